This design comes from an exercise in tuning for a short achievable clock period and few clock cycles on the open sky130 flow, not from production work.
Only simulation tests tie the RTL to the original design; equivalence was not proved.
Runs are listed by start time; runs that overlapped did not see each other's results, and the first one shown may already differ from the original design.
Some runs may be left out. An edit can pass the tests and still lose a function that they never use.
Power is estimated from default activity; no workload was simulated.

==> design/flow/design.v <==
module cpu (
    input clk,               
    input reset,             
    output reg [31:0] iaddr,     
    input [31:0] idata,      
    output reg [31:0] daddr,     
    input [31:0] drdata,     
    output reg [31:0] dwdata,    
    output reg [3:0] dwe         
);
    reg [31:0] drdata_f;         
    wire [4:0] rs1, rs2, rd;     
    wire [31:0] rv1, rv2, r_rv2, rv2_imm, rvout, rwdata, PCplus4, Br_Adder;  
    wire [5:0] ALUop;                
    reg Br_Ok;                       
    wire RegWrite, ALUSrc;           
    wire [1:0] PCSrc, ToReg;         
    parameter [6:0] LUI = 7'b0110111,
                    AUIPC = 7'b0010111,
                    JAL = 7'b1101111,
                    JALR = 7'b1100111,
                    BRANCH = 7'b1100011,
                    LOAD = 7'b0000011,
                    STORE = 7'b0100011,
                    OPIMM = 7'b0010011,
                    OP = 7'b0110011;
    alu32 u4(
        .op(ALUop),
        .rv1(rv1),
        .rv2(rv2),
        .rvout(rvout)
    );
    regfile u5(
        .reset(reset),
        .clk(clk),
        .rs1(rs1),
        .rs2(rs2),
        .rd(rd),
        .we(RegWrite),
        .wdata(rwdata),
        .rv1(rv1),
        .rv2(r_rv2)
    );
    decoder u6(
        .instr(idata),
        .Br_Ok(Br_Ok),
        .RegWrite(RegWrite),
        .ALUSrc(ALUSrc),
        .PCSrc(PCSrc),
        .ToReg(ToReg),
        .rv2_imm(rv2_imm),
        .ALUop(ALUop),
        .rs1(rs1),
        .rs2(rs2),
        .rd(rd)
    );
    always @(posedge clk) begin
        if (reset) begin
            iaddr <= 0;
        end else begin 
            case (PCSrc)                                        
                2'b10 : iaddr <= rvout;                          
                2'b01 : iaddr <= Br_Adder;                       
                default : iaddr <= PCplus4;                      
            endcase
        end
    end
    assign PCplus4 = iaddr + 4;                                  
    assign Br_Adder = iaddr + rv2_imm;                           
    assign rv2 = (ALUSrc) ? rv2_imm : r_rv2;                     
    assign rwdata = (ToReg == 2'b01) ? drdata_f :                
                    (ToReg == 2'b10) ? PCplus4 :                 
                    (ToReg == 2'b11) ? Br_Adder : rvout;         
    always @(*) begin                                
        case (idata[6:0])
            STORE : begin                                                           
                daddr = rvout;                                                      
                drdata_f = drdata;                                                  
                Br_Ok = 0;                                                          
                if(idata[14:12] == 3'b010 && rvout[1:0] == 2'b00) begin              
                    dwe = 4'b1111;
                    dwdata = r_rv2;
                end
                else if(idata[14:12] == 3'b001 && rvout[1:0] == 2'b00) begin         
                    dwe = 4'b0011;
                    dwdata = r_rv2;
                end
                else if(idata[14:12] == 3'b001 && rvout[1:0] == 2'b10) begin         
                    dwe = 4'b1100;
                    dwdata = { r_rv2[15:0],{16{1'b0}} };
                end
                else if(idata[14:12] == 3'b000 && rvout[1:0] == 2'b00) begin         
                    dwe = 4'b0001;
                    dwdata = r_rv2;
                end
                else if(idata[14:12] == 3'b000 && rvout[1:0] == 2'b01) begin         
                    dwe = 4'b0010;
                    dwdata = { {16{1'b0}}, r_rv2[7:0], {8{1'b0}} };
                end
                else if(idata[14:12] == 3'b000 && rvout[1:0] == 2'b10) begin         
                    dwe = 4'b0100;
                    dwdata = { {8{1'b0}}, r_rv2[7:0], {16{1'b0}} };
                end
                else if(idata[14:12] == 3'b000 && rvout[1:0] == 2'b11) begin         
                    dwe = 4'b1000;
                    dwdata = { r_rv2[7:0], {24{1'b0}} };
                end
                else begin
                    dwe = 4'b0000;
                    dwdata = r_rv2;
                end
            end
            LOAD : begin                                                            
                dwe = 4'b0000;                                                      
                daddr = rvout;                                                      
                dwdata = r_rv2;                                                     
                Br_Ok = 0;                                                          
                if(idata[14:12] == 3'b001 && rvout[1:0] == 2'b00) begin              
                    drdata_f = { {16{drdata[15]}}, drdata[15:0] };
                end
                else if(idata[14:12] == 3'b001 && rvout[1:0] == 2'b10) begin         
                    drdata_f = { {16{drdata[31]}}, drdata[31:16] }; 
                end
                else if(idata[14:12] == 3'b101 && rvout[1:0] == 2'b00) begin         
                    drdata_f = { {16{1'b0}}, drdata[15:0] };
                end 
                else if(idata[14:12] == 3'b101 && rvout[1:0] == 2'b10) begin         
                    drdata_f = { {16{1'b0}}, drdata[31:16] }; 
                end
                else if(idata[14:12] == 3'b000 && rvout[1:0] == 2'b00) begin         
                    drdata_f = { {24{drdata[7]}}, drdata[7:0] };
                end
                else if(idata[14:12] == 3'b000 && rvout[1:0] == 2'b01) begin         
                    drdata_f = { {24{drdata[15]}}, drdata[15:8] };
                end
                else if(idata[14:12] == 3'b000 && rvout[1:0] == 2'b10) begin         
                    drdata_f = { {24{drdata[23]}}, drdata[23:16] };
                end
                else if(idata[14:12] == 3'b000 && rvout[1:0] == 2'b11) begin         
                    drdata_f = { {24{drdata[31]}}, drdata[31:24] };
                end
                else if(idata[14:12] == 3'b100 && rvout[1:0] == 2'b00) begin         
                    drdata_f = { {24{1'b0}}, drdata[7:0] };
                end
                else if(idata[14:12] == 3'b100 && rvout[1:0] == 2'b01) begin         
                    drdata_f = { {24{1'b0}}, drdata[15:8] };
                end
                else if(idata[14:12] == 3'b100 && rvout[1:0] == 2'b10) begin         
                    drdata_f = { {24{1'b0}}, drdata[23:16] };
                end
                else if(idata[14:12] == 3'b100 && rvout[1:0] == 2'b11) begin         
                    drdata_f = { {24{1'b0}}, drdata[31:24] };
                end
                else begin                                                           
                    drdata_f = drdata;
                end
            end
            BRANCH : begin
                dwe = 4'b0000;
                daddr = {32{1'b0}};
                dwdata = r_rv2;
                drdata_f = drdata;
                case (idata[14:12])                                                  
                    3'b001, 3'b100, 3'b110 : Br_Ok = rvout != 0;                    
                    3'b000, 3'b101, 3'b111 : Br_Ok = rvout == 0;                    
                    default : Br_Ok = 1;
                endcase
            end
            default : begin
                dwe = 4'b0000;
                daddr = {32{1'b0}};
                dwdata = r_rv2;
                drdata_f = drdata;
                Br_Ok = 0;
            end
        endcase
    end
endmodule
module decoder(
    input  [31:0] instr,         
    input  Br_Ok,                
    output RegWrite,             
    output ALUSrc,               
    output [1:0] PCSrc,          
    output [1:0] ToReg,          
    output [31:0] rv2_imm,       
    output [5:0] ALUop,          
    output [4:0] rs1,            
    output [4:0] rs2,            
    output [4:0] rd              
);
    parameter [6:0] LUI = 7'b0110111,
                    AUIPC = 7'b0010111,
                    JAL = 7'b1101111,
                    JALR = 7'b1100111,
                    BRANCH = 7'b1100011,
                    LOAD = 7'b0000011,
                    STORE = 7'b0100011,
                    OPIMM = 7'b0010011,
                    OP = 7'b0110011;
    assign ALUop = (instr[6:0] == OP || instr[6:0] == OPIMM) ? {instr[30],instr[14:12],instr[5:4]} :    
                   (instr[6:0] == BRANCH && instr[14] == 0) ? 6'b100011 :                               
                   (instr[6:0] == BRANCH && instr[14] == instr[13]) ? 6'b001111 :                       
                   (instr[6:0] == BRANCH && instr[14] == 1) ? 6'b001011 : 6'b000001;                    
    assign rs1 = (instr[6:0] == LUI) ? 5'b00000 : instr[19:15];                                        
    assign rs2 = instr[24:20];                                                                                      
    assign rd =  instr[11:7];                                                                           
    assign RegWrite = (instr[6:0] != BRANCH) && (instr[6:0] != STORE);                                
    assign ALUSrc = (instr[6:0] != BRANCH && instr[6:0] != OP);                                       
    assign PCSrc = (instr[6:0] == JALR) ? 2'b10 :                                                     
                   (instr[6:0] == JAL || (instr[6:0] == BRANCH && Br_Ok)) ? 2'b01 : 2'b00;            
    assign ToReg = (instr[6:0] == LOAD) ? 2'b01 :                                                  
                      (instr[6:0] == JAL || instr[6:0] == JALR) ? 2'b10 :                             
                      (instr[6:0] == AUIPC) ? 2'b11 : 2'b00;                                          
    assign rv2_imm = (instr[6:0] == LUI || instr[6:0] == AUIPC) ? { instr[31:12], {12{1'b0}} } :                                     
                     (instr[6:0] == JAL) ? { {11{instr[31]}}, instr[31], instr[19:12], instr[20], instr[30:21], 1'b0 } :             
                     (instr[6:0] == BRANCH) ? { {19{instr[31]}}, instr[31], instr[7], instr[30:25], instr[11:8], 1'b0 } :            
                     (instr[6:0] == STORE) ? { {20{instr[31]}}, instr[31:25], instr[11:7] } : { {20{instr[31]}}, instr[31:20] };     
endmodule
module alu32(
    input [5:0] op,       
    input [31:0] rv1,     
    input [31:0] rv2,     
    output [31:0] rvout   
);
    reg signed [31:0] rout;  
    assign rvout = rout;     
    always @(rv1 or rv2 or op) begin                 
        case (op)                                    
            6'b000001, 6'b100001, 6'b000011 : begin  
                rout = rv1 + rv2;
            end
            6'b001001, 6'b101001, 6'b001011 : begin  
                rout = $signed(rv1) < $signed(rv2);
            end
            6'b001101, 6'b101101, 6'b001111 : begin  
                rout = $unsigned(rv1) < $unsigned(rv2);
            end
            6'b010001, 6'b110001, 6'b010011 : begin  
                rout = rv1 ^ rv2;
            end
            6'b011001, 6'b111001, 6'b011011 : begin  
                rout = rv1 | rv2;
            end
            6'b011101, 6'b111101, 6'b011111 : begin  
                rout = rv1 & rv2;
            end
            6'b000101, 6'b000111 : begin             
                rout = rv1 << rv2[4:0];              
            end
            6'b010101, 6'b010111 : begin             
                rout = rv1 >> rv2[4:0];              
            end
            6'b110101, 6'b110111 : begin             
                rout = $signed(rv1) >>> rv2[4:0];             
            end
            6'b100011 : begin                        
                rout = rv1 - rv2;
            end
            default : begin                          
                rout = {32{1'b0}};
            end
        endcase
    end
endmodule
module regfile(
    input [4:0] rs1,      
    input [4:0] rs2,      
    input [4:0] rd,       
    input we,             
    input [31:0] wdata,   
    output [31:0] rv1,    
    output [31:0] rv2,    
    input clk,            
    input reset           
);
    reg [31:0] reg_arr [0:31];  
    assign rv1 = (rs1 == 5'd0) ? {32{1'b0}} : reg_arr[rs1];
    assign rv2 = (rs2 == 5'd0) ? {32{1'b0}} : reg_arr[rs2];
    always @(posedge clk) begin
        if(!reset && we && rd)  
            reg_arr[rd] <= wdata;
    end
endmodule
==> design/flow/run.sh <==
#!/bin/bash
# synth_recipe.tcl (not shown) runs the flow's synth.tcl, then flattens the netlist and writes it again
# the make line also repeats each setting of config.mk as NAME=value (left out here)
make -C /OpenROAD-flow-scripts/flow DESIGN_CONFIG=/design/flow/config.mk WORK_HOME=/design/flow/orfs CLKGATE_MAP_FILE= SYNTH_SCRIPT=/design/flow/synth_recipe.tcl finish
==> design/flow/config.mk <==
export PLATFORM = sky130hd
export DESIGN_NAME = cpu
export DESIGN_NICKNAME = cpu
export VERILOG_FILES = /design/flow/design.v
export SDC_FILE = /design/flow/constraint.sdc
export NUM_CORES = 4
export LEC_CHECK = 0
export CAP_MARGIN = 20
export CORE_MARGIN = 2
export CORE_UTILIZATION = 40
export SETUP_SLACK_MARGIN = 1
export SLEW_MARGIN = 20
==> design/flow/constraint.sdc <==
create_clock -name core_clock -period 12.0 [get_ports {clk}]
set_input_delay 2.4000 -clock core_clock [delete_from_list [all_inputs] [get_ports {clk}]]
set_output_delay 2.4000 -clock core_clock [all_outputs]
set_load 0.01 [all_outputs]
==> results of run 1 <==
## worst max-delay path, delay by kind of cell
family,cells,cell delay (ns)
buf+inv,12,1.92
fa+ha+maj,1,0.36
simple gates,5,0.93
mux,4,1.64
compound gates,7,1.38
## where the power goes
part / switching, mW / internal (mW) / total, mW
Sequential: 0.0420 / 4.54 / 4.58
Clock: 1.57 / 2.14 / 3.71
Combinational: 2.21 / 1.11 / 3.32
## what timing repair did
item | in CTS | in global routing
buffers inserted | 29 | 72
hold buffers | 0 | 0
pin swaps | 21 | 59
gates resized for setup | 143 | 239
gates cloned | 7 | 11
endpoints found under the setup margin | 58 | 53
## registers in the layout, indices dropped and copies added (netlist names)
| register | count |
|---|---|
| iaddr | 32 |
| u5.reg_arr | 1024 |
## worst min path at each step
| stage | start | endpoint | slack [ns] | depth (start not counted) |
|---|---|---|---|---|
| 6_report | iaddr[0] | iaddr[0] | 0.65 | 2 |
| 4_1_cts | iaddr[0] | iaddr[0] | 0.64 | 2 |
| 3_5_place_dp | iaddr[0] | iaddr[0] | 0.62 | 2 |
| 2_1_floorplan | iaddr[0] | iaddr[0] | 0.56 | 2 |
| 5_1_grt | iaddr[0] | iaddr[0] | 0.65 | 2 |
| 3_3_place_gp | iaddr[0] | iaddr[0] | 0.63 | 2 |
## final cells by class
class	instances	area share, %
sequential	1056	39.6
clock buffer	127	3.66
multi-input combinational	3802	40.7
inverter	135	0.668
clock inverter	89	1.29
antenna	7	0.0221
tap	2160	3.41
timing repair buffer	874	10.6
## layout by cell type, fill, tap and decap left out, drive strengths merged, types with 75 or more instances in the layout
cell type | netlist | routed
nor3 | 75 | 75
clkdlybuf4s50 | 0 | 110
mux4 | 349 | 349
ha | 133 | 133
inv | 134 | 137
a22oi | 118 | 118
mux2i | 200 | 200
o21ai | 268 | 268
buf | 201 | 709
nor2 | 306 | 306
a211oi | 141 | 141
nand3 | 122 | 122
nand2 | 425 | 425
mux2 | 138 | 138
o211ai | 85 | 85
a21oi | 377 | 377
o22ai | 125 | 125
a221oi | 80 | 80
edfxtp | 1024 | 1024
clkbuf | 238 | 160
a21o | 103 | 103
## cell families after synthesis
family | after synthesis
AOI/OAI and AO/OA | 1650
other | 1
muxes | 687
adders and majority gates | 136
xor gates and xnor gates | 80
DFF | 1056
buffers and inverters | 574
and+or+nand+nor | 1217
## stage by stage
| stage | hold WS [ns] | total power, mW | setup slack [ns] | cell area, µm² |
|---|---|---|---|---|
| after detailed placement | 0.620 | 7.73 | -0.718 | 72800 |
| after CTS | 0.641 | 11.4 | 0.739 | 77600 |
| final | 0.647 | 11.6 | 0.906 | 79200 |
| after global placement | 0.625 | 7.72 | -0.730 | 72800 |
| after floorplan | 0.563 | 6.17 | 0.998 | 64900 |
| after global routing | 0.653 | 11.9 | 0.812 | 79200 |
## layer usage
layer	GRT usage, %	routed length, µm
met5	0	29
met2	55.3	137000
met1	45.3	110000
met3	8.66	34900
met4	22.5	23100
==> run notes, run 1 <==
first-pass GRT wire length 415,000 µm; fmax 90.1 MHz; most used cell, CP buf_6; Startpoint Class input port; ys flop type edfxtp_1; Syn Inst Count 5,401; initial drt markers 8,584; die height 406 µm; initial antenna violation count 12; pwr dens 146 mW/mm²; die width 406 µm; total CTS buffers 114; worst relative slew slack 27.2%; FF-to-FF setup slack 3.79 ns; post-synthesis simple-gate area fraction 8.76%; hpwl dp 204,000 µm; GRT overflow 0; max incr delay on CP 0.53 ns; Worst Skew 0.0824 ns; CTS max path bufs 3; cell taking the most area after synthesis edfxtp_1; IR drop worst, VDD 0.132 mV; max_cap viols 0; Synth Area in Compound Gates 17.3%; min-delay worst type reg -> reg; final period utilization 92.5%; synth cell count leaders edfxtp_1 (1,024), nand2_1 (425), a21oi_1 (375); Critical R2R Launch u5.reg_arr[15][0]; mux contribution to synthesized area 17.7%; status complete, no violations; synth top area cells edfxtp_1 (48%), mux4_2 (12%), mux2i_1 (3.1%); Yosys warning count 3; area grow syn2layout 22.7%; main combinational cell family by area after synthesis multiplexers; Layout Cells excl Fill 8,250; minimum clock period 11.09 ns; Final ANT Viol Nets 0; Seq cells post-synth 1,056; final core utilization 49.4%; area of the die 0.165 mm²; adder-cell share of the synthesized area 2.67%; overall routed net length 305,000 µm; vias in the first global route 52.9k; Netlist cell types 108; sequential area share after synthesis 48.6%; Worst-Margin Slew 1.09 ns; FF/Latch Area 0.0314 mm²; Initial Utilization 40.3%; Final Max Tran Viols 0; Routed WL per cell 36.9 µm; Final #Nets 6,185; multi-input logic area 0.0323 mm²; drc violations 0; Core Area 0.160 mm²; num rows 147; Final setup viols 0; post-synthesis xor/xnor area fraction 1.09%; Data arrival, critical path 8.69 ns; largest net degree at the start of global routing 69; setup_tns 0 ns; Post-synth ARST share 0%; post-synth top area share 47.6%; Reg clk slew, reported paths 0.05 ns; count leader, synth edfxtp_1; Setup crit start idata[20]; r2r worst-path depth 33; Fill cells 14.1k; EDFF count, synth 1,024; Crit Path Class in -> out; FF-to-FF End iaddr[18]; RSZ-0062 raised after global routing true; Via density 6.82; worst skew pair latency 0.78 ns; I/O Pins 166; Setup crit end dwdata[23]; DP Cell Count 7,908; Slowest cell on crit path mux4_2; input/output buffers 165; GPL Wtd Cong 1.05; root buffer cell clkbuf_16; # H-tree levels 3; Mean Syn Cell Area 12.0 µm²; Leak 28.3 nW; CP required 9.60 ns; worst-path fanout max 8; vias 56.3k; TritonCTS clock tree yes; # clock sinks 1,056; drt pass-1 iters 9; share of layout cells above drive strength 1 27.8%; post-synthesis cell area 0.0646 mm²; Setup crit end kind output port; Tot GR Track Use 35.8%; Hold Fails Final Rpt 0
Testbench counts, summed over its fixed seeds: cycles 119,298.
==> run 2, diff against run 1 <==
==> design/flow/design.v (replaced) <==
module cpu (
    input             clk,
    input             reset,
    output     [31:0] iaddr,
    input      [31:0] idata,
    output     [31:0] daddr,
    input      [31:0] drdata,
    output     [31:0] dwdata,
    output     [3:0]  dwe
);
    parameter LATE = 1;              
    parameter DRED = 1;              
    localparam BI = 5;               
    localparam BT = 7;               
    localparam BW = 12;              
    localparam BN = 1 << BI;
    reg         rst_q;               
    reg  [29:0] pc_f;                
    reg         d_v;
    reg  [31:0] d_ir;
    reg  [29:0] d_pc, d_pc4, d_pnpc;
    reg         d_pt, d_hit;
    reg  [1:0]  d_ctr;
    reg         e_v;
    reg  [31:0] e_a, e_b, e_g, e_aimm;    
    reg  [9:0]  e_aluop;
    reg  [29:0] e_tgt, e_pc4, e_pc, e_pnpc;
    reg         e_pt, e_br, e_jal, e_jalr, e_load, e_store, e_rw;
    reg  [2:0]  e_f3;
    reg  [4:0]  e_rd;
    reg         e_hit;
    reg  [1:0]  e_ctr;
    reg         m_v;
    reg  [31:0] m_res;
    reg         m_rw, m_load;
    reg  [4:0]  m_rd;
    reg  [3:0]  m_b0sel, m_sgnsel;
    reg         m_h1l1, m_h1l3, m_upl;
    reg         m_upd, m_taken, m_hit;
    reg  [1:0]  m_ctr;
    reg  [29:0] m_pc, m_tgt;
    reg         m_redir;
    reg  [29:0] m_pc4;
    reg         m_jalr;
    reg  [31:0] daddr_r, dwdata_r;
    reg  [3:0]  dwe_r;
    reg         w_v, w_rw;
    reg  [4:0]  w_rd;
    reg  [31:0] w_res;
    reg  [BN-1:0] btb_v;
    reg  [BT-1:0] btb_tag [0:BN-1];
    reg  [BW-1:0] btb_tgt [0:BN-1];
    reg  [1:0]    btb_ctr [0:BN-1];
    assign iaddr  = {pc_f, 2'b00};
    assign daddr  = daddr_r;
    assign dwdata = dwdata_r;
    assign dwe    = dwe_r;
    wire        stall;
    wire [31:0] e_y;                 
    wire [31:0] m_wb;                
    wire        redirect;            
    wire [29:0] rpc;
    wire        d_redir;             
    reg  [31:0] d_timm;              
    wire [31:0] d_tgt;               
    reg         d_back;              
    always @(posedge clk) rst_q <= reset;
    wire [BI-1:0] f_idx  = pc_f[BI-1:0];
    wire          f_hit  = btb_v[f_idx] && btb_tag[f_idx] == pc_f[BI+BT-1:BI];
    wire [1:0]    f_ctr  = btb_ctr[f_idx];
    wire          f_pt   = f_hit && f_ctr[1];
    wire [29:0]   f_pc4  = pc_f + 30'd1;
    wire [29:0]   f_pnpc = f_pt ? {pc_f[29:BW], btb_tgt[f_idx]} : f_pc4;
    always @(posedge clk) begin
        if (reset)         pc_f <= 30'd0;
        else if (redirect) pc_f <= rpc;
        else if (d_redir)  pc_f <= d_tgt[31:2];
        else if (!stall)   pc_f <= f_pnpc;
    end
    wire          f_isjal = idata[6:0] == 7'b1101111;
    wire          f_isbr  = idata[6:0] == 7'b1100011;
    wire [31:0]   f_timm  = f_isjal ? {{11{idata[31]}}, idata[31], idata[19:12], idata[20], idata[30:21], 1'b0} :
                            f_isbr  ? {{19{idata[31]}}, idata[31], idata[7], idata[30:25], idata[11:8], 1'b0} :
                                      {idata[31:12], 12'd0};
    always @(posedge clk) begin
        if (reset || redirect || d_redir) d_v <= 1'b0;
        else if (!stall)                  d_v <= 1'b1;
        if (!stall) begin
            d_ir   <= idata;
            d_pc   <= pc_f;
            d_pc4  <= f_pc4;
            d_pnpc <= f_pnpc;
            d_pt   <= f_pt;
            d_hit  <= f_hit;
            d_ctr  <= f_ctr;
            d_timm <= f_timm;
            d_back <= f_isjal || (f_isbr && idata[31]);
        end
    end
    wire        is_lui, is_auipc, is_jal, is_jalr, is_br, is_load, is_store, is_opimm, is_op;
    wire        uses_rs1, uses_rs2, d_rw;
    wire [9:0]  d_aluop;
    wire [31:0] imm_i, imm_s, imm_b, imm_u, imm_j;
    decoder dec (
        .instr(d_ir),
        .is_lui(is_lui), .is_auipc(is_auipc), .is_jal(is_jal), .is_jalr(is_jalr),
        .is_br(is_br), .is_load(is_load), .is_store(is_store),
        .is_opimm(is_opimm), .is_op(is_op),
        .uses_rs1(uses_rs1), .uses_rs2(uses_rs2), .regwrite(d_rw),
        .aluop(d_aluop),
        .imm_i(imm_i), .imm_s(imm_s), .imm_b(imm_b), .imm_u(imm_u), .imm_j(imm_j)
    );
    wire [4:0] d_rs1 = d_ir[19:15];
    wire [4:0] d_rs2 = d_ir[24:20];
    wire [4:0] d_rd  = d_ir[11:7];
    wire        w_we = w_v && w_rw;
    wire [31:0] rf1, rf2;
    regfile rf (
        .clk(clk), .rs1(d_rs1), .rs2(d_rs2), .rd(w_rd), .we(w_we), .wdata(w_res),
        .rv1(rf1), .rv2(rf2)
    );
    wire [31:0] d_rv1 = (w_we && w_rd == d_rs1 && d_rs1 != 5'd0) ? w_res : rf1;
    wire [31:0] d_rv2 = (w_we && w_rd == d_rs2 && d_rs2 != 5'd0) ? w_res : rf2;
    wire d_fa_m = e_v && e_rw && e_rd != 5'd0 && e_rd == d_rs1;
    wire d_fa_w = m_v && m_rw && m_rd != 5'd0 && m_rd == d_rs1;
    wire d_fb_m = e_v && e_rw && e_rd != 5'd0 && e_rd == d_rs2;
    wire d_fb_w = m_v && m_rw && m_rd != 5'd0 && m_rd == d_rs2;
    wire [31:0] d_v1 = d_fa_m ? e_y : d_fa_w ? m_wb : d_rv1;
    wire [31:0] d_v2 = d_fb_m ? e_y : d_fb_w ? m_wb : d_rv2;
    assign stall = d_v && e_v && e_load && e_rd != 5'd0 &&
                   ((uses_rs1 && d_rs1 == e_rd) || (uses_rs2 && d_rs2 == e_rd));
    assign d_tgt   = {d_pc, 2'b00} + d_timm;
    assign d_redir = (DRED != 0) && d_v && !d_pt && !stall && d_back;
    wire        d_bsrc_reg = is_op | is_br | is_store;
    wire        d_zero_a = is_lui | is_auipc | is_jal | is_jalr;
    wire [31:0] d_bconst = is_opimm ? imm_i :
                           is_lui   ? imm_u :
                           is_auipc ? d_tgt : {d_pc4, 2'b00};
    always @(posedge clk) begin
        if (rst_q || redirect || stall) e_v <= 1'b0;
        else                            e_v <= d_v;
        e_a      <= d_zero_a ? 32'd0 : d_v1;
        e_g      <= d_v1;
        e_b      <= d_bsrc_reg ? d_v2 : d_bconst;
        e_aimm   <= is_store ? imm_s : imm_i;
        e_aluop  <= d_aluop;
        e_tgt    <= d_tgt[31:2];
        e_pc4    <= d_pc4;
        e_pc     <= d_pc;
        e_pnpc   <= d_redir ? d_tgt[31:2] : d_pnpc;
        e_pt     <= d_pt | d_redir;
        e_br     <= is_br;
        e_jal    <= is_jal;
        e_jalr   <= is_jalr;
        e_load   <= is_load;
        e_store  <= is_store;
        e_rw     <= d_rw;
        e_f3     <= d_ir[14:12];
        e_rd     <= d_rd;
        e_hit    <= d_hit;
        e_ctr    <= d_ctr;
    end
    wire [31:0] A = e_a;
    wire [31:0] B = e_b;
    wire [31:0] G = e_g;
    wire eq  = A == B;
    wire lt  = $signed(A) < $signed(B);
    wire ltu = A < B;
    alu32 alu (.op(e_aluop), .a(A), .b(B), .lt(lt), .ltu(ltu), .y(e_y));
    wire [31:0] e_agen = G + e_aimm;
    wire e_cond  = e_f3[2] ? ((e_f3[1] ? ltu : lt) ^ e_f3[0]) : (eq ^ e_f3[0]);
    wire e_taken = e_jal || (e_br && e_cond);
    wire e_tok   = e_pt && e_pnpc == e_tgt;
    wire e_mis   = e_v && (e_jalr || (e_taken ? !e_tok : e_pt));
    wire [29:0] e_rpc = e_jalr ? e_agen[31:2] : e_taken ? e_tgt : e_pc4;
    wire e_kill = (LATE != 0) && m_redir;
    assign redirect = (LATE != 0) ? m_redir : e_mis;
    wire [29:0] m_rpc = m_jalr ? daddr_r[31:2] : m_taken ? m_tgt : m_pc4;
    assign rpc      = (LATE != 0) ? m_rpc   : e_rpc;
    wire [1:0] ea = e_agen[1:0];
    wire lb = e_f3[1:0] == 2'b00;
    wire lh = e_f3[1:0] == 2'b01 && !ea[0];
    wire lw = !lb && !lh;
    wire [1:0] l0lane = lw ? 2'd0 : lh ? {ea[1], 1'b0} : ea;
    wire [1:0] sglane = lh ? {ea[1], 1'b1} : ea;
    always @(posedge clk) begin
        if (rst_q) m_v <= 1'b0;
        else       m_v <= e_v && !e_kill;
        if (rst_q) m_redir <= 1'b0;
        else       m_redir <= e_mis && !e_kill;
        m_pc4    <= e_pc4;
        m_jalr   <= e_jalr;
        m_res    <= e_y;
        m_rw     <= e_rw;
        m_rd     <= e_rd;
        m_load   <= e_load;
        m_b0sel  <= 4'b0001 << l0lane;
        m_sgnsel <= (!e_f3[2] && (lh || lb)) ? (4'b0001 << sglane) : 4'b0000;
        m_h1l1   <= lw || (lh && !ea[1]);
        m_h1l3   <= lh && ea[1];
        m_upl    <= lw;
        m_upd    <= e_br || e_jal;
        m_taken  <= e_taken;
        m_hit    <= e_hit;
        m_ctr    <= e_ctr;
        m_pc     <= e_pc;
        m_tgt    <= e_tgt;
        daddr_r  <= e_agen;
        dwdata_r <= (e_f3[1:0] == 2'b00) ? {4{B[7:0]}} :
                    (e_f3[1:0] == 2'b01) ? {2{B[15:0]}} : B;
        if (rst_q || !(e_v && e_store) || e_kill) dwe_r <= 4'b0000;
        else if (e_f3 == 3'b000)                  dwe_r <= 4'b0001 << ea;
        else if (e_f3 == 3'b001 && !ea[0])        dwe_r <= ea[1] ? 4'b1100 : 4'b0011;
        else if (e_f3 == 3'b010 && ea == 2'b00)   dwe_r <= 4'b1111;
        else                                      dwe_r <= 4'b0000;
    end
    wire [7:0] ob0 = ({8{m_b0sel[0]}} & drdata[7:0])   | ({8{m_b0sel[1]}} & drdata[15:8]) |
                     ({8{m_b0sel[2]}} & drdata[23:16]) | ({8{m_b0sel[3]}} & drdata[31:24]);
    wire       sgn = |(m_sgnsel & {drdata[31], drdata[23], drdata[15], drdata[7]});
    wire [7:0] ob1 = m_h1l1 ? drdata[15:8] : m_h1l3 ? drdata[31:24] : {8{sgn}};
    wire [15:0] ohi = m_upl ? drdata[31:16] : {16{sgn}};
    wire [31:0] m_ld = {ohi, ob1, ob0};
    assign m_wb = m_load ? m_ld : m_res;
    always @(posedge clk) begin
        if (rst_q) w_v <= 1'b0;
        else       w_v <= m_v;
        w_rw  <= m_rw;
        w_rd  <= m_rd;
        w_res <= m_wb;
    end
    wire [BI-1:0] u_idx = m_pc[BI-1:0];
    always @(posedge clk) begin
        if (rst_q) btb_v <= {BN{1'b0}};
        else if (m_v && m_upd && m_taken) btb_v[u_idx] <= 1'b1;
        if (m_v && m_upd) begin
            if (m_taken) begin
                btb_tag[u_idx] <= m_pc[BI+BT-1:BI];
                btb_tgt[u_idx] <= m_tgt[BW-1:0];
                btb_ctr[u_idx] <= !m_hit ? 2'b10 : (m_ctr == 2'b11) ? 2'b11 : m_ctr + 2'd1;
            end else if (m_hit) begin
                btb_ctr[u_idx] <= (m_ctr == 2'b00) ? 2'b00 : m_ctr - 2'd1;
            end
        end
    end
endmodule
module decoder(
    input  [31:0] instr,
    output        is_lui, is_auipc, is_jal, is_jalr, is_br, is_load, is_store,
    output        is_opimm, is_op,
    output        uses_rs1, uses_rs2,
    output        regwrite,
    output [9:0]  aluop,        
    output [31:0] imm_i, imm_s, imm_b, imm_u, imm_j
);
    wire [6:0] opc = instr[6:0];
    wire [2:0] f3  = instr[14:12];
    assign is_lui   = opc == 7'b0110111;
    assign is_auipc = opc == 7'b0010111;
    assign is_jal   = opc == 7'b1101111;
    assign is_jalr  = opc == 7'b1100111;
    assign is_br    = opc == 7'b1100011;
    assign is_load  = opc == 7'b0000011;
    assign is_store = opc == 7'b0100011;
    assign is_opimm = opc == 7'b0010011;
    assign is_op    = opc == 7'b0110011;
    assign uses_rs1 = is_jalr | is_br | is_load | is_store | is_opimm | is_op;
    assign uses_rs2 = is_br | is_store | is_op;
    assign regwrite = is_lui | is_auipc | is_jal | is_jalr | is_load | is_opimm | is_op;
    wire alu  = is_op | is_opimm;
    wire i30  = instr[30];
    assign aluop[0] = ~alu | (f3 == 3'b000 & ~(is_op & i30));
    assign aluop[1] = alu & f3 == 3'b000 & is_op & i30;
    assign aluop[2] = alu & f3 == 3'b001;
    assign aluop[3] = alu & f3 == 3'b010;
    assign aluop[4] = alu & f3 == 3'b011;
    assign aluop[5] = alu & f3 == 3'b100;
    assign aluop[6] = alu & f3 == 3'b101 & ~i30;
    assign aluop[7] = alu & f3 == 3'b101 & i30;
    assign aluop[8] = alu & f3 == 3'b110;
    assign aluop[9] = alu & f3 == 3'b111;
    assign imm_i = {{20{instr[31]}}, instr[31:20]};
    assign imm_s = {{20{instr[31]}}, instr[31:25], instr[11:7]};
    assign imm_b = {{19{instr[31]}}, instr[31], instr[7], instr[30:25], instr[11:8], 1'b0};
    assign imm_u = {instr[31:12], 12'd0};
    assign imm_j = {{11{instr[31]}}, instr[31], instr[19:12], instr[20], instr[30:21], 1'b0};
endmodule
module alu32(
    input  [9:0]  op,
    input  [31:0] a,
    input  [31:0] b,
    input         lt,       
    input         ltu,      
    output [31:0] y
);
    wire        sub = op[1];
    wire [31:0] sum = a + (sub ? ~b : b) + {31'd0, sub};
    wire [4:0]  sh  = b[4:0];
    wire [31:0] sl  = a << sh;
    wire [31:0] sr  = a >> sh;
    wire [31:0] sra = $signed(a) >>> sh;
    assign y = ({32{op[0] | op[1]}} & sum)
             | ({32{op[2]}} & sl)
             | ({32{op[3]}} & {31'd0, lt})
             | ({32{op[4]}} & {31'd0, ltu})
             | ({32{op[5]}} & (a ^ b))
             | ({32{op[6]}} & sr)
             | ({32{op[7]}} & sra)
             | ({32{op[8]}} & (a | b))
             | ({32{op[9]}} & (a & b));
endmodule
module regfile(
    input         clk,
    input  [4:0]  rs1,
    input  [4:0]  rs2,
    input  [4:0]  rd,
    input         we,
    input  [31:0] wdata,
    output [31:0] rv1,
    output [31:0] rv2
);
    reg [31:0] reg_arr [1:31];
    assign rv1 = (rs1 == 5'd0) ? 32'd0 : reg_arr[rs1];
    assign rv2 = (rs2 == 5'd0) ? 32'd0 : reg_arr[rs2];
    always @(posedge clk)
        if (we && rd != 5'd0)
            reg_arr[rd] <= wdata;
endmodule
==> design/flow/flow/run.sh (new file) <==
#!/bin/bash
set -uo pipefail
cd "$(dirname "$0")/.."
EXTRA=$(cat flow/extra_vars.txt)
bash standard.sh $EXTRA finish > flow_make.log 2>&1
status=$?
echo "standard.sh exit $status" >> flow_make.log
exit $status
==> design/flow/flow/extra_vars.txt (new file) <==
SETUP_SLACK_MARGIN=9
==> design/flow/standard.sh (new file) <==
#!/bin/bash
# synth_recipe.tcl (not shown) runs the flow's synth.tcl, then flattens the netlist and writes it again
# the make line also repeats each setting of config.mk as NAME=value (left out here)
make -C /OpenROAD-flow-scripts/flow DESIGN_CONFIG=/design/flow/config.mk WORK_HOME=/design/flow/orfs CLKGATE_MAP_FILE= SYNTH_SCRIPT=/design/flow/synth_recipe.tcl "${@:-finish}"
--- a/design/flow/config.mk
+++ b/design/flow/config.mk
@@ -9,4 +9,4 @@
 export CORE_MARGIN = 2
-export CORE_UTILIZATION = 40
-export SETUP_SLACK_MARGIN = 1
+export CORE_UTILIZATION = 55
+export SETUP_SLACK_MARGIN = 5
 export SLEW_MARGIN = 20
removed: design/flow/run.sh
==> run 2 against run 1 <==
Against the previous run:
- maximum frequency grew to 2.9 times the previous value
- register-to-register slack gained 4.4 ns
- first-iteration DRC count grew 19%
- die area grew 22%
- sequential cell count grew 1320
- power grew 72%
- critical path type is now reg -> out
- critical endpoint is now iaddr[11]
==> run notes, run 2 <==
sequential area share after synthesis 60.8%; fmax 259 MHz; first-pass GRT wire length 523,000 µm; Core Area 0.195 mm²; IR drop worst, VDD 0.179 mV; WHS Path Cells 0; mux contribution to synthesized area 19.4%; ys flop type edfxtp_1; die height 447 µm; vias in the first global route 69.2k; synth cell count leaders edfxtp_1 (1,821), mux4_2 (792), dfxtp_1 (555); worst skew pair latency 0.89 ns; FF-to-FF End pc_f[8]; total CTS buffers 238; worst relative slew slack 22.8%; cell taking the most area after synthesis edfxtp_1; area grow syn2layout 21.8%; Routed WL per cell 35.7 µm; GPL Wtd Cong 0.971; WHS Endpoint m_ctr[0]; min-delay worst type reg -> reg; count leader, synth edfxtp_1; final core utilization 67.5%; Seq cells post-synth 2,376; num rows 162; GRT overflow 0; Hold Fails Final Rpt 0; main combinational cell family by area after synthesis multiplexers; initial antenna violation count 14; input/output buffers 163; root buffer cell clkbuf_16; Via density 6.83; commonest non-fill, non-tap cell in the layout edfxtp_1; Mean Syn Cell Area 15.2 µm²; Setup crit end kind output port; Largest register FFs 992; TritonCTS clock tree yes; Tot GR Track Use 37.4%; drc violations 0; hold path start e_ctr[0]; Worst-Margin Slew 1.16 ns; area of the die 0.200 mm²; worst-path fanout max 2; Syn Inst Count 7,135; Worst Skew 0.0488 ns; minimum clock period 3.86 ns; FF-to-FF setup slack 8.17 ns; Crit Path Class reg -> out; post-synthesis xor/xnor area fraction 1.78%; EDFF count, synth 1,821; max_cap viols 0; post-synthesis simple-gate area fraction 5.83%; vias 72.3k; Final #Nets 8,009; post-synth top area share 50.5%; overall routed net length 378,000 µm; share of layout cells above drive strength 1 34.9%; Leak 46.3 nW; Synth Area in Compound Gates 7.49%; Data arrival, critical path 1.46 ns; final period utilization 32.1%; synth top area cells edfxtp_1 (51%), mux4_2 (16%), dfxtp_1 (10%); pwr dens 152 mW/mm²; Final Max Tran Viols 0; Netlist cell types 89; die width 447 µm; # H-tree levels 4; I/O Pins 166; RSZ-0062 raised after global routing true; Yosys warning count 2; largest register by flop count rf.reg_arr; Post-synth ARST share 0%; post-synthesis cell area 0.108 mm²; Initial Utilization 55.4%; Final setup viols 0; hpwl dp 222,000 µm; setup_tns 0 ns; commonest non-fill, non-tap cells in the layout edfxtp_1 (1,821), mux4_2 (792), buf_4 (414); largest net degree at the start of global routing 62; # clock sinks 2,376; Final ANT Viol Nets 0; top flop regs rf.reg_arr (992), btb_tgt (384), btb_tag (224); initial drt markers 10.2k; drt pass-1 iters 6; adder-cell share of the synthesized area 2.31%; CTS max path bufs 3; Startpoint Class register; r2r worst-path depth 15; Reg clk slew, reported paths 0.06 ns; cts hold-fix bufs 0; CP required 9.60 ns; status complete, no violations
[run 2: cell count changes in the layout (fill, tap and decap cells not counted), sizes merged, moves of 87 or more]
| cell | previous run | this run |
|---|---|---|
| edfxtp | 1024 | 1821 |
| dfxtp | 32 | 555 |
| mux4 | 349 | 792 |
| nor2 | 306 | 504 |
| clkbuf | 160 | 319 |
| o22ai | 125 | 28 |
| xor2 | 24 | 111 |
[run 2: how the worst max path moves through the flow]
stage	start	endpoint	slack [ns]	cells past startpoint
global route	register	pc_f[8]	8.09	14
CTS	pc_f[9]	iaddr[11]	8.09	2
floorplan	drdata[7]	e_a[18]	7.98	9
finish	pc_f[9]	iaddr[11]	8.14	2
global placement	register	pc_f[8]	6.69	12
detailed placement	register	pc_f[8]	6.66	13
[run 2: power breakdown]
group	switching, mW	leakage (nW)	internal [mW]	total (mW)
Combinational	1.54	20.8	1.21	2.75
Clock	3.24	3.85	4.38	7.62
Sequential	0.391	21.7	9.25	9.64
Total	5.17	46.3	14.8	20.0
[run 2: area by class of cell]
| class | count | area, µm² |
|---|---|---|
| sequential | 2376 | 66200 |
| fill | 13500 | 63500 |
| multi-input combinational | 4132 | 43800 |
| timing repair buffer | 836 | 9800 |
| clock buffer | 311 | 6450 |
| tap | 2624 | 3280 |
| clock inverter | 137 | 1500 |
| inverter | 158 | 642 |
| timing repair inverter | 4 | 61.3 |
| antenna | 7 | 17.5 |
[run 2: per-layer routing]
layer  routed length, µm  global-route usage (%)  share of wire (%)
met3               39400                    7.86                 10
met5                  31                       0             0.0082
met2              171000                    56.1                 45
met1              147000                    52.5                 39
met4               21100                    17.9                5.6
[run 2: critical path, stage by stage, from the launching register on]
cell     delay [ns]
dfxtp_2        0.32
buf_8          0.13
buf_6          0.12
[run 2: logic make-up after synthesis]
group           Yosys count
simple gates           1379
fa+ha+maj               198
compound gates         1231
flops                  2376
other cells               1
xor+xnor                220
mux                    1100
buf+inv                 630
[run 2: repair_timing]
item,in CTS,in global routing
setup endpoints to repair,822,445
pin swaps,183,151
resized for setup,1369,296
setup buffers,326,99
endpoints found under the hold margin,0,0
cloned,59,7
[run 2: metrics by stage]
stage / area (µm²) / total power [mW] / instances / setup WS [ns] / hold slack, ns
after floorplan: 109000 / 10.9 / 7136 / 7.98 / 0.310
after global placement: 114000 / 11.8 / 9638 / 6.69 / 0.310
after detailed placement: 114000 / 11.8 / 9638 / 6.66 / 0.312
after CTS: 129000 / 19.8 / 10500 / 8.09 / 0.326
after global routing: 132000 / 20.5 / 10600 / 8.09 / 0.328
final: 132000 / 20.0 / 10600 / 8.14 / 0.326
Testbench counts for the RTL of run 2, summed over its fixed seeds: cycles 126,231.
==> run 3, diff against run 2 <==
--- a/design/flow/design.v
+++ b/design/flow/design.v
@@ -10,3 +10,3 @@
 );
-    parameter LATE = 1;              
+    parameter LATE = 0;              
     parameter DRED = 1;              
==> run 3 against run 2 <==
Against the previous run:
- synthesized cell count shrank 0.36%
- maximum frequency shrank 2.1%
- sequential share of layout area shrank 1.0 points
- power shrank 2.0%
- combinational power is 2% higher
- still clean
- synthesized area is 0.51% lower
==> run notes, run 3 <==
Post-synth ARST share 0%; commonest non-fill, non-tap cell in the layout edfxtp_1; post-synthesis cell area 0.108 mm²; largest net degree at the start of global routing 85; crit-path cells buf_6 > inv_1 > ha_4 > nor4_4 > nand4_1 > nand2_2 > o41ai_4 > or3_4 > nand3_2 > or3b_4 > buf_12 > mux2i_4 > or2_4 > buf_6 > buf_6 > buf_12 > o32ai_4; min-delay worst type reg -> reg; count leader, synth edfxtp_1; root buffer cell clkbuf_16; overall routed net length 391,000 µm; initial drt markers 10.4k; Via density 6.96; Slowest cell on crit path or3b_4; status complete, no violations; Final Max Tran Viols 0; CP delay by family, top simple AND/OR/NAND/NOR gates; synth cell count leaders edfxtp_1 (1,821), mux4_2 (801), nor2_1 (515); drc violations 0; Buf/Inv on CP 6; # H-tree levels 4; GRT overflow 0; Tot GR Track Use 38.8%; I/O Pins 166; final period utilization 32.8%; GPL Wtd Cong 1.02; largest register by flop count rf.reg_arr; Final #Nets 8,008; max_cap viols 0; RSZ-0062 raised after global routing true; Startpoint Class register; Fill cells 13.3k; vias in the first global route 70.1k; Initial Utilization 55.3%; Hold Fails Final Rpt 0; Seq cells post-synth 2,326; sequential area share after synthesis 60.2%; Final setup viols 0; Worst-Margin Slew 1.29 ns; Data arrival, critical path 4.69 ns; Final ANT Viol Nets 0; most used cell, CP buf_6; Setup crit end kind register; initial antenna violation count 14; die width 446 µm; Core Area 0.195 mm²; num rows 162; first-pass GRT wire length 539,000 µm; Worst Skew 0.0741 ns; Reg clk slew, reported paths 0.06 ns; Finished Cell Area 0.132 mm²; CTS max path bufs 3; final core utilization 68.1%; hpwl dp 227,000 µm; post-synth top area share 50.8%; setup_tns 0 ns; commonest non-fill, non-tap cells in the layout edfxtp_1 (1,821), mux4_2 (801), nor2_1 (415); placed cell area 0.113 mm²; pwr dens 148 mW/mm²; Crit Path Class reg -> reg; synth top area cells edfxtp_1 (51%), mux4_2 (17%), dfxtp_1 (9.4%); fmax 254 MHz; max incr delay on CP 0.41 ns; final hold slack 0.322 ns; IR drop worst, VDD 0.133 mV; input/output buffers 163; worst skew pair latency 0.90 ns; drt pass-1 iters 6; Routed WL per cell 37.2 µm; Mean Syn Cell Area 15.1 µm²; worst relative slew slack 13.2%; top flop regs rf.reg_arr (992), btb_tgt (384), btb_tag (224); area grow syn2layout 23.1%; Largest register FFs 992; vias 73.0k; Syn Inst Count 7,109; Leak 46.5 nW; total CTS buffers 236; TritonCTS clock tree yes; share of layout cells above drive strength 1 37.1%; ys flop type edfxtp_1; die height 446 µm; minimum clock period 3.94 ns; Netlist cell types 94; EDFF count, synth 1,821; cell taking the most area after synthesis edfxtp_1; # clock sinks 2,326; Yosys warning count 2; worst-path fanout max 5; CP required 12.75 ns; area of the die 0.199 mm²
run 3: path summary, 6_finish.rpt:
path | from | end | slack (ns) | depth (start not counted)
hold reg to reg | e_pc[4] | m_pc[4] | 0.32 | 0
setup / recovery | e_a[16] | pc_f[8] | 8.06 | 17
hold / removal | e_pc[4] | m_pc[4] | 0.32 | 0
setup reg to reg | e_a[16] | pc_f[8] | 8.06 | 17
run 3: final cells by class:
type | count | area (µm²) | share of cell area (%)
Tap cell | 2542 | 3180 | 2.40
Antenna cell | 5 | 12.5 | 0.00945
Inverter | 156 | 658 | 0.497
Clock buffer | 293 | 6290 | 4.75
Timing Repair Buffer | 872 | 10300 | 7.79
Clock inverter | 145 | 1340 | 1.01
Multi-Input combinational cell | 4151 | 45400 | 34.3
Timing Repair inverter | 2 | 25.0 | 0.0189
Sequential cell | 2326 | 65200 | 49.2
run 3: report_power, final:
group / switching (mW) / internal [mW]
Sequential: 0.437 / 9.04
Combinational: 1.57 / 1.23
Clock: 3.21 / 4.10
run 3: layer usage:
metal	part of all wire, %	GRT usage [%]
met3	11	9.06
met1	38	53.9
met2	44	56.2
met5	0.016	0
met4	7.1	23.0
run 3: cells by family after synthesis:
group           after synthesis  synth area share, %
compound gates             1212                 7.50
xor+xnor                    224                 1.82
fa+ha+maj                   198                 2.32
buf+inv                     636                 2.43
flops                      2326                 60.2
mux                        1124                 19.9
other cells                   1              0.00348
simple gates               1388                 5.86
run 3: what timing repair did:
item,in CTS,in global routing
resized for setup,1560,330
hold buffers,0,0
setup buffers,357,109
pin swaps,185,174
endpoints found under the setup margin,605,451
gates cloned,59,10
run 3: per-stage QoR:
| stage | setup WS, ns | power, mW | cells |
|---|---|---|---|
| after floorplan | 8.26 | 10.7 | 7110 |
| after global placement | 6.40 | 11.7 | 9511 |
| after detailed placement | 6.37 | 11.7 | 9513 |
| after CTS | 8.14 | 19.4 | 10400 |
| after global routing | 8.03 | 20.1 | 10500 |
| final | 8.06 | 19.6 | 10500 |
Testbench counts for the RTL of run 3, summed over its fixed seeds: cycles 124,474.
==> run 4, diff against run 3 <==
--- a/design/flow/config.mk
+++ b/design/flow/config.mk
@@ -9,3 +9,5 @@
 export CORE_MARGIN = 2
-export CORE_UTILIZATION = 55
+export CORE_UTILIZATION = 60
+export CTS_CLUSTER_DIAMETER = 120
+export CTS_CLUSTER_SIZE = 24
 export SETUP_SLACK_MARGIN = 5
==> run 4 against run 3 <==
Against the previous run:
- die area down 8.3%
- wire length down 2.7%
- global-route usage up 2.4 points
- first-iteration DRC count up 9.0%
- combinational power down 2%
- clock-buffer cell count down 112
- worst setup slack better by 0.082 ns
- cell count down 4.6%
- sequential power about the same
- hold slack better by 0.016 ns
- critical path type unchanged
- highest routed layer unchanged
==> run notes, run 4 <==
crit-path cells clkinv_4 > ha_1 > nand4b_1 > a21oi_2 > o41ai_2 > nand4_1 > nand3_1 > or3b_4 > buf_12 > mux2i_4 > or2_4 > buf_12 > o32ai_2; area of the die 0.183 mm²; post-synth top area share 50.8%; final core utilization 71.1%; Syn Inst Count 7,109; RSZ-0062 raised after global routing true; pwr dens 130 mW/mm²; largest register by flop count rf.reg_arr; die height 428 µm; Final ANT Viol Nets 0; Final Max Tran Viols 0; FF-to-FF End pc_f[11]; EDFF count, synth 1,821; commonest non-fill, non-tap cell in the layout edfxtp_1; Worst-Margin Slew 1.14 ns; FF-to-FF setup slack 8.14 ns; worst relative slew slack 23.8%; total CTS buffers 107; Via density 7.26; Slowest cell on crit path dfxtp_4; num rows 155; drc violations 0; Reg clk slew, reported paths 0.11 ns; share of layout cells above drive strength 1 34.5%; max_cap viols 0; multi-input logic area 0.0452 mm²; status complete, no violations; Hold Fails Final Rpt 0; # clock sinks 2,326; Tot GR Track Use 41.2%; largest net degree at the start of global routing 92; CTS max path bufs 3; top flop regs rf.reg_arr (992), btb_tgt (384), btb_tag (224); vias in the first global route 68.9k; Core Area 0.178 mm²; initial antenna violation count 14; post-synthesis cell area 0.108 mm²; FF/Latch Area 0.0652 mm²; Worst Skew 0.0749 ns; input/output buffers 163; total power draw 16.5 mW; minimum clock period 3.86 ns; Crit Path Class reg -> reg; initial drt markers 11.3k; I/O Pins 166; worst-path fanout max 20; Final setup viols 0; overall routed net length 380,000 µm; Setup crit end pc_f[11]; Yosys warning count 2; root buffer cell clkbuf_16; Fill cells 11.7k; worst skew pair latency 0.85 ns; Final #Nets 7,832; Initial Utilization 60.3%; area grow syn2layout 17.9%; cell taking the most area after synthesis edfxtp_1; Mean Syn Cell Area 15.1 µm²; Post-synth ARST share 0%; hpwl dp 222,000 µm; die width 428 µm; r2r worst-path depth 13; Netlist cell types 94; Routed WL per cell 38.0 µm; first-pass GRT wire length 525,000 µm; fmax 259 MHz; Startpoint Class register; ys flop type edfxtp_1; max incr delay on CP 0.52 ns; final period utilization 32.2%; min-delay worst type reg -> reg; vias 72.6k; Setup crit end kind register; final hold slack 0.338 ns; drt pass-1 iters 6; synth top area cells edfxtp_1 (51%), mux4_2 (17%), dfxtp_1 (9.4%); most used cell, CP buf_12; commonest non-fill, non-tap cells in the layout edfxtp_1 (1,821), mux4_2 (801), nor2_1 (419); Seq cells post-synth 2,326; Setup crit start e_b[4]; Critical R2R Launch e_b[4]; Data arrival, critical path 4.58 ns; synth cell count leaders edfxtp_1 (1,821), mux4_2 (801), nor2_1 (515); Largest register FFs 992; TritonCTS clock tree yes; CP required 12.72 ns; # H-tree levels 3; IR drop worst, VDD 0.137 mV; GPL Wtd Cong 1.05; Leak 43.8 nW; count leader, synth edfxtp_1; sequential area share after synthesis 60.2%; GRT overflow 0; setup_tns 0 ns
-- run 4: cell counts after synthesis --
Identical to the previous run, type by type.
-- run 4: critical path: cells and delay by family (launching register included) --
kind                       cells  cell delay, ns
AOI/OAI and AO/OA              3            0.75
and+or+nand+nor                5            1.28
adders and majority gates      1            0.39
muxes                          1            0.19
buffers and inverters          3            0.63
DFF                            1            0.52
-- run 4: worst min path at each step --
stage | startpoint | end | slack [ns] | cells after the start
3_3_place_gp | e_ctr[0] | m_ctr[0] | 0.31 | 0
3_5_place_dp | e_ctr[0] | m_ctr[0] | 0.31 | 0
2_1_floorplan | e_ctr[0] | m_ctr[0] | 0.31 | 0
6_report | e_hit | m_hit | 0.34 | 0
4_1_cts | e_pc[1] | m_pc[1] | 0.33 | 0
5_1_grt | e_pc[1] | m_pc[1] | 0.34 | 0
-- run 4: per-stage QoR --
| step | std cells | area [µm²] | worst slack [ns] |
|---|---|---|---|
| 4_1_cts | 9870 | 124000 | 8.19 |
| 6_report | 10000 | 127000 | 8.14 |
| 5_1_grt | 10000 | 127000 | 8.12 |
| 3_3_place_gp | 9320 | 113000 | 6.78 |
| 2_1_floorplan | 7110 | 108000 | 8.26 |
| 3_5_place_dp | 9321 | 113000 | 6.76 |
-- run 4: timing repair --
item                        CTS  global route
setup buffers               301           128
pin swaps                   162           148
gates resized for setup    1503           316
setup endpoints to repair   733           483
hold buffers                  0             0
cloned                       57             8
-- run 4: report_power, final --
part           internal [mW]  total, mW  switching [mW]
clock network           1.72       4.29            2.57
logic                   1.21       2.75            1.55
registers               9.03       9.46           0.429
-- run 4: layout make-up --
type / count / share of cell area [%]
sequential: 2326 / 51.4
timing repair buffer: 826 / 7.65
tap: 2355 / 2.32
antenna: 4 / 0.00789
multi-input combinational: 4152 / 35.6
inverter: 156 / 0.534
clock buffer: 181 / 2.34
clock inverter: 10 / 0.159
-- run 4: cells by family after synthesis --
family	Yosys count	synth area share, %
flip-flops	2326	60.2
adder cells (fa/ha/maj)	198	2.32
AND/OR/NAND/NOR	1388	5.86
other	1	0.00348
buffers and inverters	636	2.43
AO/OA/AOI/OAI	1212	7.50
XOR/XNOR	224	1.82
multiplexers	1124	19.9
-- run 4: metal layers --
metal / global-route usage, % / up-vias / wire length (µm)
met1: 57.2 / 37200 / 137000
met3: 10.5 / 1163 / 48800
met5: 0 / - / 80
met2: 59.4 / 5329 / 166000
li1: - / 28900 / -
met4: 24.3 / 12 / 28300
==> run 5, diff against run 4 <==
--- a/design/flow/design.v
+++ b/design/flow/design.v
@@ -25,2 +25,3 @@
     reg  [31:0] e_a, e_b, e_g, e_aimm;    
+    reg  [31:0] e_ca, e_cb;          
     reg  [9:0]  e_aluop;
@@ -75,5 +76,3 @@
         if (reset)         pc_f <= 30'd0;
-        else if (redirect) pc_f <= rpc;
-        else if (d_redir)  pc_f <= d_tgt[31:2];
-        else if (!stall)   pc_f <= f_pnpc;
+        else               pc_f <= e_taken ? nx_t : nx_n;
     end
@@ -132,2 +131,3 @@
     assign d_tgt   = {d_pc, 2'b00} + d_timm;
+    wire [31:0] d_auipc = {d_pc[29:10] + d_timm[31:12], d_pc[9:0], 2'b00};
     assign d_redir = (DRED != 0) && d_v && !d_pt && !stall && d_back;
@@ -137,3 +137,3 @@
                            is_lui   ? imm_u :
-                           is_auipc ? d_tgt : {d_pc4, 2'b00};
+                           is_auipc ? d_auipc : {d_pc4, 2'b00};
     always @(posedge clk) begin
@@ -143,2 +143,4 @@
         e_g      <= d_v1;
+        e_ca     <= is_br ? d_v1 : 32'd0;
+        e_cb     <= is_br ? d_v2 : 32'd0;
         e_b      <= d_bsrc_reg ? d_v2 : d_bconst;
@@ -170,3 +172,6 @@
     wire [31:0] e_agen = G + e_aimm;
-    wire e_cond  = e_f3[2] ? ((e_f3[1] ? ltu : lt) ^ e_f3[0]) : (eq ^ e_f3[0]);
+    wire c_eq  = e_ca == e_cb;
+    wire c_lt  = $signed(e_ca) < $signed(e_cb);
+    wire c_ltu = e_ca < e_cb;
+    wire e_cond  = e_f3[2] ? ((e_f3[1] ? c_ltu : c_lt) ^ e_f3[0]) : (c_eq ^ e_f3[0]);
     wire e_taken = e_jal || (e_br && e_cond);
@@ -175,2 +180,7 @@
     wire [29:0] e_rpc = e_jalr ? e_agen[31:2] : e_taken ? e_tgt : e_pc4;
+    wire [29:0] nx_nrm = d_redir ? d_tgt[31:2] : stall ? pc_f : f_pnpc;
+    wire        mis_t  = e_v && !e_tok;
+    wire        mis_n  = e_v && (e_jalr || e_pt);
+    wire [29:0] nx_t   = mis_t ? e_tgt : nx_nrm;
+    wire [29:0] nx_n   = !mis_n ? nx_nrm : e_jalr ? e_agen[31:2] : e_pc4;
     wire e_kill = (LATE != 0) && m_redir;
==> run 5 against run 4 <==
Against the previous run:
- synthesized area is 2.5% higher
- utilization is 0.47 points lower
- hold slack worse by 0.015 ns
- critical path type is now reg -> out
- worst setup slack worse by 0.12 ns
- final area is 1.8% higher
- critical endpoint is now iaddr[2]
- clock power is 1% higher
- cell count is 4.8% higher
- die area is 2.4% higher
- wire length is 2.5% higher
- register-to-register slack worse by 0.04 ns
- via count is 3.4% higher
==> run notes, run 5 <==
status complete, no violations; Leak 44.9 nW; Seq cells post-synth 2,384; Setup crit start pc_f[0]; Yosys warning count 2; # clock sinks 2,384; Post-synth ARST share 0%; die width 433 µm; top flop regs rf.reg_arr (992), btb_tgt (384), btb_tag (224); FF-to-FF End pc_f[0]; min-delay worst type reg -> reg; hpwl dp 231,000 µm; overall routed net length 389,000 µm; largest register by flop count rf.reg_arr; CP required 9.60 ns; Setup WS pre-CTS 6.56 ns; setup_tns 0 ns; Final Max Tran Viols 0; r2r worst-path depth 14; Data arrival, critical path 1.57 ns; final period utilization 33.1%; vias 75.1k; total CTS buffers 109; Worst Skew 0.0672 ns; EDFF count, synth 1,820; Core Area 0.183 mm²; Final setup viols 0; count leader, synth edfxtp_1; Netlist cell types 95; share of layout cells above drive strength 1 32.5%; Final ANT Viol Nets 0; IR drop worst, VDD 0.141 mV; worst skew pair latency 0.85 ns; root buffer cell clkbuf_16; die height 433 µm; worst-path fanout max 4; Mean Syn Cell Area 14.7 µm²; sequential area share after synthesis 59.8%; RSZ-0062 raised after global routing true; cell taking the most area after synthesis edfxtp_1; Via density 7.16; # H-tree levels 3; Final #Nets 8,232; largest net degree at the start of global routing 104; Startpoint Class register; fmax 252 MHz; TritonCTS clock tree yes; FF-to-FF setup slack 8.10 ns; minimum clock period 3.97 ns; drc violations 0; Critical R2R Launch pc_f[0]; Routed WL per cell 37.1 µm; Largest register FFs 992; initial drt markers 11.7k; Hold Fails Final Rpt 0; Reg clk slew, reported paths 0.10 ns; Initial Utilization 60.3%; commonest non-fill, non-tap cells in the layout edfxtp_1 (1,820), mux4_2 (786), nor2_1 (441); input/output buffers 163; Setup crit end iaddr[2]; CTS max path bufs 3; Syn Inst Count 7,494; GRT overflow 0; final core utilization 70.6%; first-pass GRT wire length 537,000 µm; hold path start e_pc[1]; commonest non-fill, non-tap cell in the layout edfxtp_1; post-synth top area share 49.6%; I/O Pins 166; ys flop type edfxtp_1; DP Cell Count 9,790; vias in the first global route 71.7k; pwr dens 131 mW/mm²; GPL Wtd Cong 0.979; Crit Path Class reg -> out; worst relative slew slack 18.4%; max_cap viols 0; area grow syn2layout 17.2%; initial antenna violation count 15; post-synthesis cell area 0.110 mm²; Worst-Margin Slew 1.22 ns; Tot GR Track Use 40.9%; num rows 157; Layout Cells excl Fill 10.5k; synth top area cells edfxtp_1 (50%), mux4_2 (16%), dfxtp_1 (10%); drt pass-1 iters 6; area of the die 0.187 mm²; synth cell count leaders edfxtp_1 (1,820), mux4_2 (786), dfxtp_1 (564); final setup margin 8.03 ns; Setup crit end kind output port
## run 5: cell count changes after synthesis, sizes merged, moves of 30 or more
cell / previous run / this run
inv: 152 / 227
a21o: 85 / 120
a21oi: 319 / 376
a211oi: 159 / 129
nor2: 515 / 554
ha: 194 / 226
dfxtp: 505 / 564
## run 5: worst min-delay path by stage
stage	endpoint	cells past startpoint
detailed placement	m_pc[5]	0
finish	m_pc[1]	0
floorplan	m_ctr[0]	0
global route	m_pc[8]	0
global placement	m_pc[8]	0
CTS	m_pc[1]	0
## run 5: per-stage QoR
step	instance area [µm²]	hold slack (ns)	total power [mW]
after floorplan	111000	0.310	11.0
after global placement	115000	0.311	12.0
after detailed placement	115000	0.312	12.0
after CTS	126000	0.316	16.6
after global routing	129000	0.338	17.3
final	129000	0.323	16.9
## run 5: power breakdown
| group | total (mW) | leakage (nW) | switching [mW] | internal (mW) |
|---|---|---|---|---|
| combinational | 2.83 | 21.8 | 1.60 | 1.22 |
| sequential | 9.72 | 21.7 | 0.455 | 9.26 |
| clock | 4.35 | 1.49 | 2.60 | 1.74 |
| total | 16.9 | 44.9 | 4.66 | 12.2 |
## run 5: cells by family (layout without fill, tap and decap cells)
group / after synthesis / count (layout) / share of synthesized area, %
compound gates: 1357 / 1357 / 8.15
xor+xnor: 232 / 232 / 1.84
fa+ha+maj: 231 / 231 / 2.65
buf+inv: 732 / 1250 / 2.64
flops: 2384 / 2384 / 59.8
mux: 1077 / 1077 / 18.8
other cells: 1 / 10 / 0.00340
simple gates: 1480 / 1481 / 6.14
## run 5: final cells by class
class                   instances  area [µm²]
well taps                    2464        3080
multi-input cells            4380       45800
diodes                          8        20.0
flip-flops and latches       2384       66200
repair buffers                830        9970
clock buffers                 182        3020
repair inverters                1        8.76
clock inverters                 7         111
inverters                     230         897
fillers                     12000       53700
## run 5: repair_timing
item | 4_1_cts | 5_1_grt
setup buffers | 300 | 120
gates resized for setup | 1346 | 354
hold buffers | 0 | 0
pin swaps | 211 | 185
gates cloned | 67 | 11
endpoints found under the setup margin | 798 | 606
## run 5: worst max-delay path: stages, from the launching register on
cell and delay [ns]:
dfxtp_4 0.47, buf_12 0.15, buf_12 0.12
## run 5: per-layer routing
| metal | track usage [%] | wire length, µm |
|---|---|---|
| met1 | 55.5 | 139000 |
| met5 | 0 | 77 |
| met2 | 62.5 | 178000 |
| met4 | 23.0 | 26300 |
| met3 | 8.18 | 45200 |
Testbench counts for the RTL of run 5, summed over its fixed seeds: cycles 124,474.
==> run 6, diff against run 5 <==
--- a/design/flow/config.mk
+++ b/design/flow/config.mk
@@ -9,5 +9,3 @@
 export CORE_MARGIN = 2
-export CORE_UTILIZATION = 60
-export CTS_CLUSTER_DIAMETER = 120
-export CTS_CLUSTER_SIZE = 24
+export CORE_UTILIZATION = 55
 export SETUP_SLACK_MARGIN = 5
==> run 6 against run 5 <==
Against the previous run:
- power up 19%
- sequential power hardly changed
- global-route usage is 2.4 points lower
- still clean on timing, DRC and antenna
- sequential share of layout area shrank 2.1 points
- synthesized area unchanged
- critical path depth did not move
- clock power increased by 73%
- worst setup slack got worse by 0.038 ns
- maximum frequency fell by 0.95%
==> run notes, run 6 <==
max_cap viols 0; TritonCTS clock tree yes; sequential area share after synthesis 59.8%; Core Area 0.199 mm²; Largest register FFs 992; num rows 164; Worst-Margin Slew 1.19 ns; sw frac 26.6%; FF-to-FF End pc_f[6]; I/O Pins 166; hpwl dp 237,000 µm; Critical R2R Launch pc_f[1]; total CTS buffers 239; Clock power frac 37.4%; synth cell count leaders edfxtp_1 (1,820), mux4_2 (786), dfxtp_1 (564); overall routed net length 398,000 µm; Crit Path Class reg -> out; root buffer cell clkbuf_16; Hold Fails Final Rpt 0; Seq cells post-synth 2,384; post-synthesis cell area 0.110 mm²; DP Cell Count 9,993; total power draw 20.2 mW; WHS Path Cells 0; die height 452 µm; area of the die 0.204 mm²; # H-tree levels 4; GRT overflow 0; fmax 249 MHz; initial antenna violation count 13; vias in the first global route 72.8k; GPL Wtd Cong 0.987; final setup margin 7.99 ns; input/output buffers 163; IR drop worst, VDD 0.153 mV; top flop regs rf.reg_arr (992), btb_tgt (384), btb_tag (224); initial drt markers 10.1k; pwr dens 150 mW/mm²; Routed WL per cell 36.3 µm; share of layout cells above drive strength 1 34.5%; worst-path fanout max 4; Internal 14.8 mW; cell taking the most area after synthesis edfxtp_1; status complete, no violations; share of total power in sequential cells 48.0%; Netlist cell types 95; Initial Utilization 55.3%; drt pass-1 iters 6; Startpoint Class register; largest register by flop count rf.reg_arr; hold path start e_ctr[1]; multi-input logic area 0.0461 mm²; CTS max path bufs 3; synth top area cells edfxtp_1 (50%), mux4_2 (16%), dfxtp_1 (10%); setup_tns 0 ns; Data arrival, critical path 1.61 ns; EDFF count, synth 1,820; commonest non-fill, non-tap cell in the layout edfxtp_1; power share of the combinational group 14.6%; Final setup viols 0; Reg clk slew, reported paths 0.06 ns; r2r worst-path depth 13; # clock sinks 2,384; FF/Latch Area 0.0662 mm²; Final ANT Viol Nets 0; Post-synth ARST share 0%; vias 75.1k; commonest non-fill, non-tap cells in the layout edfxtp_1 (1,820), mux4_2 (786), nor2_1 (440); Fill cells 13.8k; Worst Skew 0.0479 ns; Layout Cells excl Fill 11.0k; Mean Syn Cell Area 14.7 µm²; minimum clock period 4.01 ns; cts hold-fix bufs 0; min-delay worst type reg -> reg; Setup WS pre-CTS 6.17 ns; Via density 6.84; Yosys warning count 2; RSZ-0062 raised after global routing true; Leak 47.5 nW; P_sw 5.37 mW; Final #Nets 8,398; count leader, synth edfxtp_1; WHS Endpoint m_ctr[1]; worst skew pair latency 0.91 ns; drc violations 0; die width 452 µm; FF-to-FF setup slack 8.10 ns; area grow syn2layout 22.2%; Syn Inst Count 7,494; worst relative slew slack 20.5%; Tot GR Track Use 38.5%; largest net degree at the start of global routing 94; first-pass GRT wire length 552,000 µm; Setup crit end kind output port; Final Max Tran Viols 0; post-synth top area share 49.6%; final period utilization 33.4%; CP required 9.60 ns; ys flop type edfxtp_1
run 6: changes by cell type in the layout (fill, tap and decap cells not counted), moves of 20 or more:
cell / change
clkbuf_16: +130
clkinv_1: +50
clkinv_2: +45
clkbuf_1: -31
a21oi_2: -28
bufinv_16: +20
run 6: through the flow:
stage / hold WS [ns] / util [%] / cell area (µm²)
global route: 0.339 / 67.5 / 135000
detailed placement: 0.314 / 58.0 / 116000
finish: 0.329 / 67.5 / 135000
global placement: 0.313 / 58.0 / 116000
CTS: 0.330 / 66.1 / 132000
floorplan: 0.310 / - / 111000
run 6: power by group through the flow:
stage / Combinational [mW] / Clock, mW / Sequential [mW]
finish: 2.95 / 7.54 / 9.69
global route: 3.06 / 7.90 / 9.71
CTS: 2.73 / 7.58 / 9.67
detailed placement: 2.19 / 0 / 9.88
global placement: 2.19 / 0 / 9.87
floorplan: 1.34 / 0 / 9.69
run 6: cells by family after synthesis:
kind of cell,synth area share (%)
buffers and inverters,2.64
AOI/OAI and AO/OA,8.15
DFF,59.8
xor gates and xnor gates,1.84
and+or+nand+nor,6.14
other,0.00340
muxes,18.8
adders and majority gates,2.65
run 6: final cells by class:
cell class / count / share of cell area (%)
Inverter: 230 / 0.667
Antenna cell: 7 / 0.0130
Tap cell: 2656 / 2.47
Clock buffer: 300 / 4.81
Sequential cell: 2384 / 49.2
Timing Repair Buffer: 866 / 7.62
Multi-Input combinational cell: 4381 / 34.2
Clock inverter: 147 / 1.04
run 6: timing repair:
| action | 4_1_cts | 5_1_grt |
|---|---|---|
| endpoints found under the hold margin | 0 | 0 |
| endpoints found under the setup margin | 631 | 547 |
| pin swaps | 186 | 167 |
| setup buffers | 338 | 119 |
| cloned | 59 | 7 |
| resized for setup | 1365 | 387 |
run 6: per-layer routing:
| layer | track usage, % | part of all wire [%] |
|---|---|---|
| met5 | 0 | 0.010 |
| met4 | 20.4 | 6.5 |
| met3 | 6.86 | 10 |
| met2 | 59.4 | 46 |
| met1 | 52.7 | 37 |
run 6: worst max-delay path, stage by stage, from the launching register on:
cell,delay (ns)
dfxtp_4,0.44
buf_16,0.15
buf_6,0.10
run 6: how the worst max path moves through the flow:
stage	startpoint	to	slack [ns]	depth (start not counted)
after CTS	pc_f[1]	iaddr[3]	7.94	2
after global placement	pc_f[1]	pc_f[7]	6.19	13
after detailed placement	pc_f[1]	pc_f[7]	6.17	13
final	pc_f[1]	iaddr[3]	7.99	2
after global routing	pc_f[1]	iaddr[3]	7.96	2
after floorplan	drdata[23]	e_a[8]	8.07	10
==> run 7, diff against run 6 <==
--- a/design/flow/design.v
+++ b/design/flow/design.v
@@ -69,5 +69,14 @@
     wire [BI-1:0] f_idx  = pc_f[BI-1:0];
-    wire          f_hit  = btb_v[f_idx] && btb_tag[f_idx] == pc_f[BI+BT-1:BI];
+    reg  [BN-1:0] f_sel;
+    reg  [BN-1:0] f_selt;
+    integer       fi;
+    always @(*) begin
+        for (fi = 0; fi < BN; fi = fi + 1) begin
+            f_sel[fi]  = btb_v[fi] && btb_tag[fi] == pc_f[BI+BT-1:BI] && f_idx == fi;
+            f_selt[fi] = f_sel[fi] && btb_ctr[fi][1];
+        end
+    end
+    wire          f_hit  = |f_sel;
     wire [1:0]    f_ctr  = btb_ctr[f_idx];
-    wire          f_pt   = f_hit && f_ctr[1];
+    wire          f_pt   = |f_selt;
     wire [29:0]   f_pc4  = pc_f + 30'd1;
--- a/design/flow/config.mk
+++ b/design/flow/config.mk
@@ -9,3 +9,5 @@
 export CORE_MARGIN = 2
-export CORE_UTILIZATION = 55
+export CORE_UTILIZATION = 60
+export CTS_CLUSTER_DIAMETER = 120
+export CTS_CLUSTER_SIZE = 24
 export SETUP_SLACK_MARGIN = 5
==> run 7 against run 6 <==
Against the previous run:
- sequential cell count unchanged
- clock power down 41%
- sequential power grew 0.7%
- highest routed layer unchanged
- critical path type unchanged
- clock-buffer cell count down 104
- still clean on timing, DRC and antenna
- sequential share of layout area up 1.1 points
- via count up 3.0%
- synthesized area up 1.5%
- non-clock buffer count fell by 22
- utilization is 3.6 points higher
- combinational power is 9.5% higher
- largest power group unchanged
==> run notes, run 7 <==
status complete, no violations; Via density 7.12; Syn Inst Count 7,839; commonest non-fill, non-tap cells in the layout edfxtp_1 (1,820), mux4_2 (742), nor2_1 (472); # clock sinks 2,384; CP required 9.60 ns; Worst Skew 0.0958 ns; GRT overflow 0; minimum clock period 3.89 ns; Leak 45.7 nW; Reg clk slew, reported paths 0.10 ns; GPL Wtd Cong 0.998; Crit Path Class reg -> out; Critical R2R Launch pc_f[1]; root buffer cell clkbuf_16; drc violations 0; Routed WL per cell 36.6 µm; fmax 257 MHz; hold path start e_ctr[0]; Final Max Tran Viols 0; num rows 158; r2r worst-path depth 19; Hold Fails Final Rpt 0; first-pass GRT wire length 553,000 µm; Setup crit end kind output port; FF-to-FF End pc_f[8]; area grow syn2layout 17.9%; Mean Syn Cell Area 14.3 µm²; vias 77.3k; RSZ-0062 raised after global routing true; Fill cells 12.3k; min-delay worst type reg -> reg; worst-path fanout max 3; Largest register FFs 992; area of the die 0.190 mm²; synth top area cells edfxtp_1 (49%), mux4_2 (15%), dfxtp_1 (10%); FF-to-FF setup slack 8.34 ns; initial antenna violation count 10; initial drt markers 11.8k; vias in the first global route 73.8k; WHS Endpoint m_ctr[0]; die width 436 µm; share of layout cells above drive strength 1 31.7%; Initial Utilization 60.3%; EDFF count, synth 1,820; Layout Cells excl Fill 10.9k; TritonCTS clock tree yes; Final setup viols 0; Seq cells post-synth 2,384; Worst-Margin Slew 1.19 ns; die height 436 µm; DP Cell Count 10.1k; cell taking the most area after synthesis edfxtp_1; largest net degree at the start of global routing 90; input/output buffers 163; drt pass-1 iters 6; WHS Path Cells 0; I/O Pins 166; Data arrival, critical path 1.49 ns; hpwl dp 234,000 µm; overall routed net length 398,000 µm; Tot GR Track Use 41.1%; commonest non-fill, non-tap cell in the layout edfxtp_1; Post-synth ARST share 0%; Core Area 0.185 mm²; count leader, synth edfxtp_1; IR drop worst, VDD 0.176 mV; worst skew pair latency 0.85 ns; final period utilization 32.4%; Startpoint Class register; post-synth top area share 48.8%; Yosys warning count 2; largest register by flop count rf.reg_arr; max_cap viols 0; setup_tns 0 ns; worst relative slew slack 20.4%; top flop regs rf.reg_arr (992), btb_tgt (384), btb_tag (224); pwr dens 132 mW/mm²; total CTS buffers 110; CTS max path bufs 3; Final #Nets 8,587; # H-tree levels 3; total power draw 17.4 mW; Netlist cell types 92; post-synthesis cell area 0.112 mm²; Final ANT Viol Nets 0; synth cell count leaders edfxtp_1 (1,820), mux4_2 (742), nor2_1 (597); sequential area share after synthesis 58.9%; final hold slack 0.331 ns; ys flop type edfxtp_1
-- run 7: power by group --
part	internal [mW]	leakage, nW	total (mW)	switching (mW)
Combinational	1.37	22.5	3.23	1.86
Clock	1.77	1.53	4.42	2.64
Sequential	9.30	21.7	9.76	0.455
-- run 7: cell families after synthesis --
kind of cell / share of synthesized area, %
AO/OA/AOI/OAI: 7.54
XOR/XNOR: 3.56
adder cells (fa/ha/maj): 2.66
buffers and inverters: 2.67
flip-flops: 58.9
multiplexers: 17.5
other: 0.00335
AND/OR/NAND/NOR: 7.15
-- run 7: how the worst max path moves through the flow --
stage,from,to,depth (start not counted)
finish,pc_f[3],iaddr[5],2
detailed placement,register,e_b[13],11
global placement,e_b[1],e_cb[13],12
CTS,pc_f[3],iaddr[5],2
floorplan,drdata[23],e_a[13],10
global route,pc_f[2],iaddr[4],2
-- run 7: area by class of cell --
cell class                 instances  area [µm²]  share of cell area, %
sequential                      2384       66300                   50.2
multi-input combinational       4733       48400                   36.7
timing repair buffer             844        9920                   7.52
tap                             2480        3100                   2.35
clock buffer                     196        3080                   2.33
inverter                         212         866                  0.657
clock inverter                    10         178                  0.135
timing repair inverter             1        11.3                0.00854
antenna                            4        10.0                0.00759
-- run 7: repair_timing --
item                                    in CTS  in global routing
endpoints found under the hold margin        0                  0
gates cloned                                59                  4
pin swaps                                  214                174
gates resized for setup                   1557                329
endpoints found under the setup margin     559                470
buffers inserted                           339                115
hold buffers                                 0                  0
-- run 7: per-stage QoR --
stage / area, µm² / util, % / setup slack, ns
after global routing: 132000 / 71.1 / 8.11
final: 132000 / 71.1 / 8.11
after global placement: 117000 / 63.2 / 6.46
after CTS: 129000 / 69.8 / 8.09
after detailed placement: 117000 / 63.2 / 6.63
after floorplan: 113000 / - / 7.96
-- run 7: worst max-delay path, cell delays in order (launching register included) --
cell	delay (ns)
dfxtp_4	0.40
buf_16	0.14
buf_6	0.11
-- run 7: routing by layer --
metal	part of all wire, %	routed length (µm)	global-route usage, %	vias up
met5	0.018	73	0	-
met4	6.9	27500	23.1	12
met3	12	47300	8.68	1125
met2	45	181000	62.7	5643
met1	36	142000	55.5	39400
li1	-	-	-	31200
Testbench counts for the RTL of run 7, summed over its fixed seeds: cycles 124,474.
==> run 8, diff against run 7 <==
--- a/design/flow/config.mk
+++ b/design/flow/config.mk
@@ -9,5 +9,3 @@
 export CORE_MARGIN = 2
-export CORE_UTILIZATION = 60
-export CTS_CLUSTER_DIAMETER = 120
-export CTS_CLUSTER_SIZE = 24
+export CORE_UTILIZATION = 55
 export SETUP_SLACK_MARGIN = 5
==> run 8 against run 7 <==
Against the previous run:
- still clean
- clock-buffer cell count up 113
- global-route usage down 1.9 points
- sequential share of layout area down 1.9 points
- first-iteration DRC count down 6.6%
- largest cell class unchanged
==> run notes, run 8 <==
worst skew pair latency 0.93 ns; initial drt markers 11.0k; synth cell count leaders edfxtp_1 (1,820), mux4_2 (742), nor2_1 (597); Yosys warning count 2; minimum clock period 3.98 ns; cell taking the most area after synthesis edfxtp_1; I/O Pins 166; Crit Path Class reg -> out; vias 77.5k; GPL Wtd Cong 1.01; drc violations 0; r2r worst-path depth 20; Startpoint Class register; status complete, no violations; # clock sinks 2,384; worst-path fanout max 2; commonest non-fill, non-tap cells in the layout edfxtp_1 (1,820), mux4_2 (742), nor2_1 (481); cts hold-fix bufs 0; synth top area cells edfxtp_1 (49%), mux4_2 (15%), dfxtp_1 (10%); count leader, synth edfxtp_1; Setup crit end iaddr[4]; post-synth top area share 48.8%; Post-synth ARST share 0%; overall routed net length 412,000 µm; Core Area 0.202 mm²; Critical R2R Launch pc_f[2]; largest register by flop count rf.reg_arr; Data arrival, critical path 1.58 ns; Netlist cell types 92; Hold Fails Final Rpt 0; FF-to-FF setup slack 8.18 ns; fmax 251 MHz; IR drop worst, VDD 0.172 mV; top flop regs rf.reg_arr (992), btb_tgt (384), btb_tag (224); max_cap viols 0; Via density 6.87; input/output buffers 163; die width 455 µm; Largest register FFs 992; Setup crit start pc_f[2]; num rows 165; hpwl dp 238,000 µm; Routed WL per cell 36.5 µm; Worst Skew 0.0817 ns; share of layout cells above drive strength 1 32.9%; final period utilization 33.2%; GRT overflow 0; min-delay worst type reg -> reg; pwr dens 151 mW/mm²; CP required 9.60 ns; Syn Inst Count 7,839; Fill cells 13.9k; Finished Cell Area 0.137 mm²; area grow syn2layout 22.4%; Final Max Tran Viols 0; commonest non-fill, non-tap cell in the layout edfxtp_1; Final #Nets 8,691; # H-tree levels 4; EDFF count, synth 1,820; first-pass GRT wire length 569,000 µm; vias in the first global route 75.2k; sequential area share after synthesis 58.9%; total power draw 20.7 mW; initial antenna violation count 18; Final ANT Viol Nets 0; Leak 48.1 nW; Seq cells post-synth 2,384; Tot GR Track Use 39.2%; area of the die 0.207 mm²; post-synthesis cell area 0.112 mm²; largest net degree at the start of global routing 66; Final setup viols 0; Worst-Margin Slew 1.22 ns; FF-to-FF End pc_f[1]; drt pass-1 iters 6; setup_tns 0 ns; placed cell area 0.117 mm²; ys flop type edfxtp_1; die height 455 µm; root buffer cell clkbuf_16; RSZ-0062 raised after global routing true; Initial Utilization 55.4%; total CTS buffers 239; Mean Syn Cell Area 14.3 µm²; Reg clk slew, reported paths 0.06 ns; TritonCTS clock tree yes; worst relative slew slack 18.1%; Setup crit end kind output port; CTS max path bufs 3
==> run 8: cell counts after synthesis <==
No cell type changed its count.
==> run 8: worst min path at each step <==
| stage | from | slack [ns] | to | cells after the start |
|---|---|---|---|---|
| final | e_pc[6] | 0.32 | m_pc[6] | 0 |
| after global routing | e_pc[8] | 0.33 | m_pc[8] | 0 |
| after floorplan | e_ctr[0] | 0.31 | m_ctr[0] | 0 |
| after CTS | e_pc[6] | 0.32 | m_pc[6] | 0 |
| after detailed placement | e_pc[9] | 0.31 | m_pc[9] | 0 |
| after global placement | e_pc[5] | 0.31 | m_pc[5] | 0 |
==> run 8: routing by layer <==
layer  global-route usage (%)  share of wire [%]  up-vias
li1                         -                  -    31500
met1                     52.8                 37    39700
met2                     59.2                 45     5161
met3                     9.32                 11     1152
met4                     21.8                6.9       10
met5                        0              0.016        -
==> run 8: cell type report <==
cell class              instances  area [µm²]  share of cell area, %
clock buffers                 309        6520                   4.76
multi-input cells            4733       48300                   35.3
flip-flops and latches       2384       66200                   48.4
well taps                    2672        3340                   2.44
inverters                     212         840                  0.613
clock inverters               145        1630                   1.19
diodes                         12        30.0                 0.0219
repair buffers                820       10100                   7.36
==> run 8: report_power, final <==
part           switching (mW)  internal (mW)
clock network            3.36           4.38
logic                    1.87           1.34
registers               0.469           9.32
==> run 8: repair_timing <==
item                                     CTS  global route
gates resized for setup                 1449           357
pin swaps                                151           187
endpoints found under the hold margin      0             0
gates cloned                              66             4
setup buffers                            317           113
endpoints found under the setup margin   587           431
==> run 8: per-stage QoR <==
step	setup slack, ns	std cells	util, %	hold WS (ns)
4_1_cts	7.98	11200	66.4	0.324
6_report	8.02	11300	67.8	0.325
3_5_place_dp	6.81	10300	58.1	0.312
3_3_place_gp	6.75	10300	58.1	0.313
5_1_grt	7.99	11300	67.8	0.332
2_1_floorplan	7.96	7840	-	0.310
==> run 8: critical path, cell delays in order, from the launching register on <==
cell,delay [ns]
dfxtp_4,0.43
buf_16,0.13
buf_6,0.10
==> run 8: logic make-up (layout without fill, tap and decap cells) <==
kind of cell / count (synthesis) / in the layout / synth area share (%)
flip-flops: 2384 / 2384 / 58.9
AND/OR/NAND/NOR: 1705 / 1708 / 7.15
AO/OA/AOI/OAI: 1310 / 1311 / 7.54
multiplexers: 1021 / 1021 / 17.5
buffers and inverters: 727 / 1486 / 2.67
XOR/XNOR: 455 / 455 / 3.56
adder cells (fa/ha/maj): 236 / 236 / 2.66
other: 1 / 14 / 0.00335
==> run 9, diff against run 8 <==
--- a/design/flow/design.v
+++ b/design/flow/design.v
@@ -18,2 +18,3 @@
     reg  [29:0] pc_f;                
+    reg  [29:0] pc_b;                
     reg         d_v;
@@ -68,3 +69,3 @@
     always @(posedge clk) rst_q <= reset;
-    wire [BI-1:0] f_idx  = pc_f[BI-1:0];
+    wire [BI-1:0] f_idx  = pc_b[BI-1:0];
     reg  [BN-1:0] f_sel;
@@ -74,3 +75,3 @@
         for (fi = 0; fi < BN; fi = fi + 1) begin
-            f_sel[fi]  = btb_v[fi] && btb_tag[fi] == pc_f[BI+BT-1:BI] && f_idx == fi;
+            f_sel[fi]  = btb_v[fi] && btb_tag[fi] == pc_b[BI+BT-1:BI] && f_idx == fi;
             f_selt[fi] = f_sel[fi] && btb_ctr[fi][1];
@@ -87,2 +88,3 @@
     end
+    always @(posedge clk) pc_b <= e_taken ? nx_t : nx_n;
     wire          f_isjal = idata[6:0] == 7'b1101111;
--- a/design/flow/config.mk
+++ b/design/flow/config.mk
@@ -9,3 +9,5 @@
 export CORE_MARGIN = 2
-export CORE_UTILIZATION = 55
+export CORE_UTILIZATION = 60
+export CTS_CLUSTER_DIAMETER = 120
+export CTS_CLUSTER_SIZE = 24
 export SETUP_SLACK_MARGIN = 5
==> run 9 against run 8 <==
Against the previous run:
- critical endpoint is now iaddr[12]
- synthesized cell count rose by 1.4%
- via count rose by 4.8%
- utilization rose by 5.1 points
- combinational power rose by about 30%
- synthesized area rose by 0.97%
- final area fell by 0.32%
- still clean on timing, DRC and antenna
- clock-buffer cell count fell by 111
- critical path depth fell by 1
- clock power fell by 42%
==> run notes, run 9 <==
status complete, no violations; initial antenna violation count 12; drc violations 0; Post-synth ARST share 0%; Buf/Inv on CP 1; post-synthesis xor/xnor area fraction 3.60%; hpwl dp 250,000 µm; # H-tree levels 3; Setup crit end iaddr[12]; max_cap viols 0; RSZ-0062 raised after global routing true; Tot GR Track Use 43.6%; max incr delay on CP 0.43 ns; Reg clk slew, reported paths 0.10 ns; worst skew pair latency 0.85 ns; Startpoint Class register; Routed WL per cell 38.3 µm; Synth Area in Compound Gates 7.62%; I/O Pins 166; Crit Path Class reg -> out; IR drop worst, VDD 0.180 mV; sequential area share after synthesis 58.6%; Syn Inst Count 7,945; min-delay worst type reg -> reg; fmax 265 MHz; post-synth top area share 48.4%; input/output buffers 163; GRT overflow 0; pwr dens 136 mW/mm²; cts hold-fix bufs 0; Final #Nets 8,875; Internal 13.1 mW; num rows 159; FF-to-FF setup slack 8.26 ns; root buffer cell clkbuf_16; area grow syn2layout 20.8%; Setup crit end kind output port; Worst Skew 0.0596 ns; die height 438 µm; CP required 9.60 ns; Worst-Margin Slew 1.19 ns; final core utilization 72.9%; placed cell area 0.118 mm²; drt pass-1 iters 7; synth cell count leaders edfxtp_1 (1,820), mux4_2 (745), dfxtp_1 (576); commonest non-fill, non-tap cell in the layout edfxtp_1; setup_tns 0 ns; Data arrival, critical path 1.38 ns; share of total power in sequential cells 53.5%; Critical Path Stages 1; minimum clock period 3.78 ns; P_sw 5.50 mW; mux contribution to synthesized area 17.1%; r2r worst-path depth 13; overall routed net length 427,000 µm; top flop regs rf.reg_arr (992), btb_tgt (384), btb_tag (224); FF-to-FF End e_b[25]; adder-cell share of the synthesized area 2.58%; Critical R2R Launch e_aluop[1]; Setup crit start pc_f[10]; # clock sinks 2,396; Finished Cell Area 0.137 mm²; share of layout cells above drive strength 1 34.7%; Largest register FFs 992; Slowest cell on crit path dfxtp_4; Netlist cell types 103; initial drt markers 13.2k; post-synthesis simple-gate area fraction 7.74%; Hold Fails Final Rpt 0; largest register by flop count rf.reg_arr; CP delay by family, top flip-flops; total CTS buffers 111; commonest non-fill, non-tap cells in the layout edfxtp_1 (1,820), mux4_2 (745), buf_4 (482); Final ANT Viol Nets 0; Seq cells post-synth 2,396; Final Max Tran Viols 0; final period utilization 31.5%; die width 438 µm; Initial Utilization 60.3%; count leader, synth edfxtp_1; sw frac 29.6%; Via density 7.27; Core Area 0.187 mm²; cell taking the most area after synthesis edfxtp_1; TritonCTS clock tree yes; main combinational cell family by area after synthesis multiplexers; Leak 47.7 nW; ys flop type edfxtp_1; vias in the first global route 78.4k; synth top area cells edfxtp_1 (48%), mux4_2 (15%), dfxtp_1 (10%); EDFF count, synth 1,820; worst-path fanout max 2; Mean Syn Cell Area 14.2 µm²; power share of the combinational group 22.5%; Clock power frac 24.0%; largest net degree at the start of global routing 63; Final setup viols 0; vias 81.3k; crit-path cells buf_6; post-synthesis cell area 0.113 mm²; first-pass GRT wire length 587,000 µm; CTS max path bufs 3; worst relative slew slack 20.3%; GPL Wtd Cong 1.04; Yosys warning count 2; area of the die 0.192 mm²
## run 9: cell count changes after synthesis, moves of 22 or more
cell,delta
a221oi_1,+47
nor3_1,+29
buf_1,-25
a211oi_1,-61
nor2_1,-26
xnor2_1,+34
nand4_1,+28
mux2_2,+27
mux2i_1,-56
xor2_1,-27
a21o_1,+22
## run 9: cell families (layout without fill, tap and decap cells)
group | Yosys count | after routing
other cells | 1 | 5
buf+inv | 746 | 1472
simple gates | 1804 | 1806
fa+ha+maj | 231 | 231
xor+xnor | 463 | 463
compound gates | 1311 | 1311
mux | 993 | 993
flops | 2396 | 2396
## run 9: timing repair
item | in CTS | in global routing
endpoints found under the setup margin | 631 | 450
pin swaps | 293 | 223
gates cloned | 88 | 7
gates resized for setup | 1882 | 401
buffers inserted | 420 | 161
## run 9: worst min-delay path by stage
stage | startpoint | endpoint | slack [ns] | cells past startpoint
final | e_hit | m_hit | 0.34 | 0
after global routing | e_pc[8] | m_pc[8] | 0.34 | 0
after CTS | e_pc[7] | m_pc[7] | 0.33 | 0
after detailed placement | e_pc[8] | m_pc[8] | 0.31 | 0
after global placement | e_hit | m_hit | 0.31 | 0
after floorplan | e_ctr[0] | m_ctr[0] | 0.31 | 0
## run 9: power by group through the flow
stage                     clock (mW)  sequential (mW)  combinational, mW
final                           4.46             9.94               4.18
after detailed placement           0             10.1               2.93
after global routing            4.72             9.97               4.29
after CTS                       4.45             9.90               3.87
after floorplan                    0             9.83               1.96
after global placement             0             10.1               2.93
## run 9: cell type report
| cell class | count | area, µm² |
|---|---|---|
| inverter | 234 | 928 |
| timing repair inverter | 1 | 8.76 |
| clock buffer | 198 | 3130 |
| clock inverter | 10 | 155 |
| fill | 11800 | 50900 |
| multi-input combinational | 4806 | 50100 |
| sequential | 2396 | 66600 |
| antenna | 3 | 7.51 |
| tap | 2495 | 3120 |
| timing repair buffer | 1029 | 12500 |
## run 9: per-stage QoR
step	hold slack [ns]	power, mW	std cells	worst slack, ns
after global routing	0.342	19.0	11200	8.13
after floorplan	0.310	11.8	7946	8.29
after CTS	0.335	18.2	11000	8.20
after detailed placement	0.313	13.1	10300	6.50
final	0.337	18.6	11200	8.22
after global placement	0.313	13.0	10300	6.48
## run 9: metal layers
metal,share of wire [%],vias to the layer above,global-route usage [%],wire (µm)
li1,-,32100,-,-
met1,35,40700,58.7,149000
met2,43,6857,63.3,185000
met3,14,1616,12.9,61300
met4,7.7,10,25.7,32700
met5,0.014,-,0,60
Testbench counts for the RTL of run 9, summed over its fixed seeds: cycles 124,474.
==> run 10, diff against run 9 <==
--- a/design/flow/config.mk
+++ b/design/flow/config.mk
@@ -9,3 +9,3 @@
 export CORE_MARGIN = 2
-export CORE_UTILIZATION = 60
+export CORE_UTILIZATION = 58
 export CTS_CLUSTER_DIAMETER = 120
==> run 10 against run 9 <==
Against the previous run:
- combinational power grew 3%
- critical endpoint is now iaddr[2]
- critical path type unchanged
- die area increased by 3.4%
- still clean on timing, DRC and antenna
- power is 0.82% higher
- wire length grew 1.0%
- non-clock buffer count is 49 lower
- highest routed layer unchanged
==> run notes, run 10 <==
status complete, no violations; area grow syn2layout 19.6%; Routed WL per cell 38.7 µm; share of layout cells above drive strength 1 33.4%; worst relative slew slack 21.9%; Reg clk slew, reported paths 0.10 ns; ys flop type edfxtp_1; Syn Inst Count 7,945; first-pass GRT wire length 593,000 µm; synth top area cells edfxtp_1 (48%), mux4_2 (15%), dfxtp_1 (10%); area of the die 0.198 mm²; vias in the first global route 76.7k; total power draw 18.7 mW; root buffer cell clkbuf_16; Seq cells post-synth 2,396; synth cell count leaders edfxtp_1 (1,820), mux4_2 (745), dfxtp_1 (576); Internal 13.1 mW; count leader, synth edfxtp_1; IR drop worst, VDD 0.157 mV; max incr delay on CP 0.43 ns; CP required 9.60 ns; WHS Path Cells 0; post-synthesis cell area 0.113 mm²; CTS max path bufs 3; initial drt markers 13.2k; overall routed net length 432,000 µm; met2 routed WL 186,000 µm; Finished Cell Area 0.135 mm²; power share of the combinational group 23.1%; worst-path fanout max 2; fmax 262 MHz; Final ANT Viol Nets 0; Critical Path Stages 1; Post-synth ARST share 0%; Data arrival, critical path 1.42 ns; Leak 47.1 nW; Core Area 0.193 mm²; # H-tree levels 3; worst skew pair latency 0.86 ns; Final #Nets 8,828; largest register by flop count rf.reg_arr; die height 445 µm; Tot GR Track Use 42.8%; sw frac 29.9%; top flop regs rf.reg_arr (992), btb_tgt (384), btb_tag (224); met3 wire length 58,500 µm; I/O Pins 166; Via density 7.24; placed cell area 0.118 mm²; commonest non-fill, non-tap cells in the layout edfxtp_1 (1,820), mux4_2 (745), buf_4 (454); Largest register FFs 992; Setup crit end kind output port; minimum clock period 3.82 ns; Final Max Tran Viols 0; Slowest cell on crit path dfxtp_4; sequential area share after synthesis 58.6%; pwr dens 139 mW/mm²; Clock power frac 24.0%; P_sw 5.61 mW; drt pass-1 iters 7; Crit Path Class reg -> out; input/output buffers 163; Yosys warning count 2; Buf/Inv on CP 1; Final setup viols 0; cell taking the most area after synthesis edfxtp_1; Max Used Layer met5; total CTS buffers 111; initial antenna violation count 14; Netlist cell types 103; RSZ-0062 raised after global routing true; Startpoint Class register; post-synth top area share 48.4%; die width 445 µm; setup_tns 0 ns; Hold Fails Final Rpt 0; Initial Utilization 58.5%; crit-path cells buf_6; FF-to-FF setup slack 8.18 ns; r2r worst-path depth 16; Worst-Margin Slew 1.17 ns; wl on met1 156,000 µm; vias 80.7k; num rows 161; TritonCTS clock tree yes; # clock sinks 2,396; Worst Skew 0.0651 ns; final period utilization 31.8%; share of total power in sequential cells 53.0%; max_cap viols 0; GRT overflow 0; hpwl dp 251,000 µm; CP delay by family, top flip-flops; drc violations 0; Mean Syn Cell Area 14.2 µm²; GPL Wtd Cong 1.02; min-delay worst type reg -> reg; commonest non-fill, non-tap cell in the layout edfxtp_1; EDFF count, synth 1,820; largest net degree at the start of global routing 63
==> run 10: layout make-up <==
cell class                      instances  area (µm²)
Antenna cell                            4        10.0
Clock buffer                          186        3090
Clock inverter                          8         185
Fill cell                           12800       57800
Inverter                              234         928
Multi-Input combinational cell       4808       49600
Sequential cell                      2396       66600
Tap cell                             2526        3160
Timing Repair Buffer                  980       11600
Timing Repair inverter                  1        8.76
==> run 10: kinds of logic (layout without fill, tap and decap cells) <==
| logic type | count (synthesis) | count (layout) | share of synthesized area [%] |
|---|---|---|---|
| buffers and inverters | 746 | 1409 | 2.77 |
| adders and majority gates | 231 | 231 | 2.58 |
| and+or+nand+nor | 1804 | 1808 | 7.74 |
| muxes | 993 | 993 | 17.1 |
| xor gates and xnor gates | 463 | 463 | 3.60 |
| DFF | 2396 | 2396 | 58.6 |
| other | 1 | 6 | 0.00332 |
| AOI/OAI and AO/OA | 1311 | 1311 | 7.62 |
==> run 10: worst register-to-register path, cell delays in order (launching register included) <==
cell and delay (ns):
dfxtp_4 0.37, buf_12 0.13, buf_16 0.13, xor2_1 0.14
ha_1 0.37, nand4_1 0.16, o221ai_2 0.21, o21a_2 0.22
o2111a_2 0.27, o211ai_1 0.11, buf_4 0.19, a2111oi_4 0.33
mux2_4 0.38, o21ai_4 0.26, a22oi_2 0.14, buf_12 0.22
nor2_4 0.11
==> run 10: per-layer routing <==
metal  vias up  GRT usage (%)
met5         -              0
met4         6           24.1
met3      1422           11.4
met2      6516           61.9
met1     40700           59.3
li1      32000              -
==> run 10: stage by stage <==
stage	std cells	util (%)	setup WS, ns	hold slack [ns]
floorplan	7946	-	8.29	0.310
global placement	10300	61.1	6.34	0.311
detailed placement	10300	61.1	6.38	0.312
CTS	11000	68.5	8.16	0.305
global route	11100	70.0	8.14	0.322
finish	11100	70.0	8.18	0.320
==> run 10: final timing paths <==
kind	endpoint	from
worst min register to register	m_pc[2]	e_pc[2]
worst max-delay path	iaddr[2]	pc_f[0]
worst min-delay path	m_pc[2]	e_pc[2]
worst max register to register	e_cb[25]	e_b[2]
==> run 10: power groups by stage <==
stage          sequential, mW  combinational, mW  clock (mW)
3_5_place_dp             10.1               2.96           0
2_1_floorplan            9.83               1.96           0
6_report                 9.92               4.32        4.49
4_1_cts                  9.88               3.98        4.48
5_1_grt                  9.94               4.43        4.74
3_3_place_gp             10.1               2.96           0
==> run 10: what timing repair did <==
action | in CTS | in global routing
setup endpoints to repair | 652 | 585
hold buffers | 0 | 0
pin swaps | 269 | 232
buffers inserted | 423 | 118
gates cloned | 76 | 3
gates resized for setup | 1697 | 442

re-timing with driven ports:
The flow's constraints put no driver on any port. The routed layouts listed below were extracted and timed again, unchanged, in two steps.
Step 1, drivers: a clkbuf_16 drives clk and a buf_2 each remaining input, both assumed.
Step 2, shift: input delay + t, output delay - t, t = (earliest + latest rising clock arrival at the registers) / 2. This alone moves slack from input paths to output paths.
Slacks: no drivers / after step 1 / after step 2; pairs: no drivers / after step 1.
run	t, ns	slack for setup (ns)	worst setup path after step 2	cell pins on the clock port's net
run 1	0.827	0.906 / 0.642 / 0.642	input to output	1
run 2	0.957	8.142 / 8.056 / 7.540	input to register	1
run 3	0.952	8.059 / 8.059 / 7.552	input to register	1
run 4	0.895	8.141 / 8.141 / 7.625	input to register	1
run 5	0.906	8.025 / 7.934 / 7.331	input to register	1
run 6	0.980	7.987 / 7.895 / 7.381	input to register	1
run 7	0.894	8.112 / 8.014 / 7.499	input to register	1
run 8	0.985	8.020 / 7.922 / 7.376	input to register	1
run 9	0.896	8.221 / 8.135 / 7.586	input to register	1
run 10	0.915	8.180 / 8.095 / 7.593	input to register	1
After both steps every run listed still meets setup and hold. The setup slack of run 5, which loses most, moves by -0.091 ns with the drivers and by -0.694 ns with both steps.
